This is an optimization exercise on Yosys and OpenROAD, whose aim is small area, not a production implementation. The RTL was checked by simulation tests, not by an equivalence proof against the original design. Order is by start time. A run may have started before the one above it ended, and the first run may already hold edits. The series may have gaps, and a smaller design here may also do less where the tests do not look. The clock input has no modelled driver; a real chip could not lean on it and would need a root buffer or a full tree.

$ cat flow/run.sh
#!/bin/bash
# synth_recipe.tcl (not shown) runs the flow's synth.tcl, then flattens the netlist and writes it again
# the make line also repeats each setting of config.mk as NAME=value (left out here)
make -C /OpenROAD-flow-scripts/flow DESIGN_CONFIG=/design/flow/config.mk WORK_HOME=/design/flow/orfs CLKGATE_MAP_FILE= SYNTH_SCRIPT=/design/flow/synth_recipe.tcl finish
$ cat flow/config.mk
export PLATFORM = sky130hd
export DESIGN_NAME = uart_top
export DESIGN_NICKNAME = uart_top
export VERILOG_FILES = /design/flow/design.v
export SDC_FILE = /design/flow/constraint.sdc
export NUM_CORES = 4
export LEC_CHECK = 0
export CAP_MARGIN = 20
export CORE_MARGIN = 2
export CORE_UTILIZATION = 40
export SLEW_MARGIN = 20
$ cat flow/constraint.sdc
create_clock -name core_clock -period 10.0 [get_ports {clk}]
set_input_delay 2.0000 -clock core_clock [delete_from_list [all_inputs] [get_ports {clk}]]
set_output_delay 2.0000 -clock core_clock [all_outputs]
set_load 0.01 [all_outputs]
$ cat flow/design.v
module uart_send(
    input	      sys_clk,                    
    input         sys_rst_n,                  
    input         uart_en,                    
    input  [7:0]  uart_din,                   
    output        uart_tx_busy,               
    output  reg   uart_txd                    
    );
parameter  CLK_FREQ = 50000000;              
parameter  UART_BPS = 9600;                  
localparam  BPS_CNT  = CLK_FREQ/UART_BPS;    
reg        uart_en_d0; 
reg        uart_en_d1;  
reg [15:0] clk_cnt;                          
reg [ 3:0] tx_cnt;                           
reg        tx_flag;                          
reg [ 7:0] tx_data;                          
wire       en_flag;
assign uart_tx_busy = tx_flag;
assign en_flag = (~uart_en_d1) & uart_en_d0;
always @(posedge sys_clk or negedge sys_rst_n) begin         
    if (!sys_rst_n) begin
        uart_en_d0 <= 1'b0;                                  
        uart_en_d1 <= 1'b0;
    end                                                      
    else begin                                               
        uart_en_d0 <= uart_en;                               
        uart_en_d1 <= uart_en_d0;                            
    end
end
always @(posedge sys_clk or negedge sys_rst_n) begin         
    if (!sys_rst_n) begin                                  
        tx_flag <= 1'b0;
        tx_data <= 8'd0;
    end 
    else if (en_flag) begin                  
            tx_flag <= 1'b1;                 
            tx_data <= uart_din;             
        end
        else if ((tx_cnt == 4'd9) && (clk_cnt == BPS_CNT -(BPS_CNT/16))) begin                                       
            tx_flag <= 1'b0;                 
            tx_data <= 8'd0;
        end
        else begin
            tx_flag <= tx_flag;
            tx_data <= tx_data;
        end 
end
always @(posedge sys_clk or negedge sys_rst_n) begin         
    if (!sys_rst_n)                             
        clk_cnt <= 16'd0;                                  
    else if (tx_flag) begin                  
        if (clk_cnt < BPS_CNT - 1)
            clk_cnt <= clk_cnt + 1'b1;
        else
            clk_cnt <= 16'd0;                
    end
    else                             
        clk_cnt <= 16'd0; 				     
end
always @(posedge sys_clk or negedge sys_rst_n) begin         
    if (!sys_rst_n)                             
        tx_cnt <= 4'd0;
    else if (tx_flag) begin                  
        if (clk_cnt == BPS_CNT - 1)			 
            tx_cnt <= tx_cnt + 1'b1;		 
        else
            tx_cnt <= tx_cnt;       
    end
    else                              
        tx_cnt  <= 4'd0;				     
end
always @(posedge sys_clk or negedge sys_rst_n) begin        
    if (!sys_rst_n)  
        uart_txd <= 1'b1;        
    else if (tx_flag)
        case(tx_cnt)
            4'd0: uart_txd <= 1'b0;          
            4'd1: uart_txd <= tx_data[0];    
            4'd2: uart_txd <= tx_data[1];
            4'd3: uart_txd <= tx_data[2];
            4'd4: uart_txd <= tx_data[3];
            4'd5: uart_txd <= tx_data[4];
            4'd6: uart_txd <= tx_data[5];
            4'd7: uart_txd <= tx_data[6];
            4'd8: uart_txd <= tx_data[7];    
            4'd9: uart_txd <= 1'b1;          
            default: ;
        endcase
    else 
        uart_txd <= 1'b1;                    
end
endmodule	          
module  matrix_generate_3x3(
    input             clk          ,  
    input             rst_n        ,
    input             shift_en     ,
    output     [13:0] rom_addr     ,
    input      [7:0]  rom_data     ,
    output reg [7:0]  matrix_p11   ,
    output reg [7:0]  matrix_p12   , 
    output reg [7:0]  matrix_p13   ,
    output reg [7:0]  matrix_p21   , 
    output reg [7:0]  matrix_p22   , 
    output reg [7:0]  matrix_p23   ,
    output reg [7:0]  matrix_p31   , 
    output reg [7:0]  matrix_p32   , 
    output reg [7:0]  matrix_p33   ,
    output reg        matrix_finish,
    output            pix_finish
    );
    parameter size = 128*128;
    parameter init = 128    ;
    reg  [14:0] addra_counter;
    reg  [1:0]  y_counter    ;
    reg  [1:0]  y_counter_reg;
    reg         line_finish0 ;
    reg         line_finish  ;
    reg         matrix_finish0;
    reg         addr_valid_reg;
    reg [7:0]   row1_img ;
    reg [7:0]   row2_img ;
    reg [7:0]   row3_img ;
    wire [7:0]  img      ;
    wire [15:0] addr_sum ;
    wire        addr_valid;
    always @(posedge clk or negedge rst_n) begin
        if (!rst_n) begin
            y_counter <= 2'b00;
        end
        else case (y_counter) 
            2'b00: y_counter <= shift_en ? 2'b01 : 2'b00;
            2'b01: y_counter <= 2'b10;
            2'b10: y_counter <= 2'b00;
            default : y_counter <= 2'b00;
        endcase
    end
    always @(posedge clk or negedge rst_n) begin
        if (!rst_n) 
            y_counter_reg <= 2'b00;
        else 
            y_counter_reg <= y_counter;
    end
    always @(posedge clk or negedge rst_n) begin
        if(!rst_n)
            addra_counter <= 15'h0;
        else if(y_counter == 2'b10 & addra_counter < size)
            addra_counter <= addra_counter + 1'b1;
        else
            addra_counter <= addra_counter;
    end
    assign pix_finish = (addra_counter == size) ? 1'b1 : 1'b0;
    assign addr_sum   = addra_counter + y_counter*init;
    assign addr_valid = (addr_sum < size);
    assign rom_addr   = addr_sum[13:0];
    assign img        = rom_data;
    always @(posedge clk or negedge rst_n) begin
        if (!rst_n)
            addr_valid_reg <= 1'b0;
        else
            addr_valid_reg <= addr_valid;
    end
    always @(posedge clk or negedge rst_n) begin
        if (!rst_n) begin
            row1_img <= 8'h0;
            row2_img <= 8'h0;
            row3_img <= 8'h0;
        end
        else begin
            if (y_counter == 2'b01)
                row1_img <= img;
            if (y_counter == 2'b10)
                row2_img <= addr_valid_reg ? img : 8'h0;
            if (y_counter == 2'b00 && y_counter_reg == 2'b10)
                row3_img <= addr_valid_reg ? img : 8'h0;
        end
    end
    always @(posedge clk or negedge rst_n) begin
        if(!rst_n) begin
            line_finish  <= 1'b0;
            line_finish0 <= 1'b0;
        end
        else if(y_counter == 2'b10) begin
            line_finish0 <= 1'b1;
            line_finish  <= line_finish0;
        end
        else begin
            line_finish0 <= 1'b0;
            line_finish  <= line_finish0;
        end
    end
    always@(posedge clk or negedge rst_n) begin
        if(!rst_n) begin
            {matrix_p11, matrix_p12, matrix_p13} <= 24'h0;
            {matrix_p21, matrix_p22, matrix_p23} <= 24'h0;
            {matrix_p31, matrix_p32, matrix_p33} <= 24'h0;
            matrix_finish0 <= 1'b0;
            matrix_finish  <= 1'b0;
        end
        else if(line_finish) begin
            {matrix_p11, matrix_p12, matrix_p13} <= {matrix_p12, matrix_p13, row1_img};
            {matrix_p21, matrix_p22, matrix_p23} <= {matrix_p22, matrix_p23, row2_img};
            {matrix_p31, matrix_p32, matrix_p33} <= {matrix_p32, matrix_p33, row3_img};
            matrix_finish0 <= 1'b1;
            matrix_finish  <= matrix_finish0;
        end
        else begin
            {matrix_p11, matrix_p12, matrix_p13} <= {matrix_p11, matrix_p12, matrix_p13};
            {matrix_p21, matrix_p22, matrix_p23} <= {matrix_p21, matrix_p22, matrix_p23};
            {matrix_p31, matrix_p32, matrix_p33} <= {matrix_p31, matrix_p32, matrix_p33};
            matrix_finish0 <= 1'b0;
            matrix_finish  <= matrix_finish0;
        end
    end
endmodule
module sobel_edge_detector
    #(
    parameter   SOBEL_THRESHOLD = 50  
    )
    (
    input             clk          ,
    input             rst_n        , 
    input             matrix_finish,
    input             pix_finish   ,
    input      [7:0]  matrix_p11  ,
    input      [7:0]  matrix_p12  , 
    input      [7:0]  matrix_p13  ,
    input      [7:0]  matrix_p21  , 
    input      [7:0]  matrix_p22  , 
    input      [7:0]  matrix_p23  ,
    input      [7:0]  matrix_p31  , 
    input      [7:0]  matrix_p32  , 
    input      [7:0]  matrix_p33  ,
    output reg        send_en     , 
    output reg [7:0]  img_edge      
    );
    reg [9:0]  gx_temp2  ;  
    reg [9:0]  gx_temp1  ;  
    reg [9:0]  gx_data   ;  
    reg [9:0]  gy_temp1  ;  
    reg [9:0]  gy_temp2  ;  
    reg [9:0]  gy_data   ;  
    reg        send_en1;
    reg        send_en2;
    reg        send_en3;
    wire [10:0] grad_sum = gy_data + gx_data;
    always@(posedge clk or negedge rst_n)begin
        if(!rst_n)begin
            gy_temp1 <= 10'd0;
            gy_temp2 <= 10'd0;
        end
        else if (matrix_finish) begin
            gy_temp1 <= matrix_p13 + (matrix_p23 << 1) + matrix_p33; 
            gy_temp2 <= matrix_p11 + (matrix_p21 << 1) + matrix_p31; 
        end
        else begin 
            gy_temp1 <= gy_temp1;
            gy_temp2 <= gy_temp2;
        end
    end
    always@(posedge clk or negedge rst_n)begin
        if(!rst_n)begin
            gy_data <=  10'd0;
        end
        else begin
            gy_data  <= (gy_temp1 >= gy_temp2) ? gy_temp1 - gy_temp2 : (gy_temp2 - gy_temp1);
        end
    end
    always@(posedge clk or negedge rst_n)begin
        if(!rst_n)begin
            gx_temp1 <= 10'd0;
            gx_temp2 <= 10'd0;
        end
        else if (matrix_finish) begin
            gx_temp1 <= matrix_p11 + (matrix_p12 << 1) + matrix_p13;
            gx_temp2 <= matrix_p31 + (matrix_p32 << 1) + matrix_p33;
        end
        else begin 
            gx_temp1 <= gx_temp1;
            gx_temp2 <= gx_temp2;
        end
    end
    always@(posedge clk or negedge rst_n)begin
        if(!rst_n)begin
            gx_data <=  10'd0;
        end
        else  begin
            gx_data  <= (gx_temp1 >= gx_temp2) ? gx_temp1 - gx_temp2 : (gx_temp2 - gx_temp1);
        end
    end
    always@(posedge clk or negedge rst_n)begin
        if(!rst_n)begin
            img_edge <= 8'd0; 
        end
        else begin
            img_edge <= (grad_sum[10:1] < SOBEL_THRESHOLD) ? 8'd0 :
                        (grad_sum[10:9] != 2'b00) ? 8'hff : grad_sum[8:1];
        end
    end
    always @(posedge clk or negedge rst_n)begin
        if(!rst_n) begin 
            send_en1  <= 1'b1;
            send_en2  <= 1'b0;
            send_en3  <= 1'b0;
            send_en   <= 1'b0;
        end
        else if(pix_finish) begin
            send_en1 <= 1'b0    ;
            send_en2 <= send_en1;
            send_en3 <= send_en2;
            send_en  <= send_en3;
        end
        else begin
            send_en1 <= matrix_finish;
            send_en2 <= send_en1;
            send_en3 <= send_en2;
            send_en  <= send_en3;
        end
    end
endmodule
module uart_top(
    input           clk       ,      
    input           rst_n     ,      
    output  [13:0]  rom_addr  ,       
    input   [7:0]   rom_data  ,       
    output          uart_txd  ,      
    output          led
    );
    wire       shift_en    ;
    wire [7:0] matrix_p11  ;
    wire [7:0] matrix_p12  ;
    wire [7:0] matrix_p13  ;
    wire [7:0] matrix_p21  ;
    wire [7:0] matrix_p22  ;
    wire [7:0] matrix_p23  ;
    wire [7:0] matrix_p31  ;
    wire [7:0] matrix_p32  ;
    wire [7:0] matrix_p33  ;
    wire       matrix_finish;
    wire       pix_finish  ;
    wire [7:0] img_edge    ;
    wire       uart_send_en;
    parameter  CLK_FREQ = 50000000;         
    parameter  UART_BPS = 3125000;           
    wire       uart_tx_busy;           
    reg        uart_tx_busy_reg0;
    reg        uart_tx_busy_reg1;
    always @(posedge clk or negedge rst_n) begin
        if(!rst_n) begin
            uart_tx_busy_reg0 <= 1'b0;
            uart_tx_busy_reg1 <= 1'b0;
        end
        else begin
            uart_tx_busy_reg0 <= uart_tx_busy;
            uart_tx_busy_reg1 <= uart_tx_busy_reg0;       
        end
    end
    assign shift_en = uart_tx_busy_reg1 & (~uart_tx_busy_reg0);
    uart_send #(                          
        .CLK_FREQ       (CLK_FREQ),        
        .UART_BPS       (UART_BPS))        
    u_uart_send(                 
        .sys_clk        (clk         ),
        .sys_rst_n      (rst_n       ),       
        .uart_en        (uart_send_en),
        .uart_din       (img_edge    ),
        .uart_tx_busy   (uart_tx_busy),
        .uart_txd       (uart_txd    )
    );
    matrix_generate_3x3 matrix_generate_3x3_init(
        .clk          (clk          ), 
        .rst_n        (rst_n        ),
        .shift_en     (shift_en     ),
        .rom_addr     (rom_addr     ),
        .rom_data     (rom_data     ),
        .matrix_p11   (matrix_p11   ),
        .matrix_p12   (matrix_p12   ),
        .matrix_p13   (matrix_p13   ),
        .matrix_p21   (matrix_p21   ),
        .matrix_p22   (matrix_p22   ),
        .matrix_p23   (matrix_p23   ),
        .matrix_p31   (matrix_p31   ),
        .matrix_p32   (matrix_p32   ),
        .matrix_p33   (matrix_p33   ),
        .matrix_finish(matrix_finish),
        .pix_finish   (pix_finish    )  
    );
    assign led = pix_finish;
    sobel_edge_detector sobel_edge_detector_init(
        .clk          (clk          ),
        .rst_n        (rst_n        ), 
        .matrix_finish(matrix_finish),
        .pix_finish   (pix_finish   ),
        .matrix_p11   (matrix_p11   ),
        .matrix_p12   (matrix_p12   ), 
        .matrix_p13   (matrix_p13   ),
        .matrix_p21   (matrix_p21   ), 
        .matrix_p22   (matrix_p22   ), 
        .matrix_p23   (matrix_p23   ),
        .matrix_p31   (matrix_p31   ), 
        .matrix_p32   (matrix_p32   ), 
        .matrix_p33   (matrix_p33   ),
        .send_en      (uart_send_en ),   
        .img_edge     (img_edge     )    
    );
endmodule
==> results of run 1 <==
## Yosys cell counts (5+ instances only)
master    count  area share [%]
a211oi_1      5            0.31
a21o_1       18             1.1
a21oi_1      41             1.7
a22o_1        8            0.57
a31oi_1       9            0.46
and3_1        9            0.46
buf_1         5            0.15
buf_4         7            0.43
clkbuf_1     25            0.77
dfrtp_1     224              46
fa_1         38             6.2
ha_1         92             9.4
inv_1        89             2.7
mux2_2       81             7.4
mux2i_1      26             2.1
nand2_1      72             2.2
nand2b_1      7            0.36
nand3_1      12            0.49
nand3b_1     17             1.0
nand4_1       7            0.36
nor2_1       42             1.3
nor2b_1      11            0.56
nor3_1       12            0.49
nor4_1        5            0.26
o21a_1       13            0.80
o21ai_0      63             2.6
o31ai_1      11            0.67
xnor2_1      36             2.6
xor2_1       21             1.5
## final cells by class
| cell class | instances | area [um^2] |
|---|---|---|
| fillers | 2767 | 16500 |
| repair buffers | 29 | 285 |
| flip-flops and latches | 226 | 5660 |
| clock buffers | 31 | 689 |
| clock inverters | 17 | 219 |
| multi-input cells | 732 | 6130 |
| well taps | 396 | 495 |
| inverters | 90 | 338 |
## worst max-delay path, delay by kind of cell, from the launching register on
kind / cells / cell delay [ps]
fa+ha+maj: 2 / 630
xor+xnor: 1 / 190
flops: 1 / 430
simple gates: 1 / 210
buf+inv: 2 / 620
## worst max-delay path by stage
stage                     cells past startpoint                                                   start           end  slack, ps
after floorplan                               3  matrix_generate_3x3_init.addra_counter[10]$_DFFE_PN0P_           led       6550
after global placement                        6   matrix_generate_3x3_init.addra_counter[7]$_DFFE_PN0P_  rom_addr[11]       6010
after detailed placement                      6         matrix_generate_3x3_init.y_counter[0]$_DFF_PN0_  rom_addr[13]       5980
after CTS                                     6   matrix_generate_3x3_init.addra_counter[7]$_DFFE_PN0P_  rom_addr[13]       5350
after global routing                          6         matrix_generate_3x3_init.y_counter[0]$_DFF_PN0_  rom_addr[13]       5170
final                                         6   matrix_generate_3x3_init.addra_counter[7]$_DFFE_PN0P_  rom_addr[13]       5380
## cells by family (layout without fill, tap and decap cells)
logic type | count (synthesis) | count (layout) | share of synthesized area [%]
fa+ha+maj | 130 | 130 | 15.6
xor+xnor | 57 | 57 | 4.08
buf+inv | 129 | 167 | 4.19
compound gates | 214 | 214 | 11.7
flops | 226 | 226 | 46.2
other cells | 1 | 12 | 0.0306
simple gates | 212 | 212 | 8.66
mux | 107 | 107 | 9.57
## placed cells by master (no fill, tap or decap), types with 5 or more instances in the layout
master	instances
nor4_1	5
o21ai_0	63
inv_1	89
and3_1	9
nand3_1	12
xnor2_1	36
nor3_1	12
a31oi_1	8
nor2b_1	11
nand4_1	7
a211oi_1	5
dfrtp_1	222
clkinv_2	5
nand2b_1	7
ha_1	92
a22o_1	8
o21a_1	13
nand3b_1	17
nand2_1	72
nor2_1	42
a21oi_1	41
mux2i_1	26
a21o_1	18
fa_1	38
clkbuf_16	26
conb_1	12
o31ai_1	11
mux2_2	81
xor2_1	21
clkdlybuf4s50_1	24
## per-stage QoR
stage	std cells	setup WS, ps	hold WS (ps)	utilization, %
after global placement	1473	6010	332	42.5
final	1521	5380	349	45.5
after global routing	1521	5170	363	45.5
after CTS	1521	5350	350	45.5
after floorplan	1087	6550	331	-
after detailed placement	1473	5980	337	42.5
## per-layer routing
layer | vias to the layer above | part of all wire (%)
met1 | 3768 | 48
met3 | 37 | 2.7
met2 | 101 | 46
met5 | - | 0
met4 | 0 | 2.8
li1 | 3792 | -
==> impl_metrics.tcl, run 1 <==
set metrics [dict create \
    rows 64 \
    final_nets 1245 \
    cts_tree "built" \
    die_h_um 179 \
    grt_overflow 0 \
    diodes 0 \
    globalRoute.busiestLayer "met2" \
    cp.arrival_ps 2620 \
    holdPathEnd "matrix_generate_3x3_init.line_finish$_DFF_PN0_" \
    grt_antenna_before_repair 0 \
    fin_crit_ps 4620 \
    clockBufferDepth 3 \
    end_kind "primary output" \
    cts.sinks 226 \
    synth_edf_count 0 \
    start_kind "flip-flop" \
    met2_usage_pct 25.0 \
    fin_area_um2 13800 \
    dp_hpwl_um 17100 \
    die_area_um2 32000 \
    grt_use_met1_pct 21.0 \
    clk_latency_ps 550 \
    hold_viol 0 \
    path_class "flip-flop to primary output" \
    syn_area_um2 12300 \
    start_util_pct 40.4 \
    r2r_slack_ps 7140 \
    slowest_delay_ps 570 \
    core_area_um2 30300 \
    placed_area_um2 12900 \
    cts_hold_buffers 0 \
    cts_buffers 26 \
    drc 0 \
    numPortBuffers 25 \
    grt_pass1_vias 7714 \
    die_x_um 179 \
    wl_per_cell_um 15.4 \
    largest_register_ffs 16 \
    drtAntennaViolNets 0 \
    grtUsageMet3_pct 2.06 \
    postSynthCellCount 1076 \
    grt_pass1_wl_um 39300 \
    cp_cell_sequence "ha_1 -> inv_1 -> fa_1 -> nand3b_1 -> xnor2_1 -> clkdlybuf4s50_1" \
    drtPass1Iterations 5 \
    area_growth_pct 12.8 \
    ys_seq_elements 226 \
    finalSetupViolations 0 \
    r2r-end "sobel_edge_detector_init.gy_temp2[9]$_DFFE_PN0P_" \
    r2r-start "matrix_generate_3x3_init.matrix_p31[1]$_DFFE_PN0P_" \
    rsz0062_at_grt "no" \
    clk_pin_slew_ps 60 \
    place.gp.congestion 0.855 \
    track_usage_pct 15.2 \
    tightest_slew_ps 934 \
    crit_path_max_fanout 5 \
    vias 7698 \
    cts_root_buf "clkbuf_16" \
    finalClockSkew_ps 35.8 \
    drtIter0Drc 372 \
    avgSynthCellArea_um2 11.4 \
    synth_warnings 4 \
    wl_um 23400 \
    status "no timing/DRC/antenna violations" \
    reg2reg_depth 10 \
    slew_viol_final 0 \
    layout-drive-gt1-share_pct 13.2 \
    cts_htree_levels 1 \
    largest_register "u_uart_send.clk_cnt" \
    hold_path.class "flip-flop to flip-flop" \
    io-pin-count 26 \
    yosysSeqAreaShare_pct 46.2 \
    fmax_ghz 0.217 \
    tns_ps 0 \
    via_per_inst 5.06 \
    min_from "matrix_generate_3x3_init.line_finish0$_DFF_PN0_" \
    finalCritPeriodShare_pct 46.2 \
    relSlewSlack_pct 37.7 \
    synth-async-reset-ratio_pct 100 \
    reg_top3 "u_uart_send.clk_cnt x16, matrix_generate_3x3_init.addra_counter x15" \
    grt_max_degree 100 \
    synthFlopType "dfrtp_1" \
    postCtsResizedCells 0 \
    cpMaxStageDelayCell "clkdlybuf4s50_1" \
    cp.required_ps 8000 \
    maxCapViolCount 0 \
    synth_cell_types 70 \
    whs_path_depth 0 \
    post_cts_buffers 0 \
]
Power of run 1 is not shown: the default activity estimate is doubtful for this run.
==> inputs of run 2 (changes only) <==
==> flow/design.v (replaced) <==
module uart_top(
    input           clk       ,
    input           rst_n     ,
    output  [13:0]  rom_addr  ,       
    input   [7:0]   rom_data  ,       
    output          uart_txd  ,
    output          led
    );
    reg  [3:0]  cyc;      
    reg  [3:0]  slot;     
    reg  [14:0] p;        
    reg  [10:0] acc;      
    reg         s1, s2;   
    wire done = p[14];
    wire win  = slot[3];             
    always @(posedge clk or negedge rst_n) begin
        if (!rst_n) begin
            cyc  <= 4'd0;
            slot <= 4'd8;
            p    <= 15'd0;
        end
        else begin
            cyc <= cyc + 1'b1;
            if (&cyc) begin
                slot <= (slot[3] & slot[1] & slot[0]) ? 4'd0 : slot + 1'b1;
                if (slot == 4'd7 && !done)
                    p <= p + 1'b1;
            end
        end
    end
    wire [2:0] k  = cyc[3:1];
    wire [1:0] u  = {k[1] & k[0], k[1] ^ k[0]};
    wire [1:0] lo = slot[0] ? {~k[2], 1'b0} : u;
    wire [1:0] hi = slot[0] ? u : {k[2], 1'b0};
    wire [14:0] col = {1'b0, p[13:0]} + {13'h1fff, lo + 2'd1};
    wire [14:0] adr = {1'b0, col[13:0]} + {6'd0, hi, 7'd0};
    wire        valid = ~col[14] & ~adr[14];
    assign rom_addr = adr[13:0];
    wire add   = win & cyc[0] & valid;
    wire first = win & (cyc == 4'd1);
    wire clr   = first & ~(slot[1] & slot[0]);    
    wire flip  = slot[1] & (slot[0] ? s2 : s1);   
    wire sub   = k[2] ^ flip;
    wire [7:0]  op   = rom_data & {8{add}};
    wire [10:0] opx  = {3'b000, op} ^ {11{sub}};
    wire [10:0] base = acc & {11{~clr}};
    wire [11:0] sum  = {base, 1'b1} + {opx, sub};
    always @(posedge clk) begin
        acc <= sum[11:1];
        if (first & ~slot[1] & slot[0])
            s1 <= acc[10];                
        if (first & slot[1] & ~slot[0])
            s2 <= acc[10];                
    end
    wire [7:0] tb8 = acc[8:1];
    wire sat   = acc[10] | acc[9];
    wire low = ~sat & (acc[8:1] < 8'd50);
    wire dbit  = sat | (~low & tb8[slot[2:0]]);
    assign uart_txd = done | (win ? ~(slot[1] & slot[0]) : dbit);
    assign led = done;
endmodule
==> run 2 against run 1 <==
Largest cell class unchanged. Non-clock buffer count fell by 4. Wire length fell by 76%. Worst hold slack improved by 160 ps. Highest routed layer unchanged. Die area fell by 77%. Synthesized cell count fell by 74%. Sequential cell count fell by 190. Sequential share of layout area fell by 13 points.
==> impl_metrics.tcl, run 2 <==
set metrics [dict create \
    cp.required_ps 8000 \
    core_area_um2 6680 \
    die_area_um2 7470 \
    place.gp.congestion 0.782 \
    r2r_slack_ps 4570 \
    synth_cell_types 56 \
    relSlewSlack_pct 47.1 \
    synth_top_area_share_pct 20.3 \
    synthFlopType "dfrtp_1" \
    finalSetupViolations 0 \
    drtAntennaViolNets 0 \
    synth_top_area_cell "dfrtp_1" \
    grt_pass1_vias 2065 \
    diodes 0 \
    status "no timing/DRC/antenna violations" \
    die_x_um 86.4 \
    largest_register_ffs 15 \
    postCtsResizedCells 0 \
    final_common_cell "xnor2_1" \
    tightest_slew_ps 787 \
    cp.arrival_ps 4190 \
    end_kind "primary output" \
    wl_um 5670 \
    io-pin-count 26 \
    rows 30 \
    synth_top_cells_by_area "dfrtp_1 (20%), xnor2_1 (11%), ha_1 (9.7%), dfxtp_1 (8.1%), xor2_1 (3.9%)" \
    clk_latency_ps 290 \
    synth_edf_count 2 \
    r2r-start "cyc[2]$_DFF_PN0_" \
    wl_per_cell_um 14.8 \
    cts_hold_buffers 0 \
    track_usage_pct 16.7 \
    synth_warnings 1 \
    final_nets 334 \
    die_h_um 86.4 \
    postSynthCellCount 280 \
    clk_pin_slew_ps 80 \
    grt_max_degree 24 \
    cts_htree_levels 2 \
    grt_pass1_wl_um 9820 \
    clockBufferDepth 2 \
    maxCapViolCount 0 \
    rsz0062_at_grt "no" \
    cts_root_buf "clkbuf_8" \
    endpoint "rom_addr[12]" \
    r2r-end "acc[10]$_DFF_P_" \
    layout-drive-gt1-share_pct 10.3 \
    finalCritPeriodShare_pct 61.9 \
    drtIter0Drc 79 \
    synthTopCellsByCount "xnor2_1 (34), dfrtp_1 (22), nand2_1 (22), ha_1 (21), nor2_1 (16)" \
    start_kind "flip-flop" \
    cts_buffers 5 \
    yosysSeqAreaShare_pct 31.5 \
    tns_ps 0 \
    fmax_ghz 0.161 \
    numPortBuffers 25 \
    avgSynthCellArea_um2 9.71 \
    fillers 659 \
    synth-async-reset-ratio_pct 63.9 \
    drtPass1Iterations 7 \
    yosysMostFrequentCell "xnor2_1" \
    fin_crit_ps 6190 \
    dp_hpwl_um 4280 \
    reg2reg_depth 22 \
    cts_tree "built" \
    post_cts_buffers 0 \
    critical_path.startpoint "cyc[2]$_DFF_PN0_" \
    finalClockSkew_ps 4.76 \
    ys_seq_elements 36 \
    vias 2029 \
    area_growth_pct 13.5 \
    start_util_pct 40.7 \
    via_per_inst 5.31 \
    cts.sinks 36 \
    layout_common_cells "xnor2_1 (34), clkdlybuf4s50_1 (24), nand2_1 (22), dfrtp_1 (22), ha_1 (21)" \
    largest_register "p" \
    syn_area_um2 2720 \
    grt_overflow 0 \
    reg_top3 "p x15, acc x11" \
    crit_path_max_fanout 5 \
    drc 0 \
    grt_antenna_before_repair 0 \
    slew_viol_final 0 \
    path_class "flip-flop to primary output" \
    hold_path.class "flip-flop to flip-flop" \
    hold_viol 0 \
]
run 2: changes by cell type in the layout (fill, tap and decap cells not counted), moves of 36 or more:
cell,delta
dfrtp_1,-200
inv_1,-81
mux2_2,-78
ha_1,-71
o21ai_0,-55
nand2_1,-50
fa_1,-36
run 2: worst max-delay path, cell delays in order (launching register included):
cell and delay, ps:
dfrtp_1 430, ha_1 330, xor2_1 150, nor2_1 80, a21oi_1 80, fa_1 480, nor3_2 290, nand2_1 170
nor2_1 140, xor2_1 240, ha_1 280, a21o_1 200, nand3_2 90, mux2i_1 230, xnor2_1 140, clkdlybuf4s50_1 550
run 2: per-stage QoR:
step / hold slack, ps / util, % / setup WS, ps / area, um^2 / instances
after floorplan: 443 / - / 4860 / 2720 / 280
after global placement: 499 / 44.8 / 4210 / 2990 / 374
after detailed placement: 497 / 44.8 / 4120 / 2990 / 374
after CTS: 517 / 46.3 / 3790 / 3090 / 382
after global routing: 531 / 46.2 / 3500 / 3090 / 382
final: 506 / 46.2 / 3810 / 3090 / 382
run 2: final cells by class:
cell class                      count  area, um^2  area share [%]
Multi-Input combinational cell    225        1760            56.9
Sequential cell                    36         857            27.8
Timing Repair Buffer               25         245            7.95
Tap cell                           80         100            3.24
Clock buffer                        6        82.6            2.68
Inverter                            8        30.0           0.973
Clock inverter                      2        15.0           0.487
run 2: worst min-delay path by stage:
stage / startpoint / endpoint / slack (ps) / cells past startpoint
floorplan: acc[10]$_DFF_P_ / s1$_DFFE_PP_ / 440 / 0
global placement: acc[10]$_DFF_P_ / s2$_DFFE_PP_ / 500 / 0
detailed placement: acc[10]$_DFF_P_ / s1$_DFFE_PP_ / 500 / 0
CTS: acc[10]$_DFF_P_ / s1$_DFFE_PP_ / 520 / 0
global route: acc[10]$_DFF_P_ / s1$_DFFE_PP_ / 530 / 0
finish: acc[10]$_DFF_P_ / s1$_DFFE_PP_ / 510 / 0
run 2: logic make-up (layout without fill, tap and decap cells):
kind of cell / count (synthesis) / after routing / synth area share (%)
AND/OR/NAND/NOR: 103 / 103 / 21.0
XOR/XNOR: 47 / 47 / 15.4
AO/OA/AOI/OAI: 41 / 41 / 11.7
flip-flops: 36 / 36 / 31.5
multiplexers: 11 / 11 / 5.29
adder cells (fa/ha/maj): 23 / 23 / 11.1
buffers and inverters: 19 / 41 / 3.87
run 2: per-layer routing:
layer,part of all wire (%),global-route usage [%],vias to the layer above
met5,0,0,-
met4,1.2,4.69,0
met3,3.2,3.24,8
met2,47,27.3,35
met1,48,22.5,962
li1,-,-,1024
Power of run 2 is not shown: the default activity estimate is doubtful for this run.
==> inputs of run 3 (changes only) <==
--- a/flow/design.v
+++ b/flow/design.v
@@ -8,23 +8,23 @@
     );
     reg  [3:0]  cyc;      
     reg  [3:0]  slot;     
-    reg  [14:0] p;        
+    reg  [14:0] b;        
     reg  [10:0] acc;      
     reg         s1, s2;   
-    wire done = p[14];
+    wire done = (b == 15'h3ffd);
     wire win  = slot[3];             
     always @(posedge clk or negedge rst_n) begin
         if (!rst_n) begin
             cyc  <= 4'd0;
             slot <= 4'd8;
-            p    <= 15'd0;
+            b    <= 15'h7ffd;
         end
         else begin
             cyc <= cyc + 1'b1;
             if (&cyc) begin
                 slot <= (slot[3] & slot[1] & slot[0]) ? 4'd0 : slot + 1'b1;
                 if (slot == 4'd7 && !done)
-                    p <= p + 1'b1;
+                    b <= b + 1'b1;
             end
         end
     end
@@ -32,10 +32,17 @@
     wire [1:0] u  = {k[1] & k[0], k[1] ^ k[0]};
     wire [1:0] lo = slot[0] ? {~k[2], 1'b0} : u;
     wire [1:0] hi = slot[0] ? u : {k[2], 1'b0};
-    wire [14:0] col = {1'b0, p[13:0]} + {13'h1fff, lo + 2'd1};
-    wire [14:0] adr = {1'b0, col[13:0]} + {6'd0, hi, 7'd0};
-    wire        valid = ~col[14] & ~adr[14];
-    assign rom_addr = adr[13:0];
+    wire [13:0] ob = {5'd0, hi, 5'd0, lo};
+    wire [14:0] ac;
+    wire [13:0] adr;
+    assign ac[0] = 1'b0;
+    genvar i;
+    generate for (i = 0; i < 14; i = i + 1) begin : g_adr
+        assign adr[i]  = b[i] ^ ob[i] ^ ac[i];
+        assign ac[i+1] = (b[i] & ob[i]) | (ac[i] & (b[i] ^ ob[i]));
+    end endgenerate
+    wire valid = b[14] ? ac[2] : ~ac[14];
+    assign rom_addr = adr;
     wire add   = win & cyc[0] & valid;
     wire first = win & (cyc == 4'd1);
     wire clr   = first & ~(slot[1] & slot[0]);    
@@ -44,9 +51,15 @@
     wire [7:0]  op   = rom_data & {8{add}};
     wire [10:0] opx  = {3'b000, op} ^ {11{sub}};
     wire [10:0] base = acc & {11{~clr}};
-    wire [11:0] sum  = {base, 1'b1} + {opx, sub};
+    wire [11:0] cc;
+    wire [10:0] sum;
+    assign cc[0] = sub;
+    generate for (i = 0; i < 11; i = i + 1) begin : g_acc
+        assign sum[i]  = base[i] ^ opx[i] ^ cc[i];
+        assign cc[i+1] = (base[i] & opx[i]) | (cc[i] & (base[i] ^ opx[i]));
+    end endgenerate
     always @(posedge clk) begin
-        acc <= sum[11:1];
+        acc <= sum;
         if (first & ~slot[1] & slot[0])
             s1 <= acc[10];                
         if (first & slot[1] & ~slot[0])
==> run 3 against run 2 <==
Still clean on timing, DRC and antenna. Non-clock buffer count increased by 1. Global-route usage decreased by 1.5 points. Wire length decreased by 21%. Utilization increased by 1.9 points. First-iteration DRC count decreased by 27%. Via count decreased by 22%. Fmax decreased by 29%. Worst setup slack got worse by 2500 ps. Sequential share of layout area increased by 3.1 points. Clock skew increased by 1.1 ps. Die area decreased by 10%. Critical endpoint is now acc[10]$_DFF_P_. Largest cell class unchanged. Highest routed layer unchanged.
==> impl_metrics.tcl, run 3 <==
set metrics [dict create \
    status "no timing/DRC/antenna violations" \
    syn_area_um2 2420 \
    cts_buffers 5 \
    avgSynthCellArea_um2 11.0 \
    cpLargestDelayFamily "adder cells" \
    grt_pass1_wl_um 7460 \
    synth_top_area_cell "dfstp_2" \
    drtIter0Drc 58 \
    cp.arrival_ps 8860 \
    synth_top_cells_by_area "dfstp_2 (16%), fa_1 (9.9%), dfxtp_1 (9.1%), ha_1 (8.8%), xnor2_1 (8.7%)" \
    ys_seq_elements 36 \
    io-pin-count 26 \
    diodes 0 \
    tns_ps 0 \
    grt_pass1_vias 1561 \
    grt_antenna_before_repair 0 \
    fin_area_um2 2830 \
    hold_path.class "flip-flop to flip-flop" \
    wl_per_cell_um 14.0 \
    fin_crit_ps 8700 \
    cts_htree_levels 2 \
    synth-async-reset-ratio_pct 63.9 \
    cts.sinks 36 \
    post_cts_buffers 0 \
    wl_um 4480 \
    end_kind "flip-flop" \
    numPortBuffers 25 \
    crit_path_max_fanout 8 \
    fillers 561 \
    rows 28 \
    place.gp.congestion 0.786 \
    cp_num_buf_inv 4 \
    die_area_um2 6690 \
    hold_viol 0 \
    layout-drive-gt1-share_pct 16.7 \
    postSynthCellCount 220 \
    grt_max_degree 24 \
    synth_edf_count 2 \
    start_util_pct 41.1 \
    drtAntennaViolNets 0 \
    finalNonFillerCells 320 \
    slew_viol_final 0 \
    maxCapViolCount 0 \
    cts_tree "built" \
    die_h_um 81.8 \
    finalCritPeriodShare_pct 87.0 \
    fmax_ghz 0.115 \
    synthTopCellsByCount "nand2_1 (25), xnor2_1 (24), inv_1 (22), ha_1 (17), dfstp_2 (15)" \
    synth_cell_types 50 \
    tightest_slew_ps 545 \
    path_class "flip-flop to flip-flop" \
    yosysMostFrequentCell "nand2_1" \
    final_nets 283 \
    drc 0 \
    cp.required_ps 10160 \
    die_x_um 81.8 \
    clockBufferDepth 2 \
    clk_latency_ps 290 \
    rsz0062_at_grt "no" \
    core_area_um2 5890 \
    grt_overflow 0 \
    dp.cells 312 \
    placed_area_um2 2710 \
    drtPass1Iterations 4 \
    start_kind "flip-flop" \
    finalSetupViolations 0 \
    vias 1581 \
    relSlewSlack_pct 63.7 \
    via_per_inst 4.94 \
    finalClockSkew_ps 5.84 \
    track_usage_pct 15.2 \
    yosysSeqAreaShare_pct 36.1 \
    area_growth_pct 17.0 \
    layout_common_cells "nand2_1 (25), clkdlybuf4s50_1 (25), xnor2_1 (24), inv_1 (22), ha_1 (17)" \
    reg_top3 "b x15, acc x11" \
    cpMaxStageDelayCell "dfrtp_1" \
    postCtsResizedCells 0 \
    synth_top_area_share_pct 16.3 \
    cts_hold_buffers 0 \
    dp_hpwl_um 3450 \
    clk_pin_slew_ps 80 \
    synth_warnings 1 \
    largest_register_ffs 15 \
    synthFlopType "dfstp_2" \
    cts_root_buf "clkbuf_8" \
    slowest_delay_ps 450 \
    largest_register "b" \
]
[run 3: cells by family (layout without fill, tap and decap cells)]
kind of cell / count (synthesis) / after routing / synth area share, %
xor+xnor: 28 / 28 / 10.9
flops: 36 / 36 / 36.1
mux: 11 / 11 / 5.17
simple gates: 69 / 69 / 18.3
buf+inv: 31 / 56 / 6.15
fa+ha+maj: 29 / 29 / 18.7
compound gates: 16 / 16 / 4.60
[run 3: worst paths after layout]
kind                       cells past startpoint               end             start  slack [ps]
max reg2reg                                   35   acc[10]$_DFF_P_  cyc[2]$_DFF_PN0_        1300
min in group asynchronous                      2  cyc[0]$_DFF_PN0_             rst_n        2060
max in group asynchronous                      2  b[5]$_DFFE_PN1P_             rst_n        7650
min                                            2    acc[0]$_DFF_P_    acc[0]$_DFF_P_         490
max                                           35   acc[10]$_DFF_P_  cyc[2]$_DFF_PN0_        1300
min reg2reg                                    2    acc[0]$_DFF_P_    acc[0]$_DFF_P_         490
[run 3: final cells by class]
type / count / area, um^2 / area share, %
clock buffers: 7 / 96.3 / 3.40
clock inverters: 1 / 30.0 / 1.06
well taps: 75 / 93.8 / 3.31
inverters: 22 / 82.6 / 2.92
multi-input cells: 153 / 1400 / 49.3
repair buffers: 26 / 258 / 9.10
flip-flops and latches: 36 / 875 / 30.9
[run 3: stage by stage]
stage	worst slack (ps)	utilization, %	hold WS (ps)
2_1_floorplan	1810	-	442
3_3_place_gp	1340	46.0	460
3_5_place_dp	1220	46.0	481
4_1_cts	1220	48.1	495
5_1_grt	900	48.1	511
6_report	1300	48.1	494
[run 3: routing by layer]
layer,vias to the layer above,GRT usage (%),part of all wire (%)
met5,-,0,0
met4,0,5.83,1.9
met3,6,5.16,3.2
met2,23,21.8,46
met1,771,21.1,49
li1,781,-,-
[run 3: worst reg2reg max path, delay by kind of cell (launching register included)]
| family | cells | cell delay (ps) |
|---|---|---|
| DFF | 1 | 450 |
| buffers and inverters | 4 | 220 |
| muxes | 2 | 450 |
| adders and majority gates | 24 | 6500 |
| xor gates and xnor gates | 2 | 310 |
| and+or+nand+nor | 3 | 630 |
Power of run 3 is not shown: the default activity estimate is doubtful for this run.
==> inputs of run 4 (changes only) <==
--- a/flow/design.v
+++ b/flow/design.v
@@ -13,6 +13,26 @@
     reg         s1, s2;   
     wire done = (b == 15'h3ffd);
     wire win  = slot[3];             
+    wire [4:0]  tc;              
+    wire [4:0]  ts;              
+    wire [15:0] tb;              
+    wire [3:0]  nc, ns;
+    wire [14:0] nb;
+    assign tc[0] = 1'b1;
+    assign ts[0] = tc[4];        
+    assign tb[0] = tc[4] & ~slot[3] & slot[2] & slot[1] & slot[0] & ~done;
+    genvar i;
+    generate for (i = 0; i < 4; i = i + 1) begin : g_cnt
+        assign nc[i]   = cyc[i] ^ tc[i];
+        assign tc[i+1] = cyc[i] & tc[i];
+        assign ns[i]   = slot[i] ^ ts[i];
+        assign ts[i+1] = slot[i] & ts[i];
+    end endgenerate
+    generate for (i = 0; i < 15; i = i + 1) begin : g_b
+        assign nb[i]   = b[i] ^ tb[i];
+        assign tb[i+1] = b[i] & tb[i];
+    end endgenerate
+    wire wrap = ts[0] & slot[3] & slot[1] & slot[0];    
     always @(posedge clk or negedge rst_n) begin
         if (!rst_n) begin
             cyc  <= 4'd0;
@@ -20,12 +40,9 @@
             b    <= 15'h7ffd;
         end
         else begin
-            cyc <= cyc + 1'b1;
-            if (&cyc) begin
-                slot <= (slot[3] & slot[1] & slot[0]) ? 4'd0 : slot + 1'b1;
-                if (slot == 4'd7 && !done)
-                    b <= b + 1'b1;
-            end
+            cyc  <= nc;
+            slot <= wrap ? 4'd0 : ns;
+            b    <= nb;
         end
     end
     wire [2:0] k  = cyc[3:1];
@@ -36,7 +53,6 @@
     wire [14:0] ac;
     wire [13:0] adr;
     assign ac[0] = 1'b0;
-    genvar i;
     generate for (i = 0; i < 14; i = i + 1) begin : g_adr
         assign adr[i]  = b[i] ^ ob[i] ^ ac[i];
         assign ac[i+1] = (b[i] & ob[i]) | (ac[i] & (b[i] ^ ob[i]));
==> flow/flow/run.sh (new file) <==
#!/bin/bash
# Own layout flow: the standard flow (standard.sh) with
#  - port buffers of the smallest buffer cell (buf_1) instead of the
#    resizer's default choice,
#  - a clock tree of clkbuf_4 cells without dummy load cells,
#  - every combinational cell set to its smallest drive strength after
#    synthesis (downsize.tcl, run at the end of floorplan); the later
#    repair steps upsize where timing or slew needs it.
# The make output goes to flow.log here; each ORFS step keeps its own log
# under orfs/logs/.
set -euo pipefail
HERE=$(cd "$(dirname "${BASH_SOURCE[0]}")" && pwd)
export BUFFER_PORTS_ARGS="-buffer_cell sky130_fd_sc_hd__buf_1"
export CTS_ARGS="-sink_clustering_enable -repair_clock_nets -dont_use_dummy_load -buf_list sky130_fd_sc_hd__clkbuf_4 -root_buf sky130_fd_sc_hd__clkbuf_4"
export POST_FLOORPLAN_TCL="$HERE/downsize.tcl"
bash standard.sh "$@" > flow.log 2>&1
==> flow/flow/downsize.tcl (new file) <==
# Swap every combinational cell to the smallest drive strength of its
# family; later repair steps upsize again where timing needs it.
set db [ord::get_db]
set block [ord::get_db_block]
set n 0
foreach inst [$block getInsts] {
  set m [$inst getMaster]
  set name [$m getName]
  if {![regexp {^(sky130_fd_sc_hd__[a-z0-9]+)_([0-9]+)$} $name -> base sz]} { continue }
  if {[regexp {__(df|dl|sdf|edf|sedf|clk|tap|fill|decap|conb|diode)} $base]} { continue }
  set best $m
  foreach s {0 1 2} {
    set c [$db findMaster ${base}_$s]
    if {$c != "NULL" && [$c getWidth] < [$best getWidth]} { set best $c }
  }
  if {$best != $m} {
    $inst swapMaster $best
    incr n
  }
}
puts "downsize: swapped $n cells"
==> flow/standard.sh (new file) <==
#!/bin/bash
# synth_recipe.tcl (not shown) runs the flow's synth.tcl, then flattens the netlist and writes it again
# the make line also repeats each setting of config.mk as NAME=value (left out here)
make -C /OpenROAD-flow-scripts/flow DESIGN_CONFIG=/design/flow/config.mk WORK_HOME=/design/flow/orfs CLKGATE_MAP_FILE= SYNTH_SCRIPT=/design/flow/synth_recipe.tcl "${@:-finish}"
removed: flow/run.sh
==> run 4 against run 3 <==
Critical endpoint unchanged. Area after synthesis down 11%. Final cell count down 14%. Design area down 18%. Register-to-register slack about the same. Via count down 18%. Worst setup slack worse by 8.2 ps. Sequential share of layout area up 6.7 points.
==> impl_metrics.tcl, run 4 <==
set metrics [dict create \
    cts.sinks 36 \
    cpLargestDelayFamily "adder cells" \
    fin_crit_ps 8710 \
    grt_pass1_vias 1370 \
    placed_area_um2 2290 \
    postCtsResizedCells 0 \
    die_h_um 77.4 \
    critical_path.startpoint "slot[0]$_DFF_PN0_" \
    r2r_slack_ps 1290 \
    finalSetupViolations 0 \
    r2r-start "slot[0]$_DFF_PN0_" \
    grt_antenna_before_repair 0 \
    synth_edf_count 2 \
    synth_warnings 1 \
    layout_common_cells "ha_1 (33), buf_1 (25), inv_1 (22), nand2_1 (21), dfstp_2 (15)" \
    wl_per_cell_um 12.6 \
    finalClockSkew_ps 33.1 \
    largest_register "b" \
    die_x_um 77.4 \
    rows 26 \
    place.gp.congestion 0.759 \
    fmax_ghz 0.115 \
    synthFlopType "dfstp_2" \
    synth_top_area_cell "ha_1" \
    cts_root_buf "clkbuf_4" \
    grt_overflow 0 \
    crit_path_max_fanout 17 \
    tns_ps 0 \
    clk_latency_ps 340 \
    drtIter0Drc 19 \
    post_cts_buffers 0 \
    cts_htree_levels 2 \
    cp_common_cell "fa_1" \
    slowest_delay_ps 740 \
    grt_pass1_wl_um 6200 \
    layout-drive-gt1-share_pct 12.6 \
    start_kind "flip-flop" \
    cts_buffers 5 \
    drtPass1Iterations 4 \
    cts_hold_buffers 0 \
    yosysMostFrequentCell "ha_1" \
    status "no timing/DRC/antenna violations" \
    maxCapViolCount 0 \
    area_growth_pct 8.19 \
    relSlewSlack_pct 56.1 \
    clk_pin_slew_ps 120 \
    cp.arrival_ps 8940 \
    dp_hpwl_um 2690 \
    final_nets 263 \
    reg_top3 "b x15, acc x11" \
    avgSynthCellArea_um2 12.0 \
    drc 0 \
    hold_viol 0 \
    final_common_cell "ha_1" \
    fin_area_um2 2330 \
    synthTopCellsByCount "ha_1 (33), inv_1 (22), nand2_1 (20), dfstp_2 (15), fa_1 (12)" \
    cp.required_ps 10240 \
    synth_top_area_share_pct 19.2 \
    grt_max_degree 24 \
    start_util_pct 41.9 \
    slew_viol_final 0 \
    ys_seq_elements 36 \
    syn_area_um2 2150 \
    clockBufferDepth 2 \
    io-pin-count 26 \
    path_class "flip-flop to flip-flop" \
    min_from "cyc[0]$_DFF_PN0_" \
    synth-async-reset-ratio_pct 63.9 \
    yosysSeqAreaShare_pct 40.6 \
    core_area_um2 5140 \
    cts_tree "built" \
    wl_um 3470 \
    largest_register_ffs 15 \
    finalCritPeriodShare_pct 87.1 \
    end_kind "flip-flop" \
    track_usage_pct 13.3 \
    postSynthCellCount 179 \
    hold_path.class "flip-flop to flip-flop" \
    drtAntennaViolNets 0 \
    via_per_inst 4.71 \
    cp_num_buf_inv 3 \
    tightest_slew_ps 653 \
    synth_cell_types 38 \
    diodes 0 \
    cpMaxStageDelayCell "dfrtp_1" \
    synth_top_cells_by_area "ha_1 (19%), dfstp_2 (18%), fa_1 (11%), dfxtp_1 (10%), dfrtp_1 (9.3%)" \
    die_area_um2 5990 \
    numPortBuffers 25 \
    rsz0062_at_grt "no" \
    vias 1299 \
]
run 4: area by class of cell:
cell class                      instances  area (um^2)
Timing Repair Buffer                   27          109
Inverter                               22         82.6
Sequential cell                        36          875
Multi-Input combinational cell        116         1140
Clock buffer                            5         37.5
Tap cell                               70         87.6
Fill cell                             538         2810
run 4: logic make-up after synthesis:
family | Yosys count | share of synthesized area [%]
AOI/OAI and AO/OA | 7 | 2.50
xor gates and xnor gates | 11 | 5.99
adders and majority gates | 45 | 30.3
buffers and inverters | 27 | 5.11
DFF | 36 | 40.6
muxes | 8 | 4.18
and+or+nand+nor | 45 | 11.3
run 4: metal layers:
layer	GRT usage, %	part of all wire [%]	vias up
li1	-	-	647
met1	16.8	47	624
met2	22.3	48	21
met3	3.49	3.4	7
met4	4.29	1.3	0
met5	0	0	-
run 4: per-stage QoR:
| stage | worst slack [ps] | hold slack [ps] | cells | utilization (%) |
|---|---|---|---|---|
| global placement | 1400 | 466 | 271 | 44.6 |
| finish | 1290 | 489 | 276 | 45.3 |
| detailed placement | 1270 | 478 | 271 | 44.6 |
| global route | 856 | 531 | 276 | 45.3 |
| floorplan | 1710 | 441 | 179 | - |
| CTS | 1250 | 490 | 276 | 45.3 |
run 4: path summary, 6_finish.rpt:
path	end	cells after the start
max in group asynchronous	b[11]$_DFF_PN1_	2
worst min register to register	cyc[0]$_DFF_PN0_	1
worst min-delay path	cyc[0]$_DFF_PN0_	1
min in group asynchronous	slot[1]$_DFF_PN0_	2
worst max register to register	acc[10]$_DFF_P_	31
worst max-delay path	acc[10]$_DFF_P_	31
run 4: worst register-to-register path, delay by kind of cell, from the launching register on:
| family | cells | cell delay [ps] |
|---|---|---|
| adder cells (fa/ha/maj) | 22 | 6150 |
| AND/OR/NAND/NOR | 2 | 470 |
| buffers and inverters | 3 | 180 |
| XOR/XNOR | 1 | 350 |
| flip-flops | 1 | 740 |
| multiplexers | 3 | 730 |
Power of run 4 is not shown: the default activity estimate is doubtful for this run.
==> inputs of run 5 (changes only) <==
==> flow/design.v (replaced) <==
module uart_top(
    input           clk       ,
    input           rst_n     ,
    output  [13:0]  rom_addr  ,       
    input   [7:0]   rom_data  ,       
    output          uart_txd  ,
    output          led
    );
    reg  [3:0]  cyc;      
    reg  [3:0]  slot;     
    reg  [14:0] b;        
    reg  [10:0] acc;      
    reg         s1, s2;   
    wire done = ~b[14] & (&b[13:2]) & b[0];
    wire win  = ~slot[3];            
    wire [4:0]  tc;
    wire [4:0]  ts;
    wire [15:0] tb;
    wire [3:0]  nc, ns;
    wire [14:0] nb;
    assign tc[0] = 1'b1;
    assign ts[0] = tc[4];
    assign tb[0] = ts[4] & ~done;
    genvar i;
    generate for (i = 0; i < 4; i = i + 1) begin : g_cnt
        assign nc[i]   = cyc[i] ^ tc[i];
        assign tc[i+1] = cyc[i] & tc[i];
        assign ns[i]   = slot[i] ^ ts[i];
        assign ts[i+1] = slot[i] & ts[i];
    end endgenerate
    generate for (i = 0; i < 15; i = i + 1) begin : g_b
        assign nb[i]   = b[i] ^ tb[i];
        assign tb[i+1] = b[i] & tb[i];
    end endgenerate
    always @(posedge clk or negedge rst_n) begin
        if (!rst_n) begin
            cyc  <= 4'd0;
            slot <= 4'd4;
            b    <= 15'h7ffd;
        end
        else begin
            cyc  <= nc;
            slot <= {ns[3], ns[2] | ts[4], ns[1:0]};
            b    <= nb;
        end
    end
    wire [2:0] k  = cyc[3:1];
    wire [1:0] u  = {k[1] & k[0], k[1] ^ k[0]};
    wire [1:0] lo = slot[0] ? {~k[2], 1'b0} : u;
    wire [1:0] hi = slot[0] ? u : {k[2], 1'b0};
    wire [13:0] ob = {5'd0, hi, 5'd0, lo};
    wire [14:0] ac;
    wire [13:0] adr;
    assign ac[0] = 1'b0;
    generate for (i = 0; i < 14; i = i + 1) begin : g_adr
        assign adr[i]  = b[i] ^ ob[i] ^ ac[i];
        assign ac[i+1] = (b[i] & ob[i]) | (ac[i] & (b[i] ^ ob[i]));
    end endgenerate
    wire valid = b[14] ? ac[2] : ~ac[14];
    assign rom_addr = adr;
    wire add   = win & cyc[0] & valid;
    wire start = win & (cyc == 4'd0);
    wire clr   = start & ~(slot[1] & slot[0]);
    wire flip  = slot[1] & (slot[0] ? s2 : s1);   
    wire sub   = k[2] ^ flip;
    wire [7:0]  op   = rom_data & {8{add}};
    wire [10:0] opx  = {3'b000, op} ^ {11{sub}};
    wire [11:0] cc;
    wire [10:0] sum;
    assign cc[0] = sub;
    generate for (i = 0; i < 11; i = i + 1) begin : g_acc
        assign sum[i]  = acc[i] ^ opx[i] ^ cc[i];
        assign cc[i+1] = (acc[i] & opx[i]) | (cc[i] & (acc[i] ^ opx[i]));
    end endgenerate
    always @(posedge clk) begin
        acc <= sum & {11{~clr}};
        if (start & ~slot[1] & slot[0])
            s1 <= acc[10];                
        if (start & slot[1] & ~slot[0])
            s2 <= acc[10];                
    end
    wire [7:0] t8  = acc[8:1];
    wire sat  = acc[10] | acc[9];
    wire dbit = sat | (~(t8 < 8'd50) & t8[slot[2:0]]);
    assign uart_txd = done | (win ? ~(slot[1] & slot[0]) : dbit);
    assign led = done;
endmodule
==> run 5 against run 4 <==
Highest routed layer unchanged. Still clean on timing, DRC and antenna. First-iteration DRC count is 140% higher. Synthesized cell count is 8.9% lower. Largest cell class unchanged. Critical path depth is 2 higher. Non-clock buffer count stayed put. Critical path type unchanged. Count of clock-buffer cells in the layout stayed put.
==> impl_metrics.tcl, run 5 <==
set metrics [dict create \
    status "no timing/DRC/antenna violations" \
    yosysSeqAreaShare_pct 41.3 \
    cts_hold_buffers 0 \
    slew_viol_final 0 \
    avgSynthCellArea_um2 13.0 \
    r2r-start "cyc[1]$_DFF_PN0_" \
    tightest_slew_ps 773 \
    ys_seq_elements 36 \
    crit_path_max_fanout 7 \
    via_per_inst 4.83 \
    finalSetupViolations 0 \
    grt_max_degree 24 \
    synthTopCellsByCount "ha_1 (34), dfstp_2 (15), fa_1 (12), dfxtp_1 (11), nand2_1 (11)" \
    grt_use_met1_pct 18.4 \
    met2_usage_pct 22.9 \
    rows 26 \
    cts_tree "built" \
    largest_register "b" \
    tns_ps 0 \
    start_util_pct 41.5 \
    cts.sinks 36 \
    largest_register_ffs 15 \
    drtPass1Iterations 4 \
    reg2reg_depth 33 \
    globalRoute.busiestLayer "met2" \
    syn_area_um2 2120 \
    r2r_slack_ps 1030 \
    cpMaxStageDelayCell "a21oi_1" \
    cts_root_buf "clkbuf_4" \
    dp_hpwl_um 2870 \
    die_area_um2 5890 \
    die_x_um 76.8 \
    yosysMostFrequentCell "ha_1" \
    drtIter0Drc 45 \
    cts_htree_levels 2 \
    cp.required_ps 10280 \
    finalCritPeriodShare_pct 89.7 \
    vias 1269 \
    track_usage_pct 14.2 \
    cp.arrival_ps 9250 \
    place.gp.congestion 0.838 \
    layout_common_cells "ha_1 (34), buf_1 (25), dfstp_2 (15), nand2_1 (12), fa_1 (12)" \
    synth_top_cells_by_area "ha_1 (20%), dfstp_2 (19%), fa_1 (11%), dfxtp_1 (10%), dfrtp_1 (9.5%)" \
    die_h_um 76.8 \
    diodes 0 \
    r2r-end "acc[10]$_DFF_P_" \
    post_cts_buffers 0 \
    area_growth_pct 8.21 \
    final-seq-area_um2 875 \
    final_nets 251 \
    grt_pass1_wl_um 6570 \
    start_kind "flip-flop" \
    relSlewSlack_pct 48.0 \
    postCtsResizedCells 0 \
    cts_buffers 5 \
    drtAntennaViolNets 0 \
    numPortBuffers 25 \
    path_class "flip-flop to flip-flop" \
    synth_warnings 1 \
    core_area_um2 5110 \
    maxCapViolCount 0 \
    layout-drive-gt1-share_pct 13.0 \
    min_from "cyc[0]$_DFF_PN0_" \
    holdPathEnd "cyc[0]$_DFF_PN0_" \
    grt_antenna_before_repair 0 \
    clk_pin_slew_ps 110 \
    postSynthCellCount 163 \
    synth_edf_count 2 \
    final_common_cell "ha_1" \
    hold_path.class "flip-flop to flip-flop" \
    drc 0 \
    grt_overflow 0 \
    grt_pass1_vias 1384 \
    fmax_ghz 0.111 \
    synthFlopType "dfstp_2" \
    slowest_delay_ps 490 \
    fillers 494 \
    grtUsageMet3_pct 4.24 \
    io-pin-count 26 \
    synth_top_area_cell "ha_1" \
    multi_input_area_um2 1150 \
    synth_top_area_share_pct 20.1 \
    synth_cell_types 38 \
    reg_top3 "b x15, acc x11" \
    whs_path_depth 1 \
    fin_crit_ps 8970 \
    hold_viol 0 \
    synth-async-reset-ratio_pct 63.9 \
    finalClockSkew_ps 24.3 \
    rsz0062_at_grt "no" \
    wl_per_cell_um 13.6 \
    wl_um 3580 \
    end_kind "flip-flop" \
    clockBufferDepth 2 \
    clk_latency_ps 330 \
]
-- run 5: cell count changes in the layout (fill, tap and decap cells not counted), sizes merged, moves of 4 or more --
cell   previous run  this run
xor2              2        10
xnor2             8         1
and2              4         8
nor2              0         6
nand2            21        12
inv              22         8
-- run 5: area by class of cell --
type	count	area share, %
tap	70	3.82
multi-input combinational	117	50.3
inverter	8	1.31
clock buffer	5	1.64
timing repair buffer	27	4.75
sequential	36	38.2
-- run 5: worst max-delay path by stage --
stage / slack [ps] / end / startpoint
finish: 1030 / acc[10]$_DFF_P_ / cyc[1]$_DFF_PN0_
global route: 500 / acc[10]$_DFF_P_ / cyc[1]$_DFF_PN0_
CTS: 980 / acc[10]$_DFF_P_ / cyc[1]$_DFF_PN0_
detailed placement: 1050 / acc[10]$_DFF_P_ / cyc[1]$_DFF_PN0_
global placement: 1260 / acc[10]$_DFF_P_ / cyc[1]$_DFF_PN0_
floorplan: 1680 / acc[10]$_DFF_P_ / cyc[1]$_DFF_PN0_
-- run 5: cell families after synthesis --
| kind of cell | after synthesis | synth area share [%] |
|---|---|---|
| AND/OR/NAND/NOR | 45 | 12.8 |
| XOR/XNOR | 12 | 6.50 |
| flip-flops | 36 | 41.3 |
| multiplexers | 8 | 4.08 |
| AO/OA/AOI/OAI | 6 | 2.07 |
| adder cells (fa/ha/maj) | 46 | 31.4 |
| buffers and inverters | 10 | 1.83 |
-- run 5: per-stage QoR --
step	instances	instance area (um^2)	worst slack (ps)	hold slack [ps]	utilization (%)
6_report	263	2290	1030	479	44.9
2_1_floorplan	163	2120	1680	442	-
3_3_place_gp	258	2250	1260	467	44.1
4_1_cts	263	2290	981	488	44.9
5_1_grt	263	2290	501	524	44.9
3_5_place_dp	258	2250	1050	471	44.1
-- run 5: routing by layer --
| layer | vias to the layer above | routed length, um |
|---|---|---|
| met5 | - | 0 |
| met4 | 0 | 28 |
| met2 | 17 | 1800 |
| li1 | 620 | - |
| met3 | 4 | 132 |
| met1 | 628 | 1620 |
-- run 5: worst max-delay path, delay by kind of cell, from the launching register on --
family / cells / cell delay [ps]
AND/OR/NAND/NOR: 4 / 650
XOR/XNOR: 3 / 570
flip-flops: 1 / 420
adder cells (fa/ha/maj): 24 / 6690
buffers and inverters: 1 / 80
AO/OA/AOI/OAI: 1 / 490
Power of run 5 is not shown: the default activity estimate is doubtful for this run.
==> inputs of run 6 (changes only) <==
--- a/flow/flow/run.sh
+++ b/flow/flow/run.sh
@@ -1,5 +1,9 @@
 #!/bin/bash
 # Own layout flow: the standard flow (standard.sh) with
+#  - synthesis by the standard flow's own script (synth_recipe.tcl), with one change:
+#    ABC maps the combinational logic with an area-oriented script
+#    (area.abc) instead of the delay-oriented one (synth_area.tcl).
+#    Registers are untouched by ABC, so they are the standard synthesis's.
 #  - port buffers of the smallest buffer cell (buf_1) instead of the
 #    resizer's default choice,
 #  - a clock tree of clkbuf_4 cells without dummy load cells,
@@ -10,7 +14,10 @@
 # under orfs/logs/.
 set -euo pipefail
 HERE=$(cd "$(dirname "${BASH_SOURCE[0]}")" && pwd)
+WORK=$(pwd)
+export FLOW_SYNTH_TCL="$WORK/synth_recipe.tcl"
+export FLOW_AREA_ABC="$HERE/area.abc"
 export BUFFER_PORTS_ARGS="-buffer_cell sky130_fd_sc_hd__buf_1"
 export CTS_ARGS="-sink_clustering_enable -repair_clock_nets -dont_use_dummy_load -buf_list sky130_fd_sc_hd__clkbuf_4 -root_buf sky130_fd_sc_hd__clkbuf_4"
 export POST_FLOORPLAN_TCL="$HERE/downsize.tcl"
-bash standard.sh "$@" > flow.log 2>&1
+bash standard.sh SYNTH_SCRIPT="$HERE/synth_area.tcl" "${@:-finish}" > flow.log 2>&1
==> flow/flow/area.abc (new file) <==
&get -n
&st
&dch -f
&nf -a -R 1000
&put
==> flow/flow/synth_area.tcl (new file) <==
# The standard synthesis script (synth_recipe.tcl in the folder the flow
# runs in, named by FLOW_SYNTH_TCL), unchanged except that ABC maps the
# logic with an area-oriented script (FLOW_AREA_ABC) instead of the
# delay-oriented one. ABC maps combinational logic only: the registers
# are the standard synthesis's.
proc abc {args} {
  set i [lsearch -exact $args -script]
  if {$i >= 0} {
    set args [lreplace $args [expr {$i + 1}] [expr {$i + 1}] $::env(FLOW_AREA_ABC)]
  }
  puts "area abc: abc $args"
  yosys abc {*}$args
}
source $::env(FLOW_SYNTH_TCL)
==> run 6 against run 5 <==
Critical path depth grew 3. Synthesized cell count shrank 4.3%. Utilization up 1.8 points. Count of clock-buffer cells in the layout is the same. Final cell count is 2.7% lower. Non-clock buffer count grew 1. Area after synthesis down 5.7%. Largest cell class unchanged. Still clean. First-iteration DRC count decreased by 6.7%. Register-to-register slack better by 550 ps. Critical path type unchanged. Fmax rose by 6.5%.
==> impl_metrics.tcl, run 6 <==
set metrics [dict create \
    via_per_inst 4.77 \
    final_common_cell "ha_1" \
    grt_antenna_before_repair 0 \
    cts_htree_levels 2 \
    final_nets 247 \
    fmax_ghz 0.119 \
    path_class "flip-flop to flip-flop" \
    area_growth_pct 11.9 \
    tns_ps 0 \
    reg_top3 "b x15, acc x11" \
    finalSetupViolations 0 \
    slowest_delay_ps 410 \
    largest_register_ffs 15 \
    finalClockSkew_ps 18.6 \
    synth_edf_count 2 \
    maxCapViolCount 0 \
    postSynthCellCount 156 \
    track_usage_pct 15.4 \
    cts_root_buf "clkbuf_4" \
    synth_top_area_share_pct 21.3 \
    yosys-mux-area-fraction_pct 3.88 \
    synthTopCellsByCount "ha_1 (34), dfstp_2 (15), nand2_1 (13), fa_1 (12), dfxtp_1 (11)" \
    syn_area_um2 2000 \
    drtPass1Iterations 4 \
    die_h_um 74.7 \
    layout-drive-gt1-share_pct 13.2 \
    die_x_um 74.7 \
    clk_pin_slew_ps 100 \
    cts_hold_buffers 0 \
    synth-simple-area-share_pct 10.9 \
    clk_latency_ps 330 \
    dp_slack_ps 1550 \
    core_area_um2 4790 \
    synth_top_cells_by_area "ha_1 (21%), dfstp_2 (20%), fa_1 (12%), dfxtp_1 (11%), dfrtp_1 (10%)" \
    place.gp.congestion 0.788 \
    vias 1222 \
    dp.cells 251 \
    clockBufferDepth 2 \
    cts_buffers 5 \
    cts_tree "built" \
    numPortBuffers 25 \
    cp.arrival_ps 8690 \
    drc 0 \
    start_kind "flip-flop" \
    crit_path_max_fanout 8 \
    synth_fa_ha_area_share_pct 33.3 \
    fillers 464 \
    drtAntennaViolNets 0 \
    ys_seq_elements 36 \
    drtIter0Drc 42 \
    die_area_um2 5580 \
    postCtsResizedCells 0 \
    grt_pass1_vias 1387 \
    synth-compound-area-share_pct 2.19 \
    synth_top_area_cell "ha_1" \
    wl_um 3560 \
    synth-async-reset-ratio_pct 63.9 \
    avgSynthCellArea_um2 12.8 \
    slew_viol_final 0 \
    io-pin-count 26 \
    synth_warnings 1 \
    diodes 0 \
    hold_path.class "flip-flop to flip-flop" \
    synthFlopType "dfstp_2" \
    finalNonFillerCells 256 \
    layout_common_cells "ha_1 (34), buf_1 (25), dfstp_2 (15), nand2_1 (13), fa_1 (12)" \
    yosysMostFrequentCell "ha_1" \
    yosysSeqAreaShare_pct 43.8 \
    largest_register "b" \
    synth_top_family_by_area "adder cells" \
    hold_viol 0 \
    relSlewSlack_pct 51.5 \
    tightest_slew_ps 720 \
    synth_cell_types 25 \
    start_util_pct 41.8 \
    status "no timing/DRC/antenna violations" \
    cts.sinks 36 \
    wl_per_cell_um 13.9 \
    finalCritPeriodShare_pct 84.2 \
    grt_overflow 0 \
    end_kind "flip-flop" \
    cpMaxStageDelayCell "dfrtp_1" \
    rows 25 \
    grt_pass1_wl_um 6300 \
    dp_hpwl_um 2890 \
    grt_max_degree 24 \
    post_cts_buffers 0 \
    synthXorXnorAreaFrac_pct 4.82 \
    rsz0062_at_grt "no" \
    fin_crit_ps 8420 \
    cp.required_ps 10270 \
    timing.final.ws_setup_ps 1580 \
]
run 6: layer usage:
metal / routed length (um) / share of wire [%] / global-route usage (%) / vias to the layer above
met5: 0 / 0 / 0 / -
met4: 59 / 1.7 / 7.74 / 0
met3: 102 / 2.9 / 3.21 / 5
met2: 1840 / 52 / 26.7 / 16
met1: 1560 / 44 / 18.0 / 602
li1: - / - / - / 599
run 6: final cells by class:
cell class / instances / area (um^2) / area share (%)
timing repair buffer: 28 / 116 / 5.20
clock buffer: 5 / 37.5 / 1.68
sequential: 36 / 875 / 39.1
inverter: 6 / 22.5 / 1.01
multi-input combinational: 114 / 1100 / 49.2
tap: 67 / 83.8 / 3.75
run 6: cell families (layout without fill, tap and decap cells):
group           count (synthesis)  after routing
buf+inv                         6             39
fa+ha+maj                      46             46
mux                             5              5
flops                          36             36
compound gates                  8              8
simple gates                   44             44
xor+xnor                       11             11
run 6: metrics by stage:
step	area, um^2	hold WS (ps)	utilization, %
2_1_floorplan	2000	461	-
3_3_place_gp	2200	474	45.9
3_5_place_dp	2200	479	45.9
4_1_cts	2240	505	46.7
5_1_grt	2240	522	46.7
6_report	2240	496	46.7
run 6: critical path: cells and delay by family, from the launching register on:
kind | cells | cell delay [ps]
buffers and inverters | 2 | 270
AOI/OAI and AO/OA | 4 | 330
and+or+nand+nor | 5 | 560
DFF | 1 | 410
adders and majority gates | 24 | 6610
xor gates and xnor gates | 1 | 140
run 6: worst paths after layout:
path / slack [ps] / start / to / cells past startpoint
setup / recovery: 1580 / cyc[1]$_DFF_PN0_ / acc[10]$_DFF_P_ / 36
hold / removal: 500 / cyc[0]$_DFF_PN0_ / cyc[0]$_DFF_PN0_ / 1
setup reg to reg: 1580 / cyc[1]$_DFF_PN0_ / acc[10]$_DFF_P_ / 36
hold reg to reg: 500 / cyc[0]$_DFF_PN0_ / cyc[0]$_DFF_PN0_ / 1
max in group asynchronous: 8080 / rst_n / b[13]$_DFF_PN1_ / 2
min in group asynchronous: 1630 / rst_n / b[1]$_DFF_PN0_ / 2
Power of run 6 is not shown: the default activity estimate is doubtful for this run.
==> inputs of run 7 (changes only) <==
--- a/flow/config.mk
+++ b/flow/config.mk
@@ -8,4 +8,5 @@
 export CAP_MARGIN = 20
 export CORE_MARGIN = 2
 export CORE_UTILIZATION = 40
+export GPL_TIMING_DRIVEN = 0
 export SLEW_MARGIN = 20
==> run 7 against run 6 <==
Still clean. Fmax down 7.4%. Global-route usage decreased by 0.55 points. Worst setup slack worse by 680 ps. Sequential cell count is the same. Clock skew is 2.8 ps higher. Utilization fell by 0.29 points. Design area down 0.62%. Via count rose by 0.33%. Worst hold slack improved by 10 ps. Area after synthesis unchanged. Final cell count down 1.2%. Register-to-register slack lost 680 ps.
==> impl_metrics.tcl, run 7 <==
set metrics [dict create \
    layout_common_cells "ha_1 (34), buf_1 (24), dfstp_2 (15), nand2_1 (13), fa_1 (12)" \
    die_h_um 74.7 \
    globalRoute.busiestLayer "met2" \
    post_cts_buffers 0 \
    place.gp.congestion 0.799 \
    path_class "flip-flop to flip-flop" \
    grt_antenna_before_repair 0 \
    area_growth_pct 11.2 \
    fin_crit_ps 9100 \
    rsz0062_at_grt "no" \
    hold_viol 0 \
    end_kind "flip-flop" \
    numPortBuffers 25 \
    yosysSeqAreaShare_pct 43.8 \
    vias 1226 \
    syn_area_um2 2000 \
    synth_top_area_share_pct 21.3 \
    cp.required_ps 10270 \
    clk_pin_slew_ps 110 \
    crit_path_max_fanout 8 \
    dp.cells 248 \
    diodes 0 \
    maxCapViolCount 0 \
    reg_top3 "b x15, acc x11" \
    start_util_pct 41.8 \
    wl_um 3510 \
    start_kind "flip-flop" \
    grt_pass1_wl_um 6050 \
    via_per_inst 4.85 \
    synth_cell_types 25 \
    rows 25 \
    layout-drive-gt1-share_pct 12.9 \
    synth-async-reset-ratio_pct 63.9 \
    met2_usage_pct 26.2 \
    synth_edf_count 2 \
    finalSetupViolations 0 \
    avgSynthCellArea_um2 12.8 \
    die_area_um2 5580 \
    io-pin-count 26 \
    grt_pass1_vias 1351 \
    clockBufferDepth 2 \
    track_usage_pct 14.8 \
    postSynthCellCount 156 \
    postCtsResizedCells 0 \
    finalClockSkew_ps 21.4 \
    cp.arrival_ps 9370 \
    finalNonFillerCells 253 \
    largest_register "b" \
    grt_overflow 0 \
    die_x_um 74.7 \
    yosysMostFrequentCell "ha_1" \
    dp_slack_ps 870 \
    slew_viol_final 0 \
    slowest_delay_ps 810 \
    synth_warnings 1 \
    synth_top_cells_by_area "ha_1 (21%), dfstp_2 (20%), fa_1 (12%), dfxtp_1 (11%), dfrtp_1 (10%)" \
    cts_buffers 5 \
    synth_top_area_cell "ha_1" \
    synthTopCellsByCount "ha_1 (34), dfstp_2 (15), nand2_1 (13), fa_1 (12), dfxtp_1 (11)" \
    relSlewSlack_pct 28.7 \
    cpMaxStageDelayCell "nor3_1" \
    drtPass1Iterations 4 \
    tns_ps 0 \
    grtUsageMet3_pct 4.95 \
    wl_per_cell_um 13.9 \
    grt_use_met1_pct 17.6 \
    status "no timing/DRC/antenna violations" \
    dp_hpwl_um 2820 \
    synthFlopType "dfstp_2" \
    clk_latency_ps 330 \
    cts.sinks 36 \
    tightest_slew_ps 1060 \
    drtIter0Drc 24 \
    drc 0 \
    drtAntennaViolNets 0 \
    final_nets 244 \
    cts_htree_levels 2 \
    cts_hold_buffers 0 \
    cts_root_buf "clkbuf_4" \
    largest_register_ffs 15 \
    ys_seq_elements 36 \
    cts_tree "built" \
    fmax_ghz 0.110 \
    core_area_um2 4790 \
    hold_path.class "flip-flop to flip-flop" \
    grt_max_degree 24 \
    finalCritPeriodShare_pct 91.0 \
    timing.final.ws_setup_ps 901 \
    final_common_cell "ha_1" \
]
## run 7: metal layers
| layer | routed length (um) | vias up |
|---|---|---|
| met2 | 1850 | 20 |
| met1 | 1520 | 612 |
| met3 | 116 | 2 |
| met5 | 0 | - |
| li1 | - | 592 |
| met4 | 19 | 0 |
## run 7: layout make-up
class	instances	area, um^2
Tap cell	67	83.8
Clock buffer	5	37.5
Multi-Input combinational cell	114	1110
Timing Repair Buffer	25	95.1
Fill cell	452	2560
Sequential cell	36	875
Inverter	6	22.5
## run 7: stage by stage
stage                     hold WS, ps  util [%]  area (um^2)
after floorplan                   461         -         2000
after global placement            479      45.5         2180
after detailed placement          485      45.5         2180
after CTS                         506      46.3         2210
after global routing              521      46.4         2220
final                             506      46.4         2220
## run 7: cells by family after synthesis
kind of cell	Yosys count	share of synthesized area [%]
flip-flops	36	43.8
AO/OA/AOI/OAI	8	2.19
adder cells (fa/ha/maj)	46	33.3
buffers and inverters	6	1.13
XOR/XNOR	11	4.82
multiplexers	5	3.88
AND/OR/NAND/NOR	44	10.9
## run 7: path summary, 6_finish.rpt
path                                        from           endpoint  slack (ps)  cells past startpoint
worst max register to register  cyc[1]$_DFF_PN0_    acc[10]$_DFF_P_         900                     35
worst max-delay path            cyc[1]$_DFF_PN0_    acc[10]$_DFF_P_         900                     35
max in group asynchronous                  rst_n     b[5]$_DFF_PN1_        8000                      1
min in group asynchronous                  rst_n  slot[3]$_DFF_PN0_        1620                      1
worst min register to register  cyc[0]$_DFF_PN0_   cyc[0]$_DFF_PN0_         510                      1
worst min-delay path            cyc[0]$_DFF_PN0_   cyc[0]$_DFF_PN0_         510                      1
## run 7: critical path, delay by kind of cell, from the launching register on
family / cells / cell delay, ps
XOR/XNOR: 1 / 130
AO/OA/AOI/OAI: 4 / 360
AND/OR/NAND/NOR: 5 / 1420
adder cells (fa/ha/maj): 24 / 6670
buffers and inverters: 1 / 60
flip-flops: 1 / 420
Power of run 7 is not shown: the default activity estimate is doubtful for this run.
==> inputs of run 8 (changes only) <==
--- a/flow/design.v
+++ b/flow/design.v
@@ -61,7 +61,7 @@
     wire add   = win & cyc[0] & valid;
     wire start = win & (cyc == 4'd0);
     wire clr   = start & ~(slot[1] & slot[0]);
-    wire flip  = slot[1] & (slot[0] ? s2 : s1);   
+    wire flip  = slot[1] & (slot[0] ? s1 : s2);   
     wire sub   = k[2] ^ flip;
     wire [7:0]  op   = rom_data & {8{add}};
     wire [10:0] opx  = {3'b000, op} ^ {11{sub}};
@@ -74,10 +74,10 @@
     end endgenerate
     always @(posedge clk) begin
         acc <= sum & {11{~clr}};
-        if (start & ~slot[1] & slot[0])
+        if (start & (slot[1] ^ slot[0])) begin
             s1 <= acc[10];                
-        if (start & slot[1] & ~slot[0])
-            s2 <= acc[10];                
+            s2 <= s1;                     
+        end
     end
     wire [7:0] t8  = acc[8:1];
     wire sat  = acc[10] | acc[9];
==> run 8 against run 7 <==
Still clean. Register-to-register slack improved by 80 ps. Fmax rose by 0.84%. Sequential cell count did not move. Sequential share of layout area barely moved. Worst setup slack improved by 76 ps. Wire length fell by 3.4%. Synthesized cell count fell by 3.2%. Non-clock buffer count rose by 2. Final cell count fell by 1.2%. Clock skew rose by 6.4 ps. Critical path depth rose by 1. Global-route usage fell by 0.51 points. Largest cell class unchanged.
==> impl_metrics.tcl, run 8 <==
set metrics [dict create \
    status "no timing/DRC/antenna violations" \
    rows 25 \
    grt_antenna_before_repair 0 \
    synth_top_area_share_pct 22.0 \
    fin_crit_ps 9020 \
    layout-drive-gt1-share_pct 14.2 \
    synthTopCellsByCount "ha_1 (35), dfstp_2 (15), fa_1 (12), dfxtp_1 (11), xor2_1 (11)" \
    cp.required_ps 10230 \
    final_common_cell "ha_1" \
    numPortBuffers 25 \
    grt_max_degree 24 \
    postSynthCellCount 151 \
    postCtsResizedCells 0 \
    tightest_slew_ps 809 \
    reg_top3 "b x15, acc x11" \
    critical_path.startpoint "cyc[1]$_DFF_PN0_" \
    finalSetupViolations 0 \
    cpMaxStageDelayCell "nor3_1" \
    wl_um 3390 \
    grt_pass1_vias 1278 \
    cts_root_buf "clkbuf_4" \
    start_util_pct 41.9 \
    timing.final.ws_setup_ps 977 \
    end_kind "flip-flop" \
    clk_latency_ps 340 \
    crit_path_max_fanout 5 \
    relSlewSlack_pct 46.0 \
    path_class "flip-flop to flip-flop" \
    io-pin-count 26 \
    r2r-start "cyc[1]$_DFF_PN0_" \
    die_area_um2 5560 \
    cp.arrival_ps 9260 \
    synthFlopType "dfstp_2" \
    grt_overflow 0 \
    finalCritPeriodShare_pct 90.2 \
    slowest_delay_ps 480 \
    syn_area_um2 1990 \
    core_area_um2 4750 \
    dp_hpwl_um 2770 \
    fmax_ghz 0.111 \
    grt_pass1_wl_um 5800 \
    synth-async-reset-ratio_pct 63.9 \
    wl_per_cell_um 13.6 \
    rsz0062_at_grt "no" \
    die_x_um 74.5 \
    place.gp.congestion 0.728 \
    layout_common_cells "ha_1 (35), buf_1 (24), dfstp_2 (15), fa_1 (12), dfxtp_1 (11)" \
    fillers 459 \
    cts.sinks 36 \
    via_per_inst 4.74 \
    cts_hold_buffers 0 \
    track_usage_pct 14.3 \
    drtIter0Drc 44 \
    diodes 0 \
    dp_slack_ps 692 \
    ys_seq_elements 36 \
    yosysSeqAreaShare_pct 43.9 \
    drtAntennaViolNets 0 \
    hold_viol 0 \
    final_nets 242 \
    clk_pin_slew_ps 80 \
    area_growth_pct 11.8 \
    finalClockSkew_ps 27.8 \
    yosysMostFrequentCell "ha_1" \
    post_cts_buffers 0 \
    synth_top_cells_by_area "ha_1 (22%), dfstp_2 (20%), fa_1 (12%), dfxtp_1 (11%), dfrtp_1 (10%)" \
    synth_edf_count 2 \
    largest_register "b" \
    synth_warnings 1 \
    tns_ps 0 \
    maxCapViolCount 0 \
    clockBufferDepth 2 \
    slew_viol_final 0 \
    vias 1184 \
    cts_htree_levels 2 \
    min_from "s1$_DFFE_PP_" \
    synth_top_area_cell "ha_1" \
    drc 0 \
    cts_tree "built" \
    cts_buffers 5 \
    drtPass1Iterations 3 \
    largest_register_ffs 15 \
    synth_cell_types 26 \
    die_h_um 74.5 \
    start_kind "flip-flop" \
    hold_path.class "flip-flop to flip-flop" \
    avgSynthCellArea_um2 13.2 \
]
## run 8: worst paths after layout
| kind | end | slack (ps) | depth (start not counted) |
|---|---|---|---|
| setup / recovery | acc[10]$_DFF_P_ | 980 | 36 |
| hold / removal | s2$_DFFE_PP_ | 450 | 0 |
| setup reg to reg | acc[10]$_DFF_P_ | 980 | 36 |
| hold reg to reg | s2$_DFFE_PP_ | 450 | 0 |
| max in group asynchronous | cyc[1]$_DFF_PN0_ | 8030 | 1 |
| min in group asynchronous | b[1]$_DFF_PN0_ | 1610 | 1 |
## run 8: layout make-up
cell class	instances	area (um^2)	area share [%]
Sequential cell	36	875	39.3
Clock buffer	5	37.5	1.69
Inverter	5	18.8	0.844
Timing Repair Buffer	27	105	4.72
Tap cell	67	83.8	3.77
Multi-Input combinational cell	110	1100	49.7
## run 8: critical path, delay by kind of cell, from the launching register on
family,cells,cell delay (ps)
compound gates,3,350
xor+xnor,1,180
fa+ha+maj,24,6690
buf+inv,2,330
flops,1,410
simple gates,6,960
## run 8: through the flow
step	instances	util, %	area [um^2]	hold WS [ps]
floorplan	151	-	1990	417
detailed placement	244	45.9	2180	440
global route	250	46.8	2220	464
finish	250	46.8	2220	452
CTS	249	46.7	2220	459
global placement	243	45.6	2170	430
## run 8: kinds of logic after synthesis
| family | after synthesis | synth area share [%] |
|---|---|---|
| compound gates | 7 | 2.20 |
| xor+xnor | 11 | 4.84 |
| fa+ha+maj | 47 | 34.1 |
| buf+inv | 5 | 0.943 |
| flops | 36 | 43.9 |
| mux | 5 | 3.83 |
| simple gates | 40 | 10.2 |
## run 8: metal layers
metal / track usage, % / vias up / part of all wire (%)
li1: - / 584 / -
met1: 18.1 / 584 / 44
met2: 23.5 / 11 / 52
met3: 3.66 / 5 / 2.9
met4: 5.95 / 0 / 1.6
met5: 0 / - / 0
Power of run 8 is not shown: the default activity estimate is doubtful for this run.
==> inputs of run 9 (changes only) <==
--- a/flow/flow/run.sh
+++ b/flow/flow/run.sh
@@ -20,4 +20,7 @@
 export BUFFER_PORTS_ARGS="-buffer_cell sky130_fd_sc_hd__buf_1"
 export CTS_ARGS="-sink_clustering_enable -repair_clock_nets -dont_use_dummy_load -buf_list sky130_fd_sc_hd__clkbuf_4 -root_buf sky130_fd_sc_hd__clkbuf_4"
 export POST_FLOORPLAN_TCL="$HERE/downsize.tcl"
+export POST_CTS_TCL="$HERE/clk2.tcl"
+export CLK_LEAF_CELL=sky130_fd_sc_hd__clkbuf_8
+export CLK_ROOT_CELL=sky130_fd_sc_hd__clkbuf_2
 bash standard.sh SYNTH_SCRIPT="$HERE/synth_area.tcl" "${@:-finish}" > flow.log 2>&1
==> flow/flow/clk2.tcl (new file) <==
# Merge the leaf buffers of the clock tree that CTS built in pairs (each
# with its nearest other leaf), so the tree is the root buffer and two leaf
# buffers; size the leaves to CLK_LEAF_CELL and the root to CLK_ROOT_CELL.
# Then legalise the placement again.
set db [ord::get_db]
set block [ord::get_db_block]
set clk [$block findNet clk]
set root ""
foreach it [$clk getITerms] {
  if {[$it isInputSignal]} { set root [$it getInst] }
}
set rootnet [[$root findITerm X] getNet]
set leaves {}
foreach it [$rootnet getITerms] {
  set inst [$it getInst]
  if {$inst == $root} { continue }
  if {[string match "*clkbuf*" [[$inst getMaster] getName]]} { lappend leaves $inst }
}
proc dist {a b} {
  set la [$a getLocation]; set lb [$b getLocation]
  return [expr {abs([lindex $la 0]-[lindex $lb 0]) + abs([lindex $la 1]-[lindex $lb 1])}]
}
set removed 0
while {[llength $leaves] > 2} {
  set a [lindex $leaves 0]
  set best ""; set bd 1e18
  foreach b [lrange $leaves 1 end] {
    set d [dist $a $b]
    if {$d < $bd} { set bd $d; set best $b }
  }
  set an [[$a findITerm X] getNet]
  set bn [[$best findITerm X] getNet]
  foreach it [$bn getITerms] {
    if {[$it getInst] == $best} { continue }
    $it disconnect
    $it connect $an
  }
  foreach it [$best getITerms] {
    if {[$it getNet] != "NULL"} { $it disconnect }
  }
  odb::dbInst_destroy $best
  odb::dbNet_destroy $bn
  incr removed
  set rest {}
  foreach l $leaves { if {$l != $a && $l != $best} { lappend rest $l } }
  set leaves [concat $rest [list $a]]
}
foreach l $leaves { $l swapMaster [$db findMaster $::env(CLK_LEAF_CELL)] }
$root swapMaster [$db findMaster $::env(CLK_ROOT_CELL)]
puts "clk2: removed $removed leaf buffers, [llength $leaves] left"
detailed_placement
check_placement -verbose
estimate_parasitics -placement
==> run 9 against run 8 <==
Fmax fell by 0.14%. Critical path depth did not move. Worst setup slack got worse by 13 ps. Design area fell by 0.22%. Count of clock-buffer cells in the layout fell by 2. Wire length barely moved. Clock skew fell by 7.1 ps. First-iteration DRC count rose by 14%. Synthesized cell count did not move. Final cell count fell by 0.80%. Highest routed layer unchanged. Utilization fell by 0.11 points. Global-route usage fell by 0.20 points.
==> impl_metrics.tcl, run 9 <==
set metrics [dict create \
    dp.cells 244 \
    hold_path.class "flip-flop to flip-flop" \
    finalSetupViolations 0 \
    largest_register_ffs 15 \
    grt_antenna_before_repair 0 \
    io-pin-count 26 \
    start_kind "flip-flop" \
    grt_max_degree 24 \
    slew_viol_final 0 \
    die_area_um2 5560 \
    start_util_pct 41.9 \
    yosysSeqAreaShare_pct 43.9 \
    drc 0 \
    cp.arrival_ps 9280 \
    diodes 0 \
    avgSynthCellArea_um2 13.2 \
    synthTopCellsByCount "ha_1 (35), dfstp_2 (15), fa_1 (12), dfxtp_1 (11), xor2_1 (11)" \
    synth_top_area_share_pct 22.0 \
    synth_cell_types 26 \
    place.gp.congestion 0.728 \
    wl_um 3390 \
    drtAntennaViolNets 0 \
    cpLargestDelayFamily "adder cells" \
    die_x_um 74.5 \
    synth_warnings 1 \
    drtPass1Iterations 2 \
    tns_ps 0 \
    rows 25 \
    finalCritPeriodShare_pct 90.4 \
    clk_latency_ps 340 \
    vias 1194 \
    synth_edf_count 2 \
    layout_common_cells "ha_1 (35), buf_1 (24), dfstp_2 (15), fa_1 (12), dfxtp_1 (11)" \
    via_per_inst 4.81 \
    syn_area_um2 1990 \
    fmax_ghz 0.111 \
    path_class "flip-flop to flip-flop" \
    grt_pass1_vias 1255 \
    yosysMostFrequentCell "ha_1" \
    ys_seq_elements 36 \
    synth_top_area_cell "ha_1" \
    relSlewSlack_pct 46.3 \
    slowest_delay_ps 500 \
    reg_top3 "b x15, acc x11" \
    cts.sinks 36 \
    finalClockSkew_ps 20.7 \
    crit_path_max_fanout 5 \
    track_usage_pct 14.1 \
    layout-drive-gt1-share_pct 13.3 \
    cpMaxStageDelayCell "nor3_1" \
    grt_overflow 0 \
    core_area_um2 4750 \
    area_growth_pct 11.5 \
    drtIter0Drc 50 \
    wl_per_cell_um 13.7 \
    fillers 454 \
    maxCapViolCount 0 \
    fin_crit_ps 9040 \
    die_h_um 74.5 \
    finalNonFillerCells 248 \
    status "no timing/DRC/antenna violations" \
    synthFlopType "dfstp_2" \
    cp.required_ps 10240 \
    grt_pass1_wl_um 5800 \
    rsz0062_at_grt "no" \
    postSynthCellCount 151 \
    final_common_cell "ha_1" \
    end_kind "flip-flop" \
    synth_top_cells_by_area "ha_1 (22%), dfstp_2 (20%), fa_1 (12%), dfxtp_1 (11%), dfrtp_1 (10%)" \
    synth-async-reset-ratio_pct 63.9 \
    clk_pin_slew_ps 100 \
    tightest_slew_ps 804 \
    hold_viol 0 \
    numPortBuffers 25 \
    final_nets 240 \
    largest_register "b" \
    cp_num_buf_inv 2 \
    dp_hpwl_um 2770 \
]
-- run 9: kinds of logic after synthesis --
| kind of cell | share of synthesized area [%] |
|---|---|
| multiplexers | 3.83 |
| AND/OR/NAND/NOR | 10.2 |
| XOR/XNOR | 4.84 |
| buffers and inverters | 0.943 |
| adder cells (fa/ha/maj) | 34.1 |
| AO/OA/AOI/OAI | 2.20 |
| flip-flops | 43.9 |
-- run 9: metal layers --
layer / up-vias / GRT usage [%] / share of wire [%]
li1: 581 / - / -
met3: 5 / 2.85 / 2.4
met1: 598 / 19.0 / 46
met4: 0 / 4.76 / 1.5
met5: - / 0 / 0
met2: 10 / 23.0 / 50
-- run 9: path summary, 6_finish.rpt --
check,from,end,slack [ps],cells past startpoint
worst min register to register,s1$_DFFE_PP_,s2$_DFFE_PP_,460,0
max in group asynchronous,rst_n,b[2]$_DFF_PN1_,8030,1
worst min-delay path,s1$_DFFE_PP_,s2$_DFFE_PP_,460,0
min in group asynchronous,rst_n,cyc[3]$_DFF_PN0_,1610,1
worst max register to register,cyc[1]$_DFF_PN0_,acc[10]$_DFF_P_,960,36
worst max-delay path,cyc[1]$_DFF_PN0_,acc[10]$_DFF_P_,960,36
-- run 9: worst reg2reg max path, delay by kind of cell, from the launching register on --
kind / cells / cell delay, ps
buffers and inverters: 2 / 340
AOI/OAI and AO/OA: 3 / 340
DFF: 1 / 420
and+or+nand+nor: 6 / 980
adders and majority gates: 24 / 6680
xor gates and xnor gates: 1 / 180
-- run 9: cell type report --
class	instances	area (um^2)	area share [%]
repair buffers	27	105	4.74
flip-flops and latches	36	875	39.4
inverters	5	18.8	0.846
well taps	67	83.8	3.78
clock buffers	3	32.5	1.47
multi-input cells	110	1100	49.8
-- run 9: metrics by stage --
stage | area, um^2 | hold slack, ps | utilization (%) | setup slack (ps)
after global routing | 2220 | 470 | 46.7 | 522
final | 2220 | 459 | 46.7 | 964
after floorplan | 1990 | 417 | - | 1630
after global placement | 2170 | 430 | 45.6 | 897
after detailed placement | 2180 | 440 | 45.9 | 692
Power of run 9 is not shown: the default activity estimate is doubtful for this run.

==> re-timing with driven ports <==
Ports are ideal in the flow. The routed layouts listed here were re-timed in OpenROAD. Step 1 assumes that a clkbuf_16 drives the clock port and a buf_2 every other input. Step 2, shift: input delay + t, output delay - t, t = (earliest + latest rising clock arrival at the registers) / 2. This alone moves slack from input paths to output paths. Three values: no drivers, after step 1, after step 2; two values: the first two.
| run | t, ns | setup WS [ns] | latest minus earliest clock arrival (ns) | slew at the worst register clock pin (ns) | cell pins on the clock port's net |
|---|---|---|---|---|---|
| run 1 | 0.581 | 5.382 / 5.333 / 5.914 | 0.037 / 0.038 | 0.06 / 0.06 | 1 |
| run 2 | 0.320 | 3.807 / 3.780 / 4.100 | 0.005 / 0.005 | 0.08 / 0.08 | 1 |
| run 3 | 0.317 | 1.300 / 1.300 / 1.300 | 0.006 / 0.006 | 0.08 / 0.08 | 1 |
| run 4 | 0.347 | 1.292 / 1.292 / 1.292 | 0.033 / 0.033 | 0.12 / 0.12 | 1 |
| run 5 | 0.345 | 1.029 / 1.029 / 1.029 | 0.024 / 0.024 | 0.11 / 0.11 | 1 |
| run 6 | 0.344 | 1.576 / 1.576 / 1.576 | 0.018 / 0.018 | 0.10 / 0.10 | 1 |
| run 7 | 0.347 | 0.901 / 0.901 / 0.901 | 0.021 / 0.021 | 0.11 / 0.11 | 1 |
| run 8 | 0.352 | 0.977 / 0.977 / 0.977 | 0.028 / 0.028 | 0.11 / 0.11 | 1 |
| run 9 | 0.350 | 0.964 / 0.964 / 0.964 | 0.021 / 0.020 | 0.12 / 0.12 | 1 |
After both steps every run listed still meets setup and hold.
